Context: an optimization exercise on an open-source flow, tuned for small area, a short achievable clock period and few clock cycles. The choices shown serve that exercise and are no tape-out recipe.
RTL that was checked went through simulation tests only; none was proved equivalent to the original.
The runs stand in the order in which they began. Some may have run side by side, so a run need not build on the results above it, and the first need not be the original design.
The series may have gaps, and a smaller design here may also do less where the tests do not look.
The RTL of run 3 was laid out without a check of its function.

[flow/design.v]
`default_nettype none
module MAC #(
    parameter DATA_WIDTH  = 16,
    parameter ACCUM_WIDTH = 2*DATA_WIDTH + 1,
    parameter GUARD_BITS  = 2
) (
    input  wire                         rst_n,
    input  wire                         clk,
    input  wire                         clr,
    input  wire                         run,
    input  wire signed [DATA_WIDTH-1:0] in1,
    input  wire signed [DATA_WIDTH-1:0] in2,
    output logic signed [ACCUM_WIDTH-1:0] total,
    output wire                           err
);
    wire  signed [2*DATA_WIDTH-1:0] next_product;
    logic signed  [ACCUM_WIDTH-1:0] SExt_product;
    wire  signed  [ACCUM_WIDTH-1:0]   next_total;
    always_ff @(posedge clk, negedge rst_n) begin
        if(~rst_n) 
            SExt_product <= '0;
        else if (clr)
            SExt_product <= '0;
        else if(run)
            SExt_product <=  next_product;
    end
    assign next_product = in1 * in2;
    always_ff @(posedge clk, negedge rst_n) begin
        if (~rst_n)
            total <= '0;
        else if (clr)
            total <= '0;
        else if (run)
            total <= next_total;
    end
    assign next_total = total + SExt_product;
    logic signed [GUARD_BITS-1:0] guard;
    wire  signed [GUARD_BITS+ACCUM_WIDTH-1:0] ext_total = {guard, total};
    wire  signed [GUARD_BITS+ACCUM_WIDTH-1:0] ext_next  = ext_total + SExt_product;
    always_ff @(posedge clk, negedge rst_n) begin
        if (~rst_n)
            guard <= '0;
        else if (clr)
            guard <= '0;
        else if (run)
            guard <= ext_next[GUARD_BITS+ACCUM_WIDTH-1:ACCUM_WIDTH];
    end
    assign err = (guard != {GUARD_BITS{total[ACCUM_WIDTH-1]}});
endmodule
`default_nettype none
module PE #(
    parameter int P           = 8,
    parameter int DATA_WIDTH  = 16,
    parameter int ACCUM_WIDTH = 2*DATA_WIDTH + 1,
    localparam int unsigned P_BIT_WIDTH = (P > 1) ? $clog2(P) : 1
) (
    input  wire                        clk,
    input  wire                        rst_n,
    input  wire                        load_row,   
    input  wire                        start,      
    input  wire        [P*DATA_WIDTH-1:0] row,         
    input  wire signed [DATA_WIDTH-1:0] col_entry,     
    output logic                       ready,       
    output logic         [P_BIT_WIDTH-1:0] p,         
    output wire                        err,
    output wire signed [ACCUM_WIDTH-1:0] total
);
    logic signed [DATA_WIDTH-1:0] row_buffer [0:P-1];
    logic             init;      
    typedef enum logic [1:0] {
        IDLE,
        COMPUTE,
        SYNC
    } pe_state;
    pe_state curr_state, next_state;
    logic set_ready;
    logic busy;    
    assign init = start & ~busy; 
    always_ff @(posedge clk, negedge rst_n) begin
        if(~rst_n)
            ready <= '1;
        else if (init) 
            ready <= '0;
        else if (set_ready)
            ready <= '1;
    end
    always_ff @(posedge clk, negedge rst_n) begin
        if (~rst_n) begin
            for (int t = 0; t < P; t++) row_buffer[t] <= '0;
        end else if (load_row & ~busy) begin
            for (int t = 0; t < P; t++) row_buffer[t] <= row[t*DATA_WIDTH +: DATA_WIDTH];
        end
    end
    always_ff @(posedge clk, negedge rst_n) begin
        if (~rst_n)
            p <= '0;
        else if (init) 
            p <= '0;
        else if (busy && p != P-1) 
            p <= p + 1'b1;           
    end
    always_ff @(posedge clk, negedge rst_n) begin
        if (~rst_n)
            curr_state <= IDLE;
        else
            curr_state <= next_state;
    end
    always_comb begin
        next_state = curr_state;
        busy  = 1'b0;
        set_ready  = 1'b0;
        case (curr_state)
            IDLE: begin
                if (init) begin
                    set_ready  = 1'b0;
                    next_state = COMPUTE;
                end
            end
            COMPUTE: begin
                busy = 1'b1;                  
                if (p == P-1) begin
                    next_state = SYNC;       
                end
            end
            SYNC: begin
                set_ready  = 1'b1;            
                next_state = IDLE;
            end
            default: next_state = IDLE;
        endcase
    end
    wire run = busy | (curr_state == SYNC);  
    MAC #(
        .DATA_WIDTH  (DATA_WIDTH),
        .ACCUM_WIDTH (ACCUM_WIDTH)
    ) MAC (
        .rst_n (rst_n),
        .clk   (clk),
        .clr   (init),           
        .run   (run),       
        .in1   (row_buffer[p]),   
        .in2   (col_entry),       
        .total (total),
        .err   (err)
    );
endmodule
`default_nettype wire
`default_nettype none
module ring_buffer #(
    parameter int DATA_WIDTH = 8,
    parameter int FIFO_SIZE  = 20
) (
    input  wire clk,
    input  wire rst_n,
    input  wire [DATA_WIDTH-1:0] entry,
    input  wire insert, pop,  
    output logic [DATA_WIDTH-1:0] head,
    output logic full, empty
);
    localparam int FIFO_IDX_WIDTH = (FIFO_SIZE > 1) ? $clog2(FIFO_SIZE)   : 1;   
    localparam int FIFO_CNT_WIDTH = (FIFO_SIZE > 0) ? $clog2(FIFO_SIZE+1) : 1;   
    logic [FIFO_IDX_WIDTH-1:0] head_index;
    wire  [FIFO_IDX_WIDTH-1:0] nxt_head_idx;
    logic [FIFO_CNT_WIDTH-1:0] current_entries;
    wire                       inc, dec;
    logic [DATA_WIDTH-1:0]     fifo [0:FIFO_SIZE-1];
    wire  [FIFO_IDX_WIDTH-1:0] write_idx;
    wire  [FIFO_IDX_WIDTH:0]   sum;  
    wire                       write_en;
    assign full  = (current_entries == FIFO_SIZE[FIFO_CNT_WIDTH-1:0]);
    assign empty = (current_entries == '0);
    assign head  = fifo[head_index];
    always_ff @(posedge clk or negedge rst_n) begin  
        if (~rst_n) 
            head_index <= '0;
        else if (pop & ~empty) 
            head_index <= nxt_head_idx;
    end
    assign nxt_head_idx = (head_index != FIFO_SIZE - 1'b1) ? head_index + 1'b1 : '0;
    always_ff @(posedge clk or negedge rst_n) begin
        if (~rst_n)
            current_entries <= '0;
        else 
            current_entries <= current_entries + inc - dec;
    end
    assign inc =  insert & ~(pop & ~empty) & ~full;
    assign dec = ~insert &  pop & ~empty;
    integer i;
    always_ff @(posedge clk or negedge rst_n) begin
        if (~rst_n)
            for (i = 0; i < FIFO_SIZE; i++) fifo[i] <= '0;
        else if (write_en)
            fifo[write_idx] <= entry;
    end
    assign write_en = insert & (~full | pop);
    assign sum = head_index + current_entries[FIFO_IDX_WIDTH-1:0];
    assign write_idx = (sum >= FIFO_SIZE) ? sum - FIFO_SIZE : sum[FIFO_IDX_WIDTH-1:0];
endmodule
`default_nettype wire
`default_nettype none
module control_unit #(
    parameter int unsigned N = 2,
    parameter int unsigned M = 2,
    localparam int unsigned N_BIT_WIDTH = (N > 1) ? $clog2(N) : 1,
    localparam int unsigned M_BIT_WIDTH = (M > 1) ? $clog2(M) : 1
) (
    input  wire                        clk,
    input  wire                        rst_n,
    input  wire                        start,         
    input  wire                        fetch_stall,
    input  wire                        fifo_full,
    input  wire                        PE_ready,
    input  wire                        data_stall,  
    output logic                       start_PE,     
    output logic                       done,         
    output logic                       load_row,     
    output logic                       fetch_row,    
    output logic                       fetch_col,    
    output logic [N_BIT_WIDTH-1:0]     n,            
    output logic [M_BIT_WIDTH-1:0]     m             
);
    typedef enum logic [2:0] {
        IDLE,         
        FETCH_ROW,    
        PREP_ROW,     
        FETCH_COL,    
        ISSUE_PE,     
        ADVANCE,      
        DONE          
    } state_t;
    state_t curr_state, next_state;
    logic [N_BIT_WIDTH-1:0] n_nxt;
    logic [M_BIT_WIDTH-1:0] m_nxt;
    logic set_done;
    logic last_row, last_col, can_issue, can_fetch;
    assign last_row = (n == N-1);
    assign last_col = (m == M-1);
    assign can_fetch = (PE_ready & ~fetch_stall);
    assign can_issue = (PE_ready & ~fifo_full & ~data_stall);
    always_ff @(posedge clk, negedge rst_n) begin
        if (~rst_n)
            done <= 1'b0;
        else if (start)
            done <= 1'b0;
        else if (set_done)
            done <= 1'b1;
    end
    always_ff @(posedge clk, negedge rst_n) begin
        if (~rst_n) begin
           curr_state   <= IDLE;
            n       <= '0;
            m       <= '0;
        end else begin
           curr_state <= next_state;
            n     <= n_nxt;
            m     <= m_nxt;
        end
    end
    always_comb begin
        next_state = curr_state;
        n_nxt      = n;
        m_nxt      = m;
        start_PE   = 1'b0;
        load_row   = 1'b0;
        fetch_row  = 1'b0;
        fetch_col  = 1'b0;
        set_done   = 1'b0;
        case (curr_state)
            IDLE: begin
                if (start) begin
                    n_nxt   = '0;
                    m_nxt   = '0;
                    next_state = FETCH_ROW;
                end
            end
            FETCH_ROW: begin
                if (can_fetch) begin
                    fetch_row = 1'b1;
                    next_state = PREP_ROW;
                end
            end
            PREP_ROW: begin
                if (~data_stall) begin
                    load_row  = 1'b1;
                    next_state = FETCH_COL;
                end
            end
            FETCH_COL: begin
                if (can_fetch) begin
                    fetch_col = 1'b1;
                    next_state = ISSUE_PE;
                end
            end
            ISSUE_PE: begin
                if (can_issue) begin
                    start_PE = 1'b1;
                    next_state  = ADVANCE;
                end
            end
            ADVANCE: begin
                if(last_row & last_col) begin
                    next_state = DONE;
                end else if (last_col) begin
                    m_nxt      = '0;
                    n_nxt      = n + 1'b1;
                    next_state = FETCH_ROW;
                end else begin 
                    m_nxt      = m + 1'b1;
                    next_state = FETCH_COL;
                end
            end
            DONE: begin
                if (PE_ready) begin
                    set_done = 1'b1;
                    next_state = IDLE;
                end
            end
            default: next_state = IDLE;
        endcase
    end
endmodule
`default_nettype none
module matrix_multiplier #(
    parameter N           = 8,
    parameter P           = 9,
    parameter M           = 10,
    parameter int unsigned N_BIT_WIDTH = (N > 1) ? $clog2(N) : 1,
    localparam int unsigned P_BIT_WIDTH = (P > 1) ? $clog2(P) : 1,
    localparam int unsigned M_BIT_WIDTH = (M > 1) ? $clog2(M) : 1,
    parameter DATA_WIDTH  = 16,
    parameter ACCUM_WIDTH = 2*DATA_WIDTH + 1,
    parameter FIFO_SIZE   = 20
) (
    input wire clk,
    input wire rst_n,
    input wire fetch_stall,
    input wire data_stall,
    input wire pop_fifo,
    input wire start,
    input wire [P*DATA_WIDTH-1:0] mem_line,
    output wire [N_BIT_WIDTH-1:0]     n,            
    output wire [M_BIT_WIDTH-1:0]     m,             
    output wire fetch_row,
    output wire fetch_col,
    output wire [ACCUM_WIDTH-1:0] fifo_head,
    output wire fifo_empty,
    output wire fifo_full,
    output wire done,
    output wire err
);
    wire start_PE;
    wire load_row;
    wire insert;
    wire [P_BIT_WIDTH-1:0] p;
    wire PE_err;
    logic [1:0] PE_ready;
    wire [ACCUM_WIDTH-1:0] PE_total;
    wire [DATA_WIDTH-1:0] col_entry;
    control_unit #(
        .N              (N),
        .M              (M)
    ) controller (
        .clk            (clk),
        .rst_n          (rst_n),
        .start          (start),    
        .fetch_stall    (fetch_stall),
        .fifo_full      (fifo_full),
        .PE_ready       (PE_ready[1]),
        .data_stall     (data_stall),
        .start_PE       (start_PE),  
        .done           (done),  
        .load_row       (load_row),  
        .fetch_row      (fetch_row),  
        .fetch_col      (fetch_col),  
        .n              (n),  
        .m              (m)  
    );
    PE #(
        .P              (P),
        .DATA_WIDTH     (DATA_WIDTH),
        .ACCUM_WIDTH    (ACCUM_WIDTH)
    ) PE (
        .clk            (clk),
        .rst_n          (rst_n),
        .load_row       (load_row),  
        .start          (start_PE),  
        .row            (mem_line),
        .col_entry      (col_entry),
        .ready          (PE_ready[0]),
        .err            (PE_err),
        .p              (p),
        .total          (PE_total)
    );
    assign col_entry = mem_line[p*DATA_WIDTH +: DATA_WIDTH];
    ring_buffer #(
        .DATA_WIDTH    (ACCUM_WIDTH),
        .FIFO_SIZE     (FIFO_SIZE)
    ) ring_buffer (
        .clk           (clk),
        .rst_n         (rst_n),
        .entry         (PE_total),
        .insert        (insert),
        .pop           (pop_fifo),
        .head          (fifo_head),
        .full          (fifo_full),
        .empty         (fifo_empty)
    );
    assign insert = PE_ready[0] & ~PE_ready[1];
    always_ff @(posedge clk, negedge rst_n)
        if (~rst_n)
            PE_ready[1] <= '1;
        else 
            PE_ready[1] <= PE_ready[0];
    logic err_run;
    always_ff @(posedge clk, negedge rst_n)
        if (~rst_n)
            err_run <= 1'b0;
        else if (start)
            err_run <= 1'b0;
        else if (insert & PE_err)
            err_run <= 1'b1;
    assign err = err_run;
endmodule
`default_nettype wire
[flow/config.mk]
export PLATFORM = sky130hd
export DESIGN_NAME = matrix_multiplier
export DESIGN_NICKNAME = matrix_multiplier
export VERILOG_FILES = /design/flow/design.v
export SDC_FILE = /design/flow/constraint.sdc
export NUM_CORES = 4
export LEC_CHECK = 0
export CAP_MARGIN = 20
export CORE_MARGIN = 2
export CORE_UTILIZATION = 40
export SLEW_MARGIN = 20
[flow/run.sh]
#!/bin/bash
# synth_recipe.tcl (not shown) runs the flow's synth.tcl, then flattens the netlist and writes it again
# the make line also repeats each setting of config.mk as NAME=value (left out here)
make -C /OpenROAD-flow-scripts/flow DESIGN_CONFIG=/design/flow/config.mk WORK_HOME=/design/flow/orfs CLKGATE_MAP_FILE= SYNTH_SCRIPT=/design/flow/synth_recipe.tcl finish
[flow/constraint.sdc]
create_clock -name core_clock -period 9.0 [get_ports {clk}]
set_input_delay 1.8000 -clock core_clock [delete_from_list [all_inputs] [get_ports {clk}]]
set_output_delay 1.8000 -clock core_clock [all_outputs]
set_load 0.01 [all_outputs]
==> summary.txt, run 1 <==
Final layout
  – FILL cells: between 10000 and 15000
  – Fin area: roughly 60000 sq um
  – Layout cell share with drive strength beyond 1: about 28%
  – Area delta synth->final: 15.6%
  – Final net count: roughly 5000

Synthesis
  – Avg Inst Size Synth: roughly 12 sq um
  – Warnings from Yosys: 8
  – Post-synth EDFFs: 0
  – Top_reg_cell synth: dfrtp_1
  – Synth Instances: around 4300
  – Area of the mapped netlist: around 52000 sq um
  – Distinct cell type count after synthesis: 72
  – Syn nets: just under 5000
  – Synth Register Bits: 901
  – Synth async-reset ratio: between 90% and 100%
  – Post-synthesis sequential area ratio: about 44%

Min path
  – Hold crit path type: reg -> reg

Timing
  – Period minus WS final: approximately 8700 ps
  – Fin. Hold Viols: 0
  – Fin Clk Skew: 90.3 ps
  – Worst hold slack: a little under 400 ps
  – Final setup fails: 0
  – Fin crit share: 96.5%
  – Slew HR: between 20% and 30%
  – Fin. max-slew vios: 0
  – Setup TNS: 0 ps
  – Final WS setup: 318 ps
  – Worst-Margin Slew: roughly 1200 ps
  – Max Clock Freq: between 100 and 150 MHz

Clock network
  – CTS max path bufs: 3
  – Total CTS buffers: 99
  – H-tree depth: 3
  – Post_cts resized: 0
  – Clk latency of the worst-skew pair: approximately 720 ps
  – Clock Sink Count: approximately 900
  – CTS tree: yes
  – Clk pin slew, worst setup/hold paths: ~60 ps
  – Post-CTS Setup Bufs: 0
  – Root buf cell: clkbuf_16
  – # hold bufs at CTS: 0

Die
  – Site row count: between 100 and 150
  – Die Y: roughly 360 microns
  – Starting Density: 40.4%
  – Ports: roughly 200
  – Die ar.: roughly 130000 sq um
  – Horiz. Die Dim: ~360 microns
  – Core Area: 128000 sq um

Place
  – Placer Congestion: approximately 0.85
  – Post-Place Setup Slack: -470 ps
  – Cell Area, Placed: 56500 sq um
  – Port Buffers: between 150 and 200
  – DP Wirelength: 94400 microns

Status
  – Outcome: no timing/DRC/antenna violations

Routing
  – Post-detailed-route count of antenna-violating nets: 0
  – Vias/cell: 5.65
  – Post-route DRC: 0
  – Drt first pass iters: 5
  – Wirelength per Cell: roughly 24 microns
  – Vias after detailed routing: between 30000 and 40000
  – DR iter-0 viols: 3207
  – Post-Route WL: about 150000 microns

Setup path
  – Source of the critical timing path: mem_line[98]
  – WP data arrival: around 9000 ps
  – Setup CP Type: in -> reg
  – Crit-path max FO: 9
  – R2R Setup Slk: roughly 460 ps
  – Worst EP required: between 9000 and 10000 ps
  – Reg-to-reg startpoint: PE.p[0]
  – Reg2reg end: PE.MAC.SExt_product[31]
  – Reg2reg path depth: 28
  – Worst Setup End Kind: register
  – Setup crit start kind: input port
  – Worst Setup EP: PE.MAC.SExt_product[31]

Global route
  – Initial antenna violation count: 8
  – Global Route Usage Sum: between 20% and 30%
  – Vias in the first global route: roughly 37000
  – First-pass GRT wire length: approximately 230000 microns
  – Largest net degree at the start of global routing: 158
  – GRT overflow: 0

Job
  – # Max-Cap Violations: 0
area by class of cell:
type / instances / area, sq um / area share [%]
well taps: 1729 / 2160 / 3.62
flip-flops and latches: 901 / 22600 / 37.7
clock inverters: 23 / 299 / 0.500
inverters: 327 / 1230 / 2.05
clock buffers: 154 / 2910 / 4.87
diodes: 5 / 12.5 / 0.0209
repair buffers: 401 / 3630 / 6.06
multi-input cells: 2754 / 27000 / 45.2
how the worst min path moves through the flow:
| stage | from | endpoint | slack (ps) | depth (start not counted) |
|---|---|---|---|---|
| after global routing | PE.ready | PE_ready[1] | 400 | 0 |
| after floorplan | PE.ready | PE_ready[1] | 360 | 0 |
| after CTS | PE.ready | PE_ready[1] | 390 | 0 |
| after global placement | PE.ready | PE_ready[1] | 370 | 0 |
| final | PE.ready | PE_ready[1] | 380 | 0 |
| after detailed placement | PE.ready | PE_ready[1] | 370 | 0 |
through the flow:
stage          instances  utilization (%)
2_1_floorplan       4279                -
3_3_place_gp        6111             44.2
3_5_place_dp        6111             44.2
4_1_cts             6288             46.7
5_1_grt             6294             46.7
6_report            6294             46.7
cells in the final DEF (no fill, tap or decap), types with 46 or more instances in the layout:
| cell | instances |
|---|---|
| dfrtp_1 | 898 |
| mux2_2 | 792 |
| inv_1 | 327 |
| fa_1 | 265 |
| nor2_1 | 250 |
| buf_4 | 196 |
| clkdlybuf4s50_1 | 194 |
| ha_1 | 143 |
| nand2_1 | 135 |
| a22oi_1 | 124 |
| a22o_1 | 102 |
| a221oi_1 | 102 |
| clkbuf_16 | 99 |
| a21oi_1 | 71 |
| mux2i_1 | 66 |
| nand4_1 | 55 |
| o21ai_0 | 53 |
| nand3_1 | 50 |
| xnor2_1 | 46 |
state kept, by name (all words and copies together), names as in the netlist:
register                     count
PE.MAC.SExt_product             32
PE.MAC.guard                     2
PE.MAC.total                    33
PE.curr_state                    2
PE.p                             4
PE.ready                         1
PE.row_buffer                  144
PE_ready                         1
controller.curr_state            3
controller.done                  1
controller.m                     4
controller.n                     3
err_run                          1
ring_buffer.current_entries      5
ring_buffer.fifo               660
ring_buffer.head_index           5
synth_stat cells, drive strengths merged, types with 70 or more instances:
cell type | count | area (sq um)
a21oi | 72 | 364
a22oi | 124 | 931
nand2 | 135 | 507
a22o | 102 | 893
mux2 | 808 | 9100
dfrtp | 899 | 22500
clkbuf | 211 | 792
nor2 | 274 | 1030
fa | 266 | 5330
ha | 145 | 1810
inv | 327 | 1230
a221oi | 103 | 920
buf | 86 | 458
o21ai | 70 | 350
cell families after synthesis:
family                   after synthesis  synth area share [%]
buffers and inverters                624                  4.79
flip-flops                           901                  43.6
AO/OA/AOI/OAI                        668                  9.85
XOR/XNOR                              74                  1.25
AND/OR/NAND/NOR                      695                  6.50
adder cells (fa/ha/maj)              411                  13.8
multiplexers                         906                  20.2
worst max-delay path: stages:
cell             delay (ps)
clkdlybuf4s50_1         480
mux4_2                  480
mux2i_1                 250
nor2_1                   80
a21oi_1                 140
buf_4                   210
nor2_1                   90
fa_1                    540
inv_1                    60
fa_1                    490
fa_1                    540
inv_1                    60
fa_1                    490
fa_1                    490
inv_1                    50
fa_1                    470
inv_1                    40
ha_1                    280
and3_1                  210
and4_1                  210
or4_4                   520
a31o_2                  290
a21bo_2                 220
a31o_2                  260
buf_4                   140
a21o_1                  170
a211oi_1                200
routing by layer:
| layer | track usage, % | wire (microns) |
|---|---|---|
| met5 | 0 | 0 |
| met4 | 7.31 | 4390 |
| met3 | 4.25 | 9980 |
| met2 | 36.9 | 69600 |
| met1 | 31.9 | 66200 |
Testbench counts, summed over its fixed seeds: cycles 27,520.
Power of run 1 is left out: the tool's default activity adds up to more than one toggle a clock period on the data nets, which glitch-free logic cannot reach.
## Run 2: large edit since run 1, in outline
flow/design.v: 424 -> 3663 lines; modules unchanged: 0
  dot9: new, 3341 lines, shown in part
  PE: edited, 96 -> 67 lines
  ring_buffer: edited, 50 -> 17 lines
  control_unit: edited, 121 -> 109 lines
  matrix_multiplier: edited, 101 -> 121 lines
  removed: MAC
  code outside the modules changed too, not shown
==> module dot9 as of run 2, first 49 of 3341 lines <==
module dot9 (
    input  wire         clk,
    input  wire         en,         
    input  wire [143:0] a,          
    input  wire [143:0] b,          
    output wire [34:0]  y         
);
    wire [7:0] neg_0, one_0, two_0;
    wire [15:0] pp_0_0; wire npp_0_0;
    wire [15:0] pp_0_1; wire npp_0_1;
    wire [15:0] pp_0_2; wire npp_0_2;
    wire [15:0] pp_0_3; wire npp_0_3;
    wire [15:0] pp_0_4; wire npp_0_4;
    wire [15:0] pp_0_5; wire npp_0_5;
    wire [15:0] pp_0_6; wire npp_0_6;
    wire [15:0] pp_0_7; wire npp_0_7;
    wire [7:0] neg_1, one_1, two_1;
    wire [15:0] pp_1_0; wire npp_1_0;
    wire [15:0] pp_1_1; wire npp_1_1;
    wire [15:0] pp_1_2; wire npp_1_2;
    wire [15:0] pp_1_3; wire npp_1_3;
    wire [15:0] pp_1_4; wire npp_1_4;
    wire [15:0] pp_1_5; wire npp_1_5;
    wire [15:0] pp_1_6; wire npp_1_6;
    wire [15:0] pp_1_7; wire npp_1_7;
    wire [7:0] neg_2, one_2, two_2;
    wire [15:0] pp_2_0; wire npp_2_0;
    wire [15:0] pp_2_1; wire npp_2_1;
    wire [15:0] pp_2_2; wire npp_2_2;
    wire [15:0] pp_2_3; wire npp_2_3;
    wire [15:0] pp_2_4; wire npp_2_4;
    wire [15:0] pp_2_5; wire npp_2_5;
    wire [15:0] pp_2_6; wire npp_2_6;
    wire [15:0] pp_2_7; wire npp_2_7;
    wire [7:0] neg_3, one_3, two_3;
    wire [15:0] pp_3_0; wire npp_3_0;
    wire [15:0] pp_3_1; wire npp_3_1;
    wire [15:0] pp_3_2; wire npp_3_2;
    wire [15:0] pp_3_3; wire npp_3_3;
    wire [15:0] pp_3_4; wire npp_3_4;
    wire [15:0] pp_3_5; wire npp_3_5;
    wire [15:0] pp_3_6; wire npp_3_6;
    wire [15:0] pp_3_7; wire npp_3_7;
    wire [7:0] neg_4, one_4, two_4;
    wire [15:0] pp_4_0; wire npp_4_0;
    wire [15:0] pp_4_1; wire npp_4_1;
    wire [15:0] pp_4_2; wire npp_4_2;
    wire [15:0] pp_4_3; wire npp_4_3;
    wire [15:0] pp_4_4; wire npp_4_4;
==> module PE as of run 2 <==
module PE (
    input  wire         clk,
    input  wire         rst_n,
    input  wire [143:0] mem_line,
    input  wire         ans_row0,
    input  wire         ans_row1,
    input  wire         ans_col,
    input  wire [3:0]   ans_j,
    input  wire         grp_pair,
    input  wire         grp_last,
    output wire         col_busy,
    output logic        res_v,
    output logic        res_r,       
    output logic [3:0]  res_j,
    output logic        res_pair,
    output logic        res_last,
    output wire  [34:0] res
);
    logic [143:0] row0, row1, col;
    always_ff @(posedge clk) begin
        if (ans_row0) row0 <= mem_line;
        if (ans_row1) row1 <= mem_line;
        if (ans_col)  col  <= mem_line;
    end
    logic       s1_v, s1_r, s1_pair, s1_last;
    logic [3:0] s1_j;
    always_ff @(posedge clk, negedge rst_n) begin
        if (~rst_n) begin
            s1_v <= 1'b0;
            s1_r <= 1'b0;
            s1_j <= 4'd0;
            s1_pair <= 1'b0;
            s1_last <= 1'b0;
            res_v <= 1'b0;
            res_r <= 1'b0;
            res_j <= 4'd0;
            res_pair <= 1'b0;
            res_last <= 1'b0;
        end else begin
            if (ans_col) begin
                s1_v <= 1'b1;
                s1_r <= 1'b0;
                s1_j <= ans_j;
                s1_pair <= grp_pair;
                s1_last <= grp_last;
            end else if (s1_v & ~s1_r & s1_pair) begin
                s1_r <= 1'b1;
            end else begin
                s1_v <= 1'b0;
            end
            res_v <= s1_v;
            res_r <= s1_r;
            res_j <= s1_j;
            res_pair <= s1_pair;
            res_last <= s1_last;
        end
    end
    assign col_busy = s1_v & ~s1_r & s1_pair;
    wire [143:0] a = s1_r ? row1 : row0;
    dot9 dot (
        .clk (clk),
        .en  (1'b1),
        .a   (a),
        .b   (col),
        .y   (res)
    );
endmodule
==> module ring_buffer as of run 2 <==
module ring_buffer #(
    parameter int DATA_WIDTH = 33,
    parameter int FIFO_SIZE  = 20
) (
    input  wire                  clk,
    input  wire                  we,
    input  wire  [4:0]           wslot,
    input  wire  [DATA_WIDTH-1:0] wdata,
    input  wire  [4:0]           rslot,
    output wire  [DATA_WIDTH-1:0] head
);
    logic [DATA_WIDTH-1:0] fifo [0:FIFO_SIZE-1];
    always_ff @(posedge clk) begin
        if (we) fifo[wslot] <= wdata;
    end
    assign head = fifo[rslot];
endmodule
==> module control_unit as of run 2 <==
module control_unit (
    input  wire       clk,
    input  wire       rst_n,
    input  wire       start,
    input  wire       fetch_stall,
    input  wire       data_stall,
    input  wire [4:0] space,         
    input  wire       col_busy,      
    output wire       fetch_row,
    output wire       fetch_col,
    output logic [2:0] n,
    output logic [3:0] m,
    output wire       ans_row0,
    output wire       ans_row1,
    output wire       ans_col,
    output logic      grp_pair,      
    output logic      grp_last,      
    output wire [4:0] reserve,       
    output logic [3:0] ans_j         
);
    logic       busy;        
    logic       pend;        
    logic [1:0] pk;          
    logic [1:0] ph;          
    logic [3:0] wait_cnt;    
    logic       two;         
    logic       prer;        
    wire answer  = pend & ~data_stall & ~(pk[1] & col_busy);
    wire mem_ok  = ~pend | answer;
    assign ans_row0 = answer & (pk == 2'd0);
    assign ans_row1 = answer & (pk == 2'd1);
    assign ans_col  = answer & (pk == 2'd2);
    wire first_col = (m == 4'd0);
    wire room1     = (space <= 5'd19);
    wire room11    = (space <= 5'd9);
    wire two_rows  = two;    
    wire go_pair   = two_rows & room11;
    wire go_single = room1 & (~two_rows | (wait_cnt == 4'd15));
    wire col_ok    = first_col ? (go_pair | go_single) : (room1 | prer);
    wire stuck     = busy & (ph == 2'd2) & ~first_col & grp_pair & ~room1;
    wire drop      = stuck & (wait_cnt == 4'd15);
    wire want_row  = busy & (ph != 2'd2);
    wire want_col  = busy & (ph == 2'd2) & col_ok;
    assign fetch_row = want_row & mem_ok & ~fetch_stall;
    assign fetch_col = want_col & mem_ok & ~fetch_stall;
    wire pair_now  = first_col ? go_pair : grp_pair;
    assign reserve = drop ? 5'd0 - {1'b0, m} :
                     ~fetch_col ? 5'd0 : first_col ? (go_pair ? 5'd11 : 5'd1) : prer ? 5'd0 : 5'd1;
    always_ff @(posedge clk, negedge rst_n) begin
        if (~rst_n) begin
            busy     <= 1'b0;
            pend     <= 1'b0;
            pk       <= 2'd0;
            ph       <= 2'd0;
            n        <= 3'd0;
            m        <= 4'd0;
            grp_pair <= 1'b0;
            grp_last <= 1'b0;
            wait_cnt <= 4'd0;
            two      <= 1'b0;
            prer     <= 1'b0;
            ans_j    <= 4'd0;
        end else begin
            if (answer) pend <= 1'b0;
            if (start) begin
                busy     <= 1'b1;
                ph       <= 2'd0;
                n        <= 3'd0;
                m        <= 4'd0;
                wait_cnt <= 4'd0;
            end else if (fetch_row) begin
                pend <= 1'b1;
                pk   <= {1'b0, ph[0]};
                if (ph == 2'd0) two <= (n != 3'd7);
                if (ph == 2'd0 && n != 3'd7) begin
                    ph <= 2'd1;
                    n  <= n + 3'd1;
                end else begin
                    ph <= 2'd2;
                end
            end else if (fetch_col) begin
                pend <= 1'b1;
                pk   <= 2'd2;
                ans_j <= m;
                wait_cnt <= 4'd0;
                if (first_col) begin
                    prer     <= 1'b0;
                    grp_pair <= go_pair;
                    grp_last <= (n == 3'd7) & (go_pair | ~two_rows);
                end
                if (m == 4'd9) begin
                    m  <= 4'd0;
                    ph <= 2'd0;
                    if (n == 3'd7 & (pair_now | ~two_rows)) busy <= 1'b0;
                    else if (pair_now) n <= n + 3'd1;
                end else begin
                    m <= m + 4'd1;
                end
            end else if (drop) begin
                grp_pair <= 1'b0;
                grp_last <= 1'b0;
                prer     <= 1'b1;
                wait_cnt <= 4'd0;
            end else if (busy & (ph == 2'd2) & ((first_col & ~col_ok) | stuck)) begin
                if (wait_cnt != 4'd15) wait_cnt <= wait_cnt + 4'd1;
            end
        end
    end
endmodule
==> module matrix_multiplier as of run 2 <==
module matrix_multiplier #(
    parameter N           = 8,
    parameter P           = 9,
    parameter M           = 10,
    parameter N_BIT_WIDTH = 3,
    parameter M_BIT_WIDTH = 4,
    parameter DATA_WIDTH  = 16,
    parameter ACCUM_WIDTH = 2*DATA_WIDTH + 1,
    parameter FIFO_SIZE   = 20
) (
    input wire clk,
    input wire rst_n,
    input wire fetch_stall,
    input wire data_stall,
    input wire pop_fifo,
    input wire start,
    input wire [P*DATA_WIDTH-1:0] mem_line,
    output wire [N_BIT_WIDTH-1:0]     n,
    output wire [M_BIT_WIDTH-1:0]     m,
    output wire fetch_row,
    output wire fetch_col,
    output wire [ACCUM_WIDTH-1:0] fifo_head,
    output wire fifo_empty,
    output wire fifo_full,
    output wire done,
    output wire err
);
    wire       ans_row0, ans_row1, ans_col;
    wire [3:0] ans_j;
    wire       grp_pair, grp_last;
    wire [4:0] reserve;
    wire       col_busy;
    logic [4:0] cnt;       
    logic [4:0] space;     
    logic [4:0] hp;        
    logic       bsel;      
    logic       done_r, err_r;
    control_unit controller (
        .clk         (clk),
        .rst_n       (rst_n),
        .start       (start),
        .fetch_stall (fetch_stall),
        .data_stall  (data_stall),
        .space       (space),
        .col_busy    (col_busy),
        .fetch_row   (fetch_row),
        .fetch_col   (fetch_col),
        .n           (n),
        .m           (m),
        .ans_row0    (ans_row0),
        .ans_row1    (ans_row1),
        .ans_col     (ans_col),
        .grp_pair    (grp_pair),
        .grp_last    (grp_last),
        .reserve     (reserve),
        .ans_j       (ans_j)
    );
    wire        res_v, res_r, res_pair, res_last;
    wire [3:0]  res_j;
    wire [34:0] res;
    PE pe (
        .clk      (clk),
        .rst_n    (rst_n),
        .mem_line (mem_line),
        .ans_row0 (ans_row0),
        .ans_row1 (ans_row1),
        .ans_col  (ans_col),
        .ans_j    (ans_j),
        .grp_pair (grp_pair),
        .grp_last (grp_last),
        .col_busy (col_busy),
        .res_v    (res_v),
        .res_r    (res_r),
        .res_j    (res_j),
        .res_pair (res_pair),
        .res_last (res_last),
        .res      (res)
    );
    wire [4:0] wslot = {1'b0, res_j} + (((bsel ^ res_r) == 1'b1) ? 5'd10 : 5'd0);
    ring_buffer #(
        .DATA_WIDTH (ACCUM_WIDTH),
        .FIFO_SIZE  (FIFO_SIZE)
    ) queue (
        .clk   (clk),
        .we    (res_v),
        .wslot (wslot),
        .wdata (res[ACCUM_WIDTH-1:0]),
        .rslot (hp),
        .head  (fifo_head)
    );
    assign fifo_empty = (cnt == 5'd0);
    assign fifo_full  = (cnt == 5'd20);
    assign done       = done_r;
    assign err        = err_r;
    wire pop  = pop_fifo & ~fifo_empty;
    wire row9 = (res_j == 4'd9);
    wire [4:0] vis = ~res_v ? 5'd0 : ~res_r ? 5'd1 : row9 ? 5'd10 : 5'd0;
    wire ovf = (res[34:32] != 3'b000) & (res[34:32] != 3'b111);
    always_ff @(posedge clk, negedge rst_n) begin
        if (~rst_n) begin
            cnt    <= 5'd0;
            space  <= 5'd0;
            hp     <= 5'd0;
            bsel   <= 1'b0;
            done_r <= 1'b0;
            err_r  <= 1'b0;
        end else begin
            cnt   <= cnt + vis - {4'd0, pop};
            space <= space + reserve - {4'd0, pop};
            if (pop) hp <= (hp == 5'd19) ? 5'd0 : hp + 5'd1;
            if (res_v & ~res_pair & row9) bsel <= ~bsel;
            if (start) begin
                done_r <= 1'b0;
                err_r  <= 1'b0;
            end else begin
                if (res_v & res_last & row9 & (res_r == res_pair)) done_r <= 1'b1;
                if (res_v & ovf) err_r <= 1'b1;
            end
        end
    end
endmodule
--- a/flow/config.mk
+++ b/flow/config.mk
@@ -6,4 +6,5 @@
 export NUM_CORES = 4
 export LEC_CHECK = 0
+export ABC_AREA = 1
 export CAP_MARGIN = 20
 export CORE_MARGIN = 2
==> run 2 against run 1 <==
  * Still clean on timing, DRC and antenna
  * Global-route usage rose by 7.0 points
  * Cell count up 100%
  * Sequential share of layout area fell by 2.4 points
  * Register-to-register slack gained 2000 ps
  * Sequential cell count up 532
  * Hold slack got worse by 9.7 ps
  * Cell area rose by 89%
  * Die area grew 96%
  * Critical path type is now reg -> out
  * Highest routed layer is now met5
==> summary.txt, run 2 <==
Setup path
  – Worst Setup End Kind: primary output
  – Crit-path max FO: 82 (+73)
  – CP top delay family: buffers and inverters
  – Worst path buffer plus inverter count: 3 (-4)
  – Crit-path cells: inv_4 -> buf_4 -> o21ai_0 -> o221ai_1 -> o211ai_1 -> a2bb2oi_1 -> clkdlybuf4s50_1
  – Worst EP required: 7200 ps (-2390 ps)
  – Setup CP Type: reg -> out
  – Critical Path Max Stage Delay: 810 ps (+270 ps)
  – WP data arrival: 4940 ps (-4330 ps)
  – Setup crit start kind: register
  – Slowest cell on the critical path: dfrtp_4

Timing
  – Fin. Hold Viols: 0 (unchanged)
  – Max Clock Freq: 148 MHz (+29%)
  – Worst-Margin Slew: 1180 ps (-12.4 ps)
  – Slew HR: 19.5% (-0.74 points)
  – Period minus WS final: 6740 ps (-1940 ps)
  – RSZ-0062 raised after global routing: false
  – Fin Clk Skew: 72.3 ps (-18.0 ps)
  – Final setup fails: 0 (unchanged)
  – Fin crit share: 74.9% (-22 points)
  – Setup TNS: 0 ps (unchanged)
  – Fin. max-slew vios: 0 (unchanged)

Synthesis
  – Avg Inst Size Synth: 11.0 sq um (-9.2%)
  – Syn nets: 10720 (+120%)
  – Post-synth EDFFs: 1092 (+1092)
  – Most area-hungry cell type in the Yosys netlist: edfxtp_1
  – Post-synthesis sequential area ratio: 39.1% (-4.5 points)
  – Distinct cell type count after synthesis: 54 (-25%)
  – Top post-synthesis cells by area: edfxtp_1 (32%), fa_1 (23%), xor2_1 (10%)
  – Synth async-reset ratio: 4.12% (-96 points)
  – Synth Instances: 9295 (+120%)
  – Top_reg_cell synth: edfxtp_1
  – Most frequent cell after synthesis: inv_1
  – Area of the mapped netlist: 102000 sq um (+97%)
  – Top cells by count, synth: inv_1 (1387), xor2_1 (1194), fa_1 (1187)
  – Synth Register Bits: 1433 (+59%)
  – Warnings from Yosys: 5 (-3)
  – Share of the synthesized area in the top cell type: 32.1% (-11 points)

Final layout
  – Fin area: 113000 sq um (+89%)
  – Biggest regs: queue.fifo x660, pe.dot.rr x282
  – Commonest non-fill, non-tap cell in the layout: inv_1
  – FF+latch area: 39900 sq um (+77%)
  – Largest Register: queue.fifo
  – Area delta synth->final: 10.8%
  – Layout cell share with drive strength beyond 1: 6.74% (-21 points)
  – Largest register FFs: 660 (unchanged)
  – Final net count: 10710 (+110%)
  – Commonest non-fill, non-tap cells in the layout: inv_1 (1386), xor2_1 (1187), fa_1 (1187)
  – Area taken by multi-input logic gates: 54300 sq um (+100%)
  – FILL cells: 23546 (+100%)

Clock network
  – Clock Sink Count: 1433 (+59%)
  – CTS tree: yes
  – Clk latency of the worst-skew pair: 880 ps (+160 ps)
  – H-tree depth: 4 (+1)
  – Root buf cell: clkbuf_16
  – Total CTS buffers: 161 (+63%)
  – Post-CTS Setup Bufs: 0 (unchanged)
  – # hold bufs at CTS: 0 (unchanged)
  – CTS max path bufs: 3 (unchanged)
  – Clk pin slew, worst setup/hold paths: 60 ps (about the same)
  – Post_cts resized: 0 (unchanged)

Die
  – Core Area: 254000 sq um (+98%)
  – Horiz. Die Dim: 509 microns (+40%)
  – Die Y: 509 microns (+40%)
  – Ports: 196 (unchanged)
  – Site row count: 185 (+41%)
  – Starting Density: 40.2% (-0.24 points)
  – Die ar.: 259000 sq um (+96%)

Place
  – DP Wirelength: 297000 microns (+210%)
  – Port Buffers: 195 (unchanged)
  – Cell Area, Placed: 107000 sq um (+90%)
  – Placer Congestion: 1.08 (+27%)

Global route
  – Global Route Usage Sum: 30.1% (+7.0 points)
  – Vias in the first global route: 72095 (+92%)
  – GRT overflow: 0 (unchanged)
  – First-pass GRT wire length: 551000 microns (+140%)
  – Initial antenna violation count: 10 (+2)
  – Largest net degree at the start of global routing: 200 (+27%)

Routing
  – Post-detailed-route count of antenna-violating nets: 0 (unchanged)
  – Post-Route WL: 395000 microns (+160%)
  – Drt first pass iters: 8 (+3)
  – Post-route DRC: 0 (unchanged)
  – Vias/cell: 5.74 (+1.5%)
  – Wirelength per Cell: 30.9 microns (+29%)
  – Vias after detailed routing: 73432 (+110%)
  – DR iter-0 viols: 9323 (+190%)

Min path
  – Hold crit path type: reg -> reg

Status
  – Outcome: no timing/DRC/antenna violations

Job
  – # Max-Cap Violations: 0 (unchanged)
[run 2: cell count changes in the layout (fill, tap and decap cells not counted), moves of 124 or more]
cell      delta
inv_1     +1059
nor2_1     +338
nand2_1    +326
fa_1       +922
dfxtp_1    +282
edfxtp_1  +1092
dfrtp_1    -843
o21ai_0    +441
a22oi_1    -124
mux2_2     -792
o22ai_1   +1156
xor2_1    +1159
[run 2: per-stage QoR]
step / worst slack, ps / cells / hold slack (ps) / util (%)
after floorplan: 355 / 9295 / 343 / -
after global placement: 2650 / 12485 / 364 / 42.3
after detailed placement: 2630 / 12486 / 366 / 42.3
after CTS: 2290 / 12786 / 379 / 44.5
after global routing: 2080 / 12793 / 397 / 44.5
final: 2260 / 12794 / 375 / 44.5
[run 2: worst reg2reg max path, delay by kind of cell, from the launching register on]
family | cells | cell delay, ps
adder cells (fa/ha/maj) | 6 | 3080
multiplexers | 1 | 1020
buffers and inverters | 5 | 930
flip-flops | 1 | 820
AO/OA/AOI/OAI | 1 | 260
XOR/XNOR | 1 | 230
[run 2: cell families after synthesis]
| group | Yosys count | share of synthesized area [%] |
|---|---|---|
| muxes | 129 | 1.52 |
| AOI/OAI and AO/OA | 1951 | 11.6 |
| xor gates and xnor gates | 1251 | 10.8 |
| DFF | 1433 | 39.1 |
| buffers and inverters | 2066 | 8.00 |
| and+or+nand+nor | 1190 | 4.58 |
| adders and majority gates | 1275 | 24.4 |
[run 2: metal layers]
| layer | part of all wire [%] | up-vias | wire [microns] | global-route usage, % |
|---|---|---|---|---|
| li1 | - | 30955 | - | - |
| met1 | 39 | 37719 | 155000 | 39.8 |
| met2 | 46 | 3982 | 180000 | 47.3 |
| met3 | 8.1 | 764 | 31900 | 4.60 |
| met4 | 7.0 | 12 | 27700 | 17.2 |
| met5 | 0.019 | - | 74 | 0 |
[run 2: worst paths after layout]
| check | startpoint | endpoint | slack, ps | cells after the start |
|---|---|---|---|---|
| max | hp[1] | fifo_head[14] | 2260 | 7 |
| min | pe.s1_j[3] | pe.res_j[3] | 370 | 0 |
| max reg2reg | pe.s1_r | pe.dot.rr[151] | 2490 | 14 |
| min reg2reg | pe.s1_j[3] | pe.res_j[3] | 370 | 0 |
| max in group asynchronous | rst_n | hp[1] | 7310 | 1 |
| min in group asynchronous | rst_n | controller.m[0] | 1030 | 1 |
[run 2: area by class of cell]
cell class,count,share of cell area (%)
inverters,1498,4.98
multi-input cells,5796,48.0
diodes,6,0.0133
repair buffers,395,3.12
well taps,3366,3.72
clock buffers,189,3.68
clock inverters,111,1.19
flip-flops and latches,1433,35.3
Testbench counts for the RTL of run 2, summed over its fixed seeds: cycles 2,592.
Power of run 2 is left out for the same reason.
==> inputs of run 3 (changes only) <==
--- a/flow/design.v
+++ b/flow/design.v
@@ -3418,6 +3418,8 @@
     input  wire  [4:0]           wslot,
     input  wire  [DATA_WIDTH-1:0] wdata,
-    input  wire  [4:0]           rslot,
-    output wire  [DATA_WIDTH-1:0] head
+    input  wire  [4:0]           hslot,      
+    input  wire  [4:0]           rslot,      
+    input  wire                  pop,        
+    output logic [DATA_WIDTH-1:0] head       
 );
     logic [DATA_WIDTH-1:0] fifo [0:FIFO_SIZE-1];
@@ -3425,5 +3427,9 @@
         if (we) fifo[wslot] <= wdata;
     end
-    assign head = fifo[rslot];
+    wire [4:0] nslot = pop ? rslot : hslot;
+    always_ff @(posedge clk) begin
+        if (we && wslot == nslot) head <= wdata;
+        else if (pop)             head <= fifo[rslot];
+    end
 endmodule
 `default_nettype wire
@@ -3575,4 +3581,6 @@
     logic [4:0] space;     
     logic [4:0] hp;        
+    logic [4:0] hp1;       
+    logic       empty_r, full_r;
     logic       bsel;      
     logic       done_r, err_r;
@@ -3627,9 +3635,11 @@
         .wslot (wslot),
         .wdata (res[ACCUM_WIDTH-1:0]),
-        .rslot (hp),
+        .hslot (hp),
+        .rslot (hp1),
+        .pop   (pop),
         .head  (fifo_head)
     );
-    assign fifo_empty = (cnt == 5'd0);
-    assign fifo_full  = (cnt == 5'd20);
+    assign fifo_empty = empty_r;
+    assign fifo_full  = full_r;
     assign done       = done_r;
     assign err        = err_r;
@@ -3637,17 +3647,26 @@
     wire row9 = (res_j == 4'd9);
     wire [4:0] vis = ~res_v ? 5'd0 : ~res_r ? 5'd1 : row9 ? 5'd10 : 5'd0;
+    wire [4:0] cnt_n = cnt + vis - {4'd0, pop};
     wire ovf = (res[34:32] != 3'b000) & (res[34:32] != 3'b111);
     always_ff @(posedge clk, negedge rst_n) begin
         if (~rst_n) begin
             cnt    <= 5'd0;
+            empty_r <= 1'b1;
+            full_r <= 1'b0;
             space  <= 5'd0;
             hp     <= 5'd0;
+            hp1    <= 5'd1;
             bsel   <= 1'b0;
             done_r <= 1'b0;
             err_r  <= 1'b0;
         end else begin
-            cnt   <= cnt + vis - {4'd0, pop};
+            cnt   <= cnt_n;
+            empty_r <= (cnt_n == 5'd0);
+            full_r  <= (cnt_n == 5'd20);
             space <= space + reserve - {4'd0, pop};
-            if (pop) hp <= (hp == 5'd19) ? 5'd0 : hp + 5'd1;
+            if (pop) begin
+                hp  <= hp1;
+                hp1 <= (hp1 == 5'd19) ? 5'd0 : hp1 + 5'd1;
+            end
             if (res_v & ~res_pair & row9) bsel <= ~bsel;
             if (start) begin
--- a/flow/config.mk
+++ b/flow/config.mk
@@ -10,3 +10,4 @@
 export CORE_MARGIN = 2
 export CORE_UTILIZATION = 40
+export SETUP_SLACK_MARGIN = 4.5
 export SLEW_MARGIN = 20
==> run 3 against run 2 <==
  * Still clean on timing, DRC and antenna
  * Non-clock buffer count increased by 635
  * Maximum frequency increased by 32%
  * Setup slack improved by 1600 ps
  * Hold slack got worse by 63 ps
  * Routed wire length increased by 14%
  * Die area increased by 1.9%
  * Cell area increased by 13%
  * Cell count increased by 7.6%
  * Register-to-register slack improved by 1400 ps
  * Largest cell class unchanged
==> summary.txt, run 3 <==
Setup path
  – Worst path buffer plus inverter count: 5 (+2)
  – R2R Setup Slk: 3880 ps (+1390 ps)
  – Worst Setup End Kind: register
  – Slowest cell on the critical path: fa_2
  – Setup CP Type: reg -> reg
  – Top cell by count, worst path: fa_2
  – CP top delay family: adder cells
  – Crit-path max FO: 6 (-93%)
  – Critical Path Max Stage Delay: 660 ps (-150 ps)
  – Worst EP required: 9830 ps (+2630 ps)
  – Crit-path cells: buf_12 -> buf_12 -> buf_16 -> mux2i_4 -> buf_12 -> o22ai_2 -> xor2_1 -> fa_2 -> fa_1 -> fa_2 -> fa_2 -> fa_2 -> inv_2 -> fa_2
  – Setup crit start kind: register
  – WP data arrival: 5960 ps (+1020 ps)

Final layout
  – Fin area: 128000 sq um (+13%)
  – Largest register FFs: 660 (unchanged)
  – Biggest regs: queue.fifo x660, pe.dot.rr x282
  – Area delta synth->final: 23.2%
  – Commonest non-fill, non-tap cell in the layout: inv_1
  – Commonest non-fill, non-tap cells in the layout: inv_1 (1217), edfxtp_1 (1125), xor2_1 (1114)
  – Layout cell share with drive strength beyond 1: 24.9% (+18 points)
  – Final net count: 11645 (+8.7%)
  – FILL cells: 23037 (-2.2%)
  – Largest Register: queue.fifo

Place
  – Port Buffers: 195 (unchanged)
  – Cell Area, Placed: 110000 sq um (+2.1%)
  – DP Wirelength: 321000 microns (+8.0%)
  – Placer Congestion: 1.09 (+0.54%)

Timing
  – Fin crit share: 56.9% (-18 points)
  – RSZ-0062 raised after global routing: true
  – Setup TNS: 0 ps (unchanged)
  – Fin Clk Skew: 102 ps (+29.6 ps)
  – Fin. max-slew vios: 0 (unchanged)
  – Slew HR: 18.9% (-0.52 points)
  – Fin. Hold Viols: 0 (unchanged)
  – Worst-Margin Slew: 1210 ps (+27.1 ps)
  – Max Clock Freq: 195 MHz (+32%)
  – Period minus WS final: 5120 ps (-1620 ps)
  – Final setup fails: 0 (unchanged)

Status
  – Outcome: no timing/DRC/antenna violations

Synthesis
  – Syn nets: 11001 (+2.6%)
  – Distinct cell type count after synthesis: 57 (+5.6%)
  – Synth Instances: 9576 (+3.0%)
  – Top post-synthesis cells by area: edfxtp_1 (32%), fa_1 (23%), xor2_1 (10%)
  – Area of the mapped netlist: 104000 sq um (+1.9%)
  – Share of the synthesized area in the top cell type: 32.5% (+0.34 points)
  – Post-synthesis sequential area ratio: 39.5% (+0.38 points)
  – Most area-hungry cell type in the Yosys netlist: edfxtp_1
  – Warnings from Yosys: 5 (unchanged)
  – Synth Register Bits: 1473 (+2.8%)
  – Most frequent cell after synthesis: inv_1
  – Avg Inst Size Synth: 10.9 sq um (-1.0%)
  – Post-synth EDFFs: 1125 (+3.0%)
  – Synth async-reset ratio: 4.48% (+0.36 points)
  – Top cells by count, synth: inv_1 (1424), xor2_1 (1196), fa_1 (1187)
  – Top_reg_cell synth: edfxtp_1

Global route
  – Vias in the first global route: 78079 (+8.3%)
  – Global Route Usage Sum: 33.1% (+3.0 points)
  – GRT overflow: 0 (unchanged)
  – First-pass GRT wire length: 613000 microns (+11%)
  – Largest net degree at the start of global routing: 189 (-5.5%)
  – Initial antenna violation count: 25 (+15)

Die
  – Ports: 196 (unchanged)
  – Starting Density: 40.2% (about the same)
  – Die Y: 514 microns (+0.96%)
  – Core Area: 259000 sq um (+2.0%)
  – Horiz. Die Dim: 514 microns (+0.96%)
  – Die ar.: 264000 sq um (+1.9%)
  – Site row count: 187 (+1.1%)

Clock network
  – Total CTS buffers: 163 (+1.2%)
  – # hold bufs at CTS: 0 (unchanged)
  – CTS max path bufs: 3 (unchanged)
  – Clk latency of the worst-skew pair: 920 ps (+40 ps)
  – CTS tree: yes
  – Clock Sink Count: 1473 (+2.8%)
  – Clk pin slew, worst setup/hold paths: 60 ps (about the same)
  – H-tree depth: 4 (unchanged)
  – Root buf cell: clkbuf_16

Routing
  – Post-route DRC: 0 (unchanged)
  – Vias after detailed routing: 79669 (+8.5%)
  – Post-detailed-route count of antenna-violating nets: 0 (unchanged)
  – Vias/cell: 5.79 (+0.81%)
  – DR iter-0 viols: 10206 (+9.5%)
  – Wirelength per Cell: 32.7 microns (+5.9%)
  – Drt first pass iters: 6 (-2)
  – Post-Route WL: 450000 microns (+14%)

Min path
  – Hold crit path type: reg -> reg

Job
  – # Max-Cap Violations: 0 (unchanged)
## run 3: cell types whose count changed after synthesis, moves of 20 or more
cell / previous run / this run
clkbuf_1: 294 / 274
a221oi_1: 29 / 6
nand2_1: 461 / 534
a2bb2oi_1: 27 / 0
inv_1: 1387 / 1424
edfxtp_1: 1092 / 1125
o22ai_1: 1159 / 1180
a32oi_1: 30 / 4
o21ai_0: 495 / 567
a21oi_1: 91 / 69
nor2_1: 610 / 659
nand3_1: 63 / 86
nand4_1: 3 / 33
## run 3: cell families (layout without fill, tap and decap cells)
family / count (synthesis) / in the layout / share of synthesized area [%]
and+or+nand+nor: 1368 / 1389 / 5.27
adders and majority gates: 1275 / 1275 / 23.9
xor gates and xnor gates: 1244 / 1248 / 10.5
AOI/OAI and AO/OA: 1982 / 1982 / 11.4
muxes: 116 / 116 / 1.33
buffers and inverters: 2118 / 2873 / 8.11
other: 0 / 11 / 0
DFF: 1473 / 1473 / 39.5
## run 3: final timing paths
kind | startpoint | to | cells past startpoint
max reg2reg | pe.s1_r | pe.dot.rr[151] | 14
min | pe.s1_v | pe.res_v | 0
max in group asynchronous | rst_n | pe.s1_r | 1
min in group asynchronous | rst_n | hp1[1] | 1
min reg2reg | pe.s1_v | pe.res_v | 0
max | pe.s1_r | pe.dot.rr[151] | 14
## run 3: metrics by stage
step | hold slack [ps] | cells | utilization (%) | setup slack [ps]
after floorplan | 343 | 9576 | - | 2570
after detailed placement | 360 | 12745 | 42.4 | 2750
after CTS | 304 | 13586 | 47.9 | 3930
after global placement | 359 | 12744 | 42.4 | 2750
after global routing | 322 | 13763 | 49.5 | 3820
final | 312 | 13769 | 49.5 | 3880
## run 3: what timing repair did
item,in CTS,in global routing
resized for setup,1083,668
setup endpoints to repair,692,594
setup buffers,501,144
gates cloned,39,28
pin swaps,236,347
## run 3: layer usage
layer	share of wire (%)	up-vias	track usage [%]
met5	0.034	-	0
met4	8.6	22	21.7
met3	8.9	1135	6.46
met2	45	4652	51.6
met1	38	40725	42.1
li1	-	33135	-
## run 3: area by class of cell
cell class	instances	area (sq um)	share of cell area (%)
Multi-Input combinational cell	6010	60800	47.4
Sequential cell	1473	41100	32.1
Timing Repair Buffer	1030	10300	8.08
Inverter	1540	6040	4.71
Clock buffer	199	4280	3.34
Tap cell	3402	4260	3.32
Clock inverter	102	1260	0.980
Antenna cell	11	27.5	0.0215
Timing Repair inverter	2	12.5	0.00976
Power of run 3 is left out for the same reason.
## Run 4: large edit since run 3, in outline
flow/design.v: 3682 -> 2426 lines; modules unchanged: 3
  dot9: edited, 3341 -> 2084 lines, shown in part
  PE: edited, 67 -> 68 lines
==> module dot9 as of run 4, first 49 of 2084 lines <==
module dot9 (
    input  wire         clk,
    input  wire         en,         
    input  wire [143:0] a,          
    input  wire [143:0] b,          
    output wire [34:0]  y         
);
    wire [7:0] neg_0, one_0, two_0;
    wire [15:0] pp_0_0; wire npp_0_0;
    wire [15:0] pp_0_1; wire npp_0_1;
    wire [15:0] pp_0_2; wire npp_0_2;
    wire [15:0] pp_0_3; wire npp_0_3;
    wire [15:0] pp_0_4; wire npp_0_4;
    wire [15:0] pp_0_5; wire npp_0_5;
    wire [15:0] pp_0_6; wire npp_0_6;
    wire [15:0] pp_0_7; wire npp_0_7;
    wire [7:0] neg_1, one_1, two_1;
    wire [15:0] pp_1_0; wire npp_1_0;
    wire [15:0] pp_1_1; wire npp_1_1;
    wire [15:0] pp_1_2; wire npp_1_2;
    wire [15:0] pp_1_3; wire npp_1_3;
    wire [15:0] pp_1_4; wire npp_1_4;
    wire [15:0] pp_1_5; wire npp_1_5;
    wire [15:0] pp_1_6; wire npp_1_6;
    wire [15:0] pp_1_7; wire npp_1_7;
    wire [7:0] neg_2, one_2, two_2;
    wire [15:0] pp_2_0; wire npp_2_0;
    wire [15:0] pp_2_1; wire npp_2_1;
    wire [15:0] pp_2_2; wire npp_2_2;
    wire [15:0] pp_2_3; wire npp_2_3;
    wire [15:0] pp_2_4; wire npp_2_4;
    wire [15:0] pp_2_5; wire npp_2_5;
    wire [15:0] pp_2_6; wire npp_2_6;
    wire [15:0] pp_2_7; wire npp_2_7;
    wire [7:0] neg_3, one_3, two_3;
    wire [15:0] pp_3_0; wire npp_3_0;
    wire [15:0] pp_3_1; wire npp_3_1;
    wire [15:0] pp_3_2; wire npp_3_2;
    wire [15:0] pp_3_3; wire npp_3_3;
    wire [15:0] pp_3_4; wire npp_3_4;
    wire [15:0] pp_3_5; wire npp_3_5;
    wire [15:0] pp_3_6; wire npp_3_6;
    wire [15:0] pp_3_7; wire npp_3_7;
    wire [7:0] neg_4, one_4, two_4;
    wire [15:0] pp_4_0; wire npp_4_0;
    wire [15:0] pp_4_1; wire npp_4_1;
    wire [15:0] pp_4_2; wire npp_4_2;
    wire [15:0] pp_4_3; wire npp_4_3;
    wire [15:0] pp_4_4; wire npp_4_4;
==> module PE, changes in run 4 <==
@@ -57,5 +57,6 @@
     end
     assign col_busy = s1_v & ~s1_r & s1_pair;
-    wire [143:0] a = s1_r ? row1 : row0;
+    logic [143:0] a;
+    always_ff @(posedge clk) a <= ans_col ? row0 : row1;
     dot9 dot (
         .clk (clk),
==> run 4 against run 3 <==
  * Still clean
  * Core utilization shrank 1.9 points
  * Register-to-register slack improved by 200 ps
  * Clock-buffer cell count grew 18
  * Cell count increased by 0.70%
  * Hold slack gained 58 ps
  * Synthesized cell count up 2.1%
  * Sequential share of layout area up 3.2 points
  * Via count is 1.6% lower
  * Clock skew decreased by 21 ps
  * Global-route usage decreased by 1.9 points
  * Setup slack improved by 200 ps
  * Largest cell class unchanged
==> summary.txt, run 4 <==
Status
  – Outcome: no timing/DRC/antenna violations

Final layout
  – FF+latch area: 44000 sq um (+7.0%)
  – Largest register FFs: 660 (unchanged)
  – Layout cell share with drive strength beyond 1: 16.8% (-8.1 points)
  – Commonest non-fill, non-tap cell in the layout: o22ai_1
  – Area taken by multi-input logic gates: 58000 sq um (-4.7%)
  – Commonest non-fill, non-tap cells in the layout: o22ai_1 (1157), edfxtp_1 (1125), xor2_1 (1095)
  – Largest Register: queue.fifo
  – Fin area: 125000 sq um (-2.6%)
  – Biggest regs: queue.fifo x660, pe.dot.rr x282
  – Final net count: 11600 (-0.39%)
  – FILL cells: 23812 (+3.4%)
  – Area delta synth->final: 18.5%

Synthesis
  – Syn nets: 11203 (+1.8%)
  – Distinct cell type count after synthesis: 62 (+8.8%)
  – Most area-hungry cell type in the Yosys netlist: edfxtp_1
  – Synth async-reset ratio: 4.08% (-0.40 points)
  – Avg Inst Size Synth: 10.8 sq um (-0.88%)
  – Post-synth EDFFs: 1125 (unchanged)
  – Top post-synthesis cells by area: edfxtp_1 (32%), fa_1 (23%), xor2_1 (9.5%)
  – Top cells by count, synth: o22ai_1 (1189), fa_1 (1187), inv_1 (1184)
  – Share of the synthesized area in the top cell type: 32.1% (-0.39 points)
  – Synth Register Bits: 1617 (+9.8%)
  – Area of the mapped netlist: 105000 sq um (+1.2%)
  – Most frequent cell after synthesis: o22ai_1
  – Top_reg_cell synth: edfxtp_1
  – Warnings from Yosys: 5 (unchanged)
  – Synth Instances: 9778 (+2.1%)
  – Post-synthesis sequential area ratio: 41.8% (+2.3 points)

Routing
  – Vias after detailed routing: 78405 (-1.6%)
  – Drt first pass iters: 6 (unchanged)
  – Wirelength per Cell: 30.8 microns (-5.7%)
  – Post-Route WL: 427000 microns (-5.0%)
  – Vias/cell: 5.65 (-2.3%)
  – DR iter-0 viols: 9576 (-6.2%)
  – Post-route DRC: 0 (unchanged)
  – Post-detailed-route count of antenna-violating nets: 0 (unchanged)

Global route
  – First-pass GRT wire length: 587000 microns (-4.2%)
  – Initial antenna violation count: 27 (+8.0%)
  – Vias in the first global route: 76379 (-2.2%)
  – Largest net degree at the start of global routing: 216 (+14%)
  – GRT overflow: 0 (unchanged)
  – Global Route Usage Sum: 31.3% (-1.9 points)

Timing
  – RSZ-0062 raised after global routing: true
  – Fin crit share: 54.7% (-2.2 points)
  – Final setup fails: 0 (unchanged)
  – Worst-Margin Slew: 1240 ps (+25.5 ps)
  – Slew HR: 16.6% (-2.3 points)
  – Fin. max-slew vios: 0 (unchanged)
  – Period minus WS final: 4920 ps (-199 ps)
  – Fin Clk Skew: 81.1 ps (-20.7 ps)
  – Max Clock Freq: 203 MHz (+4.0%)
  – Final WS setup: 4080 ps (+199 ps)
  – Fin. Hold Viols: 0 (unchanged)
  – Setup TNS: 0 ps (unchanged)

Place
  – Placer Congestion: 1.06 (-3.1%)
  – Port Buffers: 195 (unchanged)
  – DP Wirelength: 311000 microns (-3.3%)
  – Post-Place Setup Slack: 3250 ps (+507 ps)
  – Cell Area, Placed: 111000 sq um (+0.81%)

Setup path
  – Slowest cell on the critical path: fa_2
  – Worst EP required: 9720 ps (-110 ps)
  – Critical Path Max Stage Delay: 670 ps (about the same)
  – Worst Setup End Kind: register
  – Worst path buffer plus inverter count: 5 (unchanged)
  – Reg2reg path depth: 16 (+2)
  – R2R Setup Slk: 4080 ps (+200 ps)
  – Reg2reg end: pe.dot.rr[124]
  – Setup CP Type: reg -> reg
  – Setup crit start kind: register
  – WP depth: 16 (+2)
  – Top cell by count, worst path: fa_2
  – Crit-path max FO: 6 (unchanged)
  – Crit-path cells: buf_6 -> nand2_4 -> nand2_4 -> o21ai_4 -> buf_12 -> o22ai_4 -> xor2_2 -> fa_1 -> inv_2 -> fa_1 -> inv_1 -> fa_2 -> fa_2 -> fa_2 -> fa_2 -> inv_1
  – Reg-to-reg startpoint: pe.col[1]
  – CP top delay family: adder cells
  – WP data arrival: 5650 ps (-310 ps)

Die
  – Ports: 196 (unchanged)
  – Starting Density: 40.2% (about the same)
  – Die ar.: 267000 sq um (+1.2%)
  – Site row count: 188 (+0.53%)
  – Die Y: 517 microns (+0.60%)
  – Core Area: 262000 sq um (+1.2%)
  – Horiz. Die Dim: 517 microns (+0.60%)

Clock network
  – CTS max path bufs: 3 (unchanged)
  – Clk latency of the worst-skew pair: 900 ps (-20 ps)
  – Clk pin slew, worst setup/hold paths: 60 ps (about the same)
  – Total CTS buffers: 175 (+7.4%)
  – CTS tree: yes
  – H-tree depth: 4 (unchanged)
  – Clock Sink Count: 1617 (+9.8%)
  – Root buf cell: clkbuf_16

Min path
  – Hold Crit Depth: 0 (unchanged)
  – Hold EP: pe.res_v
  – Hold crit path type: reg -> reg
  – Hold path start: pe.s1_v

Job
  – # Max-Cap Violations: 0 (unchanged)
-- run 4: worst register-to-register path, stage by stage, from the launching register on --
cell	delay, ps
edfxtp_1	480
buf_6	180
nand2_4	110
nand2_4	70
o21ai_4	70
buf_12	160
o22ai_4	80
xor2_2	210
fa_1	600
inv_2	70
fa_1	500
inv_1	50
fa_2	670
fa_2	510
fa_2	460
fa_2	530
inv_1	40
-- run 4: worst max-delay path by stage --
stage / end / slack, ps / startpoint
after global placement: pe.dot.rr[178] / 3180 / pe.col[127]
after CTS: pe.dot.rr[133] / 4180 / pe.col[1]
final: pe.dot.rr[124] / 4080 / pe.col[1]
after floorplan: pe.row0[0] / 4460 / data_stall
after global routing: pe.dot.rr[133] / 4040 / pe.a[7]
after detailed placement: pe.dot.rr[187] / 3250 / pe.col[15]
-- run 4: logic make-up after synthesis --
group	count (synthesis)	synth area share (%)
muxes	4	0.0404
adders and majority gates	1275	23.6
and+or+nand+nor	1869	6.96
AOI/OAI and AO/OA	2007	11.2
DFF	1617	41.8
xor gates and xnor gates	1170	9.73
buffers and inverters	1836	6.70
-- run 4: final cells by class --
cell class	instances	share of cell area, %
tap	3515	3.52
inverter	1255	4.13
sequential	1617	35.3
clock inverter	113	1.21
multi-input combinational	6341	46.4
timing repair inverter	1	0.00702
antenna	22	0.0441
timing repair buffer	784	5.66
clock buffer	217	3.70
-- run 4: per-layer routing --
metal / part of all wire, % / routed length, microns / vias to the layer above / track usage, %
li1: - / - / 33369 / -
met1: 39 / 166000 / 40047 / 40.2
met2: 46 / 196000 / 4109 / 49.9
met3: 8.4 / 36100 / 862 / 5.89
met4: 6.8 / 29000 / 18 / 16.9
met5: 0.027 / 117 / - / 0
-- run 4: stage by stage --
stage	util [%]	hold WS (ps)	std cells
floorplan	-	343	9778
global placement	42.2	359	13030
detailed placement	42.2	364	13030
CTS	46.7	373	13722
global route	47.6	389	13851
finish	47.6	370	13865
-- run 4: what timing repair did --
item / 4_1_cts / 5_1_grt
pin swaps: 239 / 188
gates resized for setup: 745 / 377
endpoints found under the setup margin: 734 / 399
buffers inserted: 346 / 100
gates cloned: 16 / 21
hold buffers: 0 / 0
Testbench counts for the RTL of run 4, summed over its fixed seeds: cycles 2,592.
Power of run 4 is left out for the same reason.
--- run 5: outline of the changes from run 4 ---
flow/design.v: 2426 -> 2333 lines; modules unchanged: 3
  dot9: edited, 2084 -> 1992 lines, shown in part
  PE: edited, 68 -> 67 lines
==> module dot9 as of run 5, first 49 of 1992 lines <==
module dot9 (
    input  wire         clk,
    input  wire [143:0] a,          
    input  wire [143:0] b,          
    output wire [34:0]  y          
);
    wire [7:0] neg_0, one_0, two_0;
    wire [15:0] pp_0_0; wire npp_0_0;
    wire [15:0] pp_0_1; wire npp_0_1;
    wire [15:0] pp_0_2; wire npp_0_2;
    wire [15:0] pp_0_3; wire npp_0_3;
    wire [15:0] pp_0_4; wire npp_0_4;
    wire [15:0] pp_0_5; wire npp_0_5;
    wire [15:0] pp_0_6; wire npp_0_6;
    wire [15:0] pp_0_7; wire npp_0_7;
    wire [7:0] neg_1, one_1, two_1;
    wire [15:0] pp_1_0; wire npp_1_0;
    wire [15:0] pp_1_1; wire npp_1_1;
    wire [15:0] pp_1_2; wire npp_1_2;
    wire [15:0] pp_1_3; wire npp_1_3;
    wire [15:0] pp_1_4; wire npp_1_4;
    wire [15:0] pp_1_5; wire npp_1_5;
    wire [15:0] pp_1_6; wire npp_1_6;
    wire [15:0] pp_1_7; wire npp_1_7;
    wire [7:0] neg_2, one_2, two_2;
    wire [15:0] pp_2_0; wire npp_2_0;
    wire [15:0] pp_2_1; wire npp_2_1;
    wire [15:0] pp_2_2; wire npp_2_2;
    wire [15:0] pp_2_3; wire npp_2_3;
    wire [15:0] pp_2_4; wire npp_2_4;
    wire [15:0] pp_2_5; wire npp_2_5;
    wire [15:0] pp_2_6; wire npp_2_6;
    wire [15:0] pp_2_7; wire npp_2_7;
    wire [7:0] neg_3, one_3, two_3;
    wire [15:0] pp_3_0; wire npp_3_0;
    wire [15:0] pp_3_1; wire npp_3_1;
    wire [15:0] pp_3_2; wire npp_3_2;
    wire [15:0] pp_3_3; wire npp_3_3;
    wire [15:0] pp_3_4; wire npp_3_4;
    wire [15:0] pp_3_5; wire npp_3_5;
    wire [15:0] pp_3_6; wire npp_3_6;
    wire [15:0] pp_3_7; wire npp_3_7;
    wire [7:0] neg_4, one_4, two_4;
    wire [15:0] pp_4_0; wire npp_4_0;
    wire [15:0] pp_4_1; wire npp_4_1;
    wire [15:0] pp_4_2; wire npp_4_2;
    wire [15:0] pp_4_3; wire npp_4_3;
    wire [15:0] pp_4_4; wire npp_4_4;
    wire [15:0] pp_4_5; wire npp_4_5;
==> module PE, changes in run 5 <==
@@ -61,5 +61,4 @@
     dot9 dot (
         .clk (clk),
-        .en  (1'b1),
         .a   (a),
         .b   (col),
==> run 5 against run 4 <==
  * Maximum frequency is 8.2% higher
  * Sequential cell count is 82 lower
  * Routed wire length is 0.30% higher
==> summary.txt, run 5 <==
Routing
  – Wirelength per Cell: 32.0 microns (+3.9%)
  – Post-detailed-route count of antenna-violating nets: 0 (unchanged)
  – Post-Route WL: 428000 microns (+0.30%)
  – Vias after detailed routing: 77526 (-1.1%)
  – Post-route DRC: 0 (unchanged)
  – Post-Route M1 WL: 164000 microns (-0.79%)
  – Met2 WL: 190000 microns (-3.2%)
  – Vias/cell: 5.79 (+2.4%)
  – WL met3: 41600 microns (+15%)
  – DR iter-0 viols: 10411 (+8.7%)
  – Top Layer Used: met5
  – Drt first pass iters: 6 (unchanged)

Timing
  – Fin. Hold Viols: 0 (unchanged)
  – Max Clock Freq: 220 MHz (+8.2%)
  – RSZ-0062 raised after global routing: true
  – Final WS setup: 4450 ps (+375 ps)
  – Worst-Margin Slew: 1090 ps (-146 ps)
  – Final setup fails: 0 (unchanged)
  – Fin crit share: 50.5% (-4.2 points)
  – Setup TNS: 0 ps (unchanged)
  – Fin. max-slew vios: 0 (unchanged)
  – Period minus WS final: 4550 ps (-375 ps)
  – Fin Clk Skew: 49.0 ps (-32.1 ps)
  – Slew HR: 27.2% (+11 points)
  – Worst hold slack: 372 ps (+1.74 ps)

Clock network
  – Total CTS buffers: 169 (-3.4%)
  – Clk pin slew, worst setup/hold paths: 60 ps (about the same)
  – CTS max path bufs: 3 (unchanged)
  – CTS tree: yes
  – H-tree depth: 4 (unchanged)
  – Clock Sink Count: 1535 (-5.1%)
  – Clk latency of the worst-skew pair: 890 ps (about the same)
  – # hold bufs at CTS: 0 (unchanged)
  – Root buf cell: clkbuf_16

Setup path
  – Setup crit start kind: register
  – Worst Setup End Kind: register
  – Crit-path max FO: 5 (-1)
  – Worst EP required: 9640 ps (-80 ps)
  – Setup CP Type: reg -> reg
  – Reg2reg path depth: 19 (+3)
  – WP data arrival: 5190 ps (-460 ps)

Synthesis
  – Distinct cell type count after synthesis: 58 (-6.5%)
  – Top cells by count, synth: fa_1 (1232), xor2_1 (1169), nand2_1 (1148)
  – Top_reg_cell synth: edfxtp_1
  – Post-synthesis sequential area ratio: 41.0% (-0.80 points)
  – Warnings from Yosys: 5 (unchanged)
  – Area of the mapped netlist: 103000 sq um (-1.9%)
  – Top post-synthesis cells by area: edfxtp_1 (33%), fa_1 (24%), xor2_1 (9.9%)
  – Most area-hungry cell type in the Yosys netlist: edfxtp_1
  – Synth async-reset ratio: 4.30% (+0.22 points)
  – Synth Instances: 9449 (-3.4%)
  – Syn nets: 10907 (-2.6%)
  – Share of the synthesized area in the top cell type: 32.7% (+0.61 points)
  – Avg Inst Size Synth: 10.9 sq um (+1.6%)
  – Most frequent cell after synthesis: fa_1
  – Synth Register Bits: 1535 (-5.1%)
  – Post-synth EDFFs: 1125 (unchanged)

Place
  – Placer Congestion: 1.13 (+7.5%)
  – Port Buffers: 195 (unchanged)
  – DP Wirelength: 315000 microns (+1.5%)
  – Post-Place Setup Slack: 3430 ps (+174 ps)

Final layout
  – Commonest non-fill, non-tap cell in the layout: xor2_1
  – Final net count: 11300 (-2.6%)
  – Largest Register: queue.fifo
  – Biggest regs: queue.fifo x660, pe.dot.rr x200
  – Layout cell share with drive strength beyond 1: 15.3% (-1.4 points)
  – Largest register FFs: 660 (unchanged)
  – Area delta synth->final: 18.0%
  – Commonest non-fill, non-tap cells in the layout: xor2_1 (1131), edfxtp_1 (1125), o22ai_1 (1105)
  – Post-layout util: 47.4% (-0.17 points)

Die
  – Site row count: 186 (-1.1%)
  – Starting Density: 40.2% (about the same)
  – Die ar.: 262000 sq um (-1.8%)
  – Die Y: 512 microns (-0.93%)
  – Core Area: 257000 sq um (-2.0%)
  – Ports: 196 (unchanged)
  – Horiz. Die Dim: 512 microns (-0.93%)

Min path
  – Hold crit path type: reg -> reg
  – Hold Crit Depth: 0 (unchanged)

Global route
  – First-pass GRT wire length: 585000 microns (-0.40%)
  – Global Route Usage Sum: 31.7% (+0.49 points)
  – Vias in the first global route: 74141 (-2.9%)
  – GRT overflow: 0 (unchanged)
  – Initial antenna violation count: 20 (-26%)
  – Largest net degree at the start of global routing: 227 (+5.1%)

Status
  – Outcome: no timing/DRC/antenna violations

Job
  – # Max-Cap Violations: 0 (unchanged)
==> run 5: cell types whose count changed in the layout (fill, tap and decap cells not counted), sizes merged, moves of 41 or more <==
cell | previous run | this run
inv | 1224 | 1022
dfxtp | 426 | 344
o22ai | 1189 | 1111
buf | 588 | 543
fa | 1187 | 1232
nand3 | 103 | 62
==> run 5: layout make-up <==
type	instances	area, sq um
timing repair buffer	737	6780
clock buffer	217	4580
fill	23215	135000
timing repair inverter	10	67.6
inverter	1063	4430
multi-input combinational	6326	58200
sequential	1535	42300
clock inverter	102	1260
antenna	12	30.0
tap	3384	4230
==> run 5: worst max-delay path: stages (launching register included) <==
cell	delay [ps]
dfxtp_2	340
fa_2	580
inv_2	40
fa_2	360
fa_2	550
fa_2	200
inv_2	40
fa_1	580
ha_4	240
nand2_4	100
inv_2	30
nand2_1	50
nand2_1	60
a21oi_2	150
nand3_4	170
a21oi_4	240
o21ai_4	110
xor2_4	180
buf_4	190
buf_16	120
==> run 5: cell families (layout without fill, tap and decap cells) <==
kind of cell,count (synthesis),count (layout),share of synthesized area [%]
XOR/XNOR,1184,1197,10.0
other,0,12,0
AND/OR/NAND/NOR,1832,1841,6.96
multiplexers,3,3,0.0291
flip-flops,1535,1535,41.0
adder cells (fa/ha/maj),1308,1308,24.8
buffers and inverters,1611,2129,5.99
AO/OA/AOI/OAI,1976,1977,11.2
==> run 5: stage by stage <==
step                instance area [sq um]  std cells
global placement                   108000      12574
global route                       122000      13375
CTS                                118000      13091
floorplan                          103000       9449
finish                             122000      13386
detailed placement                 108000      12575
==> run 5: worst paths after layout <==
check,start,end,slack [ps]
worst max-delay path,pe.dot.rr[75],queue.fifo[0][29],4450
max in group asynchronous,rst_n,hp1[1],7270
worst min register to register,pe.s1_v,pe.res_v,370
worst min-delay path,pe.s1_v,pe.res_v,370
min in group asynchronous,rst_n,controller.ph[1],1030
worst max register to register,pe.dot.rr[75],queue.fifo[0][29],4450
==> run 5: what timing repair did <==
action                     4_1_cts  5_1_grt
setup buffers                  174      268
cloned                          23       15
pin swaps                       85      139
setup endpoints to repair      556      466
gates resized for setup        573      415
==> run 5: metal layers <==
metal  up-vias  GRT usage (%)
met5         -              0
met4        10           18.9
met2      4766           48.5
met3       951           6.88
met1     39329           41.5
li1      32470              -
Testbench counts for the RTL of run 5, summed over its fixed seeds: cycles 2,592.
Power of run 5 is left out for the same reason.
==> inputs of run 6 (changes only) <==
==> flow/flow/run.sh (new file) <==
#!/bin/bash
# The standard layout (standard synthesis unchanged), with two changes to
# placement and repair: the port buffers are buf_4 cells instead of the
# default delay-buffer cells, and the resizer may swap a cell for any cell of
# the same function (not only one of the same footprint).
set -euo pipefail
bash standard.sh \
    "BUFFER_PORTS_ARGS=-buffer_cell sky130_fd_sc_hd__buf_4" \
    MATCH_CELL_FOOTPRINT=0 \
    finish > standard_flow.log 2>&1
==> flow/standard.sh (new file) <==
#!/bin/bash
# synth_recipe.tcl (not shown) runs the flow's synth.tcl, then flattens the netlist and writes it again
# the make line also repeats each setting of config.mk as NAME=value (left out here)
make -C /OpenROAD-flow-scripts/flow DESIGN_CONFIG=/design/flow/config.mk WORK_HOME=/design/flow/orfs CLKGATE_MAP_FILE= SYNTH_SCRIPT=/design/flow/synth_recipe.tcl "${@:-finish}"
removed: flow/run.sh
==> run 6 against run 5 <==
  * Die area is the same
  * Still clean
  * Via count shrank 0.94%
  * Core utilization shrank 0.53 points
  * Cell count shrank 0.52%
  * Sequential share of layout area grew 0.39 points
  * Hold slack gained 1.6 ps
  * Sequential cell count is the same
==> summary.txt, run 6 <==
Status
  – Outcome: no timing/DRC/antenna violations

Min path
  – Hold EP: pe.res_j[2]
  – Hold crit path type: reg -> reg
  – Hold path start: pe.s1_j[2]
  – Hold Crit Depth: 0 (unchanged)

Setup path
  – Crit-path max FO: 8 (+3)
  – Setup CP Type: reg -> reg
  – Worst Setup End Kind: register
  – Setup crit start kind: register
  – Reg-to-reg startpoint: pe.dot.rr[72]
  – Worst EP required: 9590 ps (-50 ps)
  – R2R Setup Slk: 4460 ps (about the same)
  – Reg2reg end: queue.head[25]
  – Source of the critical timing path: pe.dot.rr[72]
  – Reg2reg path depth: 20 (+1)
  – WP data arrival: 5130 ps (-60 ps)

Die
  – Starting Density: 40.2% (unchanged)
  – Core Area: 257000 sq um (unchanged)
  – Die ar.: 262000 sq um (unchanged)
  – Die Y: 512 microns (unchanged)
  – Ports: 196 (unchanged)
  – Horiz. Die Dim: 512 microns (unchanged)
  – Site row count: 186 (unchanged)

Global route
  – Vias in the first global route: 74681 (+0.73%)
  – Global Route Usage Sum: 32.3% (+0.60 points)
  – Initial antenna violation count: 10 (-50%)
  – GRT overflow: 0 (unchanged)
  – First-pass GRT wire length: 594000 microns (+1.6%)
  – Largest net degree at the start of global routing: 198 (-13%)

Synthesis
  – Syn nets: 10907 (unchanged)
  – Synth Register Bits: 1535 (unchanged)
  – Most area-hungry cell type in the Yosys netlist: edfxtp_1
  – Top post-synthesis cells by area: edfxtp_1 (33%), fa_1 (24%), xor2_1 (9.9%)
  – Share of the synthesized area in the top cell type: 32.7% (unchanged)
  – Post-synth EDFFs: 1125 (unchanged)
  – Top_reg_cell synth: edfxtp_1
  – Synth Instances: 9449 (unchanged)
  – Avg Inst Size Synth: 10.9 sq um (unchanged)
  – Top cells by count, synth: fa_1 (1232), xor2_1 (1169), nand2_1 (1148)
  – Distinct cell type count after synthesis: 58 (unchanged)
  – Warnings from Yosys: 5 (unchanged)
  – Post-synthesis sequential area ratio: 41.0% (unchanged)
  – Most frequent cell after synthesis: fa_1
  – Area of the mapped netlist: 103000 sq um (unchanged)
  – Synth async-reset ratio: 4.30% (unchanged)

Timing
  – Final WS setup: 4460 ps (+12.6 ps)
  – Fin Clk Skew: 56.2 ps (+7.18 ps)
  – Setup TNS: 0 ps (unchanged)
  – Period minus WS final: 4540 ps (-12.6 ps)
  – Fin crit share: 50.4% (-0.14 points)
  – Slew HR: 28.2% (+0.99 points)
  – RSZ-0062 raised after global routing: true
  – Worst-Margin Slew: 1080 ps (-14.9 ps)
  – Max Clock Freq: 220 MHz (+0.28%)
  – Fin. Hold Viols: 0 (unchanged)
  – Final setup fails: 0 (unchanged)
  – Fin. max-slew vios: 0 (unchanged)

Final layout
  – Commonest non-fill, non-tap cells in the layout: edfxtp_1 (1125), xor2_1 (1122), o22ai_1 (1108)
  – Commonest non-fill, non-tap cell in the layout: edfxtp_1
  – Fin area: 121000 sq um (-1.1%)
  – Biggest regs: queue.fifo x660, pe.dot.rr x200
  – Post-layout util: 46.9% (-0.53 points)
  – Final net count: 11240 (-0.53%)
  – Layout cell share with drive strength beyond 1: 16.6% (+1.2 points)
  – Area delta synth->final: 16.7%
  – Largest Register: queue.fifo
  – Largest register FFs: 660 (unchanged)

Place
  – Placer Congestion: 1.08 (-4.6%)
  – DP Wirelength: 321000 microns (+1.9%)
  – Port Buffers: 195 (unchanged)
  – Cell Area, Placed: 108000 sq um (-0.36%)
  – Post-Place Setup Slack: 3450 ps (+22.6 ps)

Routing
  – Drt first pass iters: 6 (unchanged)
  – Vias after detailed routing: 76800 (-0.94%)
  – Wirelength per Cell: 32.6 microns (+1.8%)
  – Top Layer Used: met4
  – Met2 WL: 191000 microns (+0.71%)
  – WL met3: 37000 microns (-11%)
  – Post-Route WL: 434000 microns (+1.3%)
  – DR iter-0 viols: 10202 (-2.0%)
  – Post-Route M1 WL: 170000 microns (+3.5%)
  – Post-detailed-route count of antenna-violating nets: 0 (unchanged)
  – Vias/cell: 5.77 (-0.42%)
  – Post-route DRC: 0 (unchanged)

Clock network
  – Clock Sink Count: 1535 (unchanged)
  – Root buf cell: clkbuf_16
  – H-tree depth: 4 (unchanged)
  – Clk latency of the worst-skew pair: 870 ps (-20 ps)
  – CTS tree: yes
  – Clk pin slew, worst setup/hold paths: 60 ps (about the same)
  – CTS max path bufs: 3 (unchanged)
  – Total CTS buffers: 169 (unchanged)

Job
  – # Max-Cap Violations: 0 (unchanged)
-- run 6: cell types whose count changed in the layout (fill, tap and decap cells not counted), moves of 8 or more --
cell / before / now
buf_12: 48 / 30
clkbuf_1: 34 / 25
xor2_1: 1131 / 1122
clkdlybuf4s50_1: 190 / 0
nand2_2: 58 / 50
nor2_1: 464 / 476
buf_4: 456 / 614
-- run 6: routing by layer --
layer | up-vias | GRT usage (%)
met5 | - | 0
met4 | 0 | 21.0
met3 | 916 | 5.40
met2 | 4372 | 49.1
met1 | 39205 | 43.0
li1 | 32307 | -
-- run 6: logic make-up after synthesis --
logic type / count (synthesis) / share of synthesized area [%]
AO/OA/AOI/OAI: 1976 / 11.2
AND/OR/NAND/NOR: 1832 / 6.96
buffers and inverters: 1611 / 5.99
flip-flops: 1535 / 41.0
adder cells (fa/ha/maj): 1308 / 24.8
XOR/XNOR: 1184 / 10.0
multiplexers: 3 / 0.0291
-- run 6: final cells by class --
| cell class | instances | area (sq um) |
|---|---|---|
| Antenna cell | 6 | 15.0 |
| Clock buffer | 213 | 4590 |
| Clock inverter | 102 | 1190 |
| Fill cell | 23540 | 136000 |
| Inverter | 1063 | 4420 |
| Multi-Input combinational cell | 6323 | 58100 |
| Sequential cell | 1535 | 42300 |
| Tap cell | 3384 | 4230 |
| Timing Repair Buffer | 679 | 5590 |
| Timing Repair inverter | 11 | 82.6 |
-- run 6: how the worst max path moves through the flow --
| stage | endpoint | slack, ps | cells past startpoint |
|---|---|---|---|
| floorplan | pe.row0[0] | 4460 | 3 |
| global placement | queue.fifo[6][26] | 3520 | 16 |
| detailed placement | queue.fifo[6][26] | 3450 | 16 |
| CTS | queue.fifo[3][26] | 4370 | 16 |
| global route | queue.head[25] | 4330 | 20 |
| finish | queue.head[25] | 4460 | 20 |
-- run 6: what timing repair did --
item / 4_1_cts / 5_1_grt
resized for setup: 615 / 395
endpoints found under the setup margin: 550 / 449
pin swaps: 86 / 126
buffers inserted: 174 / 194
gates cloned: 21 / 16
hold buffers: 0 / 0
-- run 6: through the flow --
step	hold WS, ps	instances
finish	373	13316
CTS	375	13100
global placement	360	12590
global route	381	13311
detailed placement	359	12590
floorplan	354	9449
-- run 6: critical path, stage by stage (launching register included) --
cell     delay [ps]
dfxtp_2         320
fa_1            550
inv_2            50
fa_2            390
fa_2            390
inv_2            70
fa_1            400
fa_1            550
ha_4            250
nand2_4         100
inv_2            40
nand2_2          60
nand2_2          50
a21oi_2         150
nand3_4         130
buf_6           150
a31oi_4         270
xnor2_4         100
buf_12          150
nand2_4          50
o21ai_2          60
Power of run 6 is left out for the same reason.
==> inputs of run 7 (changes only) <==
==> flow/run.sh (new file) <==
#!/bin/bash
# synth_recipe.tcl (not shown) runs the flow's synth.tcl, then flattens the netlist and writes it again
# the make line also repeats each setting of config.mk as NAME=value (left out here)
make -C /OpenROAD-flow-scripts/flow DESIGN_CONFIG=/design/flow/config.mk WORK_HOME=/design/flow/orfs CLKGATE_MAP_FILE= SYNTH_SCRIPT=/design/flow/synth_recipe.tcl finish
--- a/flow/config.mk
+++ b/flow/config.mk
@@ -10,4 +10,4 @@
 export CORE_MARGIN = 2
 export CORE_UTILIZATION = 40
-export SETUP_SLACK_MARGIN = 4.5
+export SETUP_SLACK_MARGIN = 4.0
 export SLEW_MARGIN = 20
removed: flow/flow/run.sh
removed: flow/standard.sh
==> run 7 against run 6 <==
  * Still clean on timing, DRC and antenna
  * Hold slack worse by 3.6 ps
  * Clock skew is 13 ps higher
  * Area after synthesis stayed put
  * Core utilization is 2.1 points lower
  * Synthesized cell count stayed put
  * Maximum frequency is 9.1% lower
  * Die area stayed put
  * Global-route usage is 1.2 points lower
  * Setup slack worse by 450 ps
  * Sequential cell count stayed put
  * Routed wire length is 4.1% lower
  * Non-clock buffer count is 340 lower
  * Largest cell class unchanged
  * Highest routed layer is now met5
==> summary.txt, run 7 <==
Clock network
  – CTS max path bufs: 3 (unchanged)
  – Clk latency of the worst-skew pair: 870 ps (about the same)
  – CTS tree: yes
  – Clock Sink Count: 1535 (unchanged)
  – H-tree depth: 4 (unchanged)
  – Clk pin slew, worst setup/hold paths: 60 ps (about the same)
  – Root buf cell: clkbuf_16
  – Total CTS buffers: 170 (+0.59%)

Timing
  – Fin. Hold Viols: 0 (unchanged)
  – Max Clock Freq: 200 MHz (-9.1%)
  – Period minus WS final: 4990 ps (+452 ps)
  – Slew HR: 13.6% (-15 points)
  – Fin Clk Skew: 69.0 ps (+12.8 ps)
  – Fin. max-slew vios: 0 (unchanged)
  – RSZ-0062 raised after global routing: false
  – Setup TNS: 0 ps (unchanged)
  – Worst-Margin Slew: 1280 ps (+206 ps)
  – Final setup fails: 0 (unchanged)
  – Fin crit share: 55.4% (+5.0 points)

Final layout
  – Largest register FFs: 660 (unchanged)
  – Final non-filler cell total: 12946 (-2.8%)
  – Commonest non-fill, non-tap cell in the layout: fa_1
  – Commonest non-fill, non-tap cells in the layout: fa_1 (1228), xor2_1 (1159), edfxtp_1 (1125)
  – Biggest regs: queue.fifo x660, pe.dot.rr x200
  – Final net count: 10872 (-3.3%)
  – Area delta synth->final: 11.5%
  – Layout cell share with drive strength beyond 1: 6.96% (-9.6 points)
  – Largest Register: queue.fifo

Routing
  – Post-route DRC: 0 (unchanged)
  – DR iter-0 viols: 9373 (-8.1%)
  – Post-detailed-route count of antenna-violating nets: 0 (unchanged)
  – Vias/cell: 5.79 (+0.39%)
  – Vias after detailed routing: 74958 (-2.4%)
  – Drt first pass iters: 6 (unchanged)
  – Wirelength per Cell: 32.1 microns (-1.4%)
  – Post-Route WL: 416000 microns (-4.1%)

Synthesis
  – Area of the mapped netlist: 103000 sq um (unchanged)
  – Avg Inst Size Synth: 10.9 sq um (unchanged)
  – Top cells by count, synth: fa_1 (1232), xor2_1 (1169), nand2_1 (1148)
  – Top post-synthesis cells by area: edfxtp_1 (33%), fa_1 (24%), xor2_1 (9.9%)
  – Most area-hungry cell type in the Yosys netlist: edfxtp_1
  – Synth async-reset ratio: 4.30% (unchanged)
  – Distinct cell type count after synthesis: 58 (unchanged)
  – Share of the synthesized area in the top cell type: 32.7% (unchanged)
  – Post-synth EDFFs: 1125 (unchanged)
  – Post-synthesis sequential area ratio: 41.0% (unchanged)
  – Synth Register Bits: 1535 (unchanged)
  – Syn nets: 10907 (unchanged)
  – Top_reg_cell synth: edfxtp_1
  – Most frequent cell after synthesis: fa_1
  – Synth Instances: 9449 (unchanged)
  – Warnings from Yosys: 5 (unchanged)

Setup path
  – Slowest cell on the critical path: xor2_1
  – Reg2reg path depth: 10 (-50%)
  – Setup CP Type: reg -> reg
  – Reg-to-reg startpoint: pe.col[139]
  – Reg2reg end: pe.dot.rr[178]
  – Critical Path Max Stage Delay: 690 ps (+140 ps)
  – Crit-path cells: inv_2 -> o21ai_2 -> o22ai_1 -> xor2_1 -> fa_1 -> fa_1 -> fa_1 -> fa_1 -> inv_1 -> fa_1
  – Top cell by count, worst path: fa_1
  – Setup crit start kind: register
  – R2R Setup Slk: 4010 ps (-450 ps)
  – Worst Setup End Kind: register
  – CP top delay family: adder cells
  – Crit-path max FO: 18 (+10)
  – WP data arrival: 5720 ps (+590 ps)
  – Worst EP required: 9730 ps (+140 ps)
  – Worst path buffer plus inverter count: 2 (-3)

Die
  – Site row count: 186 (unchanged)
  – Starting Density: 40.2% (unchanged)
  – Core Area: 257000 sq um (unchanged)
  – Die ar.: 262000 sq um (unchanged)
  – Horiz. Die Dim: 512 microns (unchanged)
  – Die Y: 512 microns (unchanged)
  – Ports: 196 (unchanged)

Global route
  – First-pass GRT wire length: 572000 microns (-3.7%)
  – GRT overflow: 0 (unchanged)
  – Largest net degree at the start of global routing: 183 (-7.6%)
  – Global Route Usage Sum: 31.1% (-1.2 points)
  – Initial antenna violation count: 14 (+4)
  – Vias in the first global route: 72829 (-2.5%)

Place
  – Port Buffers: 195 (unchanged)
  – Inst Count DP: 12587 (-0.024%)
  – Placer Congestion: 1.11 (+2.1%)
  – DP Wirelength: 314000 microns (-2.2%)

Min path
  – Hold crit path type: reg -> reg
  – Hold Crit Depth: 0 (unchanged)
  – Hold path start: pe.s1_j[2]
  – Hold EP: pe.res_j[2]

Job
  – # Max-Cap Violations: 0 (unchanged)

Status
  – Outcome: no timing/DRC/antenna violations
-- run 7: cell count changes in the layout (fill, tap and decap cells not counted), moves of 39 or more --
cell             delta
nand2_4            -80
nor2_1             +39
nand2_1            +99
buf_4             -487
clkinv_4           -42
clkdlybuf4s50_1   +192
fa_1              +147
fa_2              -147
-- run 7: final cells by class --
cell class              instances  area, sq um
fillers                     23863       142000
repair buffers                339         3180
diodes                          4         10.0
well taps                    3384         4230
clock buffers                 219         4610
clock inverters                97         1140
flip-flops and latches       1535        42300
inverters                    1063         4080
multi-input cells            6304        55600
repair inverters                1         7.51
-- run 7: how the worst max path moves through the flow --
stage | startpoint | to | slack, ps | depth (start not counted)
3_3_place_gp | pe.dot.rr[92] | queue.fifo[0][26] | 3200 | 16
6_report | pe.col[139] | pe.dot.rr[178] | 4010 | 10
5_1_grt | pe.col[59] | pe.dot.rr[134] | 3980 | 11
2_1_floorplan | data_stall | pe.row0[0] | 2790 | 3
4_1_cts | pe.dot.rr[92] | queue.fifo[10][19] | 3990 | 16
3_5_place_dp | pe.dot.rr[92] | queue.fifo[3][26] | 3130 | 16
-- run 7: layer usage --
layer  global-route usage [%]  vias to the layer above  part of all wire [%]
li1                         -                    31545                     -
met1                     40.6                    38182                    39
met2                     47.5                     4282                    44
met3                     6.60                      935                   9.3
met4                     18.9                       14                   7.7
met5                        0                        -                 0.021
-- run 7: worst register-to-register path: cells and delay by family, from the launching register on --
kind,cells,cell delay (ps)
adder cells (fa/ha/maj),5,2450
AO/OA/AOI/OAI,2,770
XOR/XNOR,1,690
flip-flops,1,600
buffers and inverters,2,370
-- run 7: cell families (layout without fill, tap and decap cells) --
family	after synthesis	count (layout)	synth area share (%)
compound gates	1976	1976	11.2
simple gates	1832	1832	6.96
buf+inv	1611	1719	5.99
flops	1535	1535	41.0
fa+ha+maj	1308	1308	24.8
xor+xnor	1184	1185	10.0
mux	3	3	0.0291
other cells	0	4	0
-- run 7: stage by stage --
stage	util, %	hold WS, ps	setup WS, ps	cell area [sq um]
floorplan	-	354	2790	103000
global placement	42.2	362	3200	108000
detailed placement	42.2	363	3130	108000
CTS	44.5	375	3990	114000
global route	44.8	390	3980	115000
finish	44.8	370	4010	115000
-- run 7: what timing repair did --
action | CTS | global route
hold buffers | 0 | 0
setup endpoints to repair | 266 | 360
pin swaps | 1 | 12
gates cloned | 1 | 4
gates resized for setup | 56 | 135
buffers inserted | 3 | 31
Power of run 7 is left out for the same reason.
==> inputs of run 8 (changes only) <==
==> flow/flow/run.sh (new file) <==
#!/bin/bash
# The standard layout (standard synthesis unchanged), with two changes to
# placement and repair: the port buffers are buf_4 cells instead of the
# default delay-buffer cells, and the resizer may swap a cell for any cell of
# the same function (not only one of the same footprint).
set -euo pipefail
bash standard.sh \
    "BUFFER_PORTS_ARGS=-buffer_cell sky130_fd_sc_hd__buf_4" \
    MATCH_CELL_FOOTPRINT=0 \
    finish > standard_flow.log 2>&1
==> flow/standard.sh (new file) <==
#!/bin/bash
# synth_recipe.tcl (not shown) runs the flow's synth.tcl, then flattens the netlist and writes it again
# the make line also repeats each setting of config.mk as NAME=value (left out here)
make -C /OpenROAD-flow-scripts/flow DESIGN_CONFIG=/design/flow/config.mk WORK_HOME=/design/flow/orfs CLKGATE_MAP_FILE= SYNTH_SCRIPT=/design/flow/synth_recipe.tcl "${@:-finish}"
--- a/flow/config.mk
+++ b/flow/config.mk
@@ -9,5 +9,5 @@
 export CAP_MARGIN = 20
 export CORE_MARGIN = 2
-export CORE_UTILIZATION = 40
-export SETUP_SLACK_MARGIN = 4.0
+export CORE_UTILIZATION = 55
+export SETUP_SLACK_MARGIN = 4.5
 export SLEW_MARGIN = 20
removed: flow/run.sh
==> run 8 against run 7 <==
  * Still clean
  * Via count up 2.8%
  * Synthesized cell count stayed put
  * Cell area up 3.1%
  * Clock skew rose by 4.5 ps
  * Cell count is 4.6% lower
  * Critical path type unchanged
  * Highest routed layer unchanged
==> summary.txt, run 8 <==
Final layout
  – Largest Register: queue.fifo
  – Biggest regs: queue.fifo x660, pe.dot.rr x200
  – FF+latch area: 42300 sq um (about the same)
  – Commonest non-fill, non-tap cells in the layout: xor2_1 (1135), edfxtp_1 (1125), o22ai_1 (1107)
  – Layout cell share with drive strength beyond 1: 16.0% (+9.0 points)
  – Final net count: 11181 (+2.8%)
  – Area taken by multi-input logic gates: 58100 sq um (+4.5%)
  – Commonest non-fill, non-tap cell in the layout: xor2_1
  – FILL cells: 14859 (-38%)
  – Largest register FFs: 660 (unchanged)
  – Post-layout util: 63.5% (+19 points)
  – Area delta synth->final: 15.0%

Setup path
  – Crit-path max FO: 5 (-13)
  – Worst Setup EP: queue.fifo[9][26]
  – Reg2reg path depth: 17 (+7)
  – Source of the critical timing path: pe.dot.rr[100]
  – Setup crit start kind: register
  – Worst EP required: 9580 ps (-150 ps)
  – Worst Setup End Kind: register
  – Setup CP Type: reg -> reg
  – Critical Path Max Stage Delay: 550 ps (-140 ps)
  – CP top delay family: adder cells
  – WP data arrival: 5140 ps (-580 ps)
  – WP depth: 17 (+7)
  – Reg2reg end: queue.fifo[9][26]
  – Worst path buffer plus inverter count: 2 (unchanged)
  – Crit-path cells: fa_1 -> inv_2 -> fa_2 -> fa_2 -> fa_2 -> inv_1 -> ha_4 -> ha_4 -> nand2_1 -> nand2_2 -> o21bai_4 -> a21oi_2 -> nand2_2 -> a21oi_4 -> o21bai_4 -> or2_4 -> and2_4
  – Top cell by count, worst path: fa_2
  – R2R Setup Slk: 4440 ps (+430 ps)
  – Reg-to-reg startpoint: pe.dot.rr[100]
  – Slowest cell on the critical path: fa_1

Synthesis
  – Post-synth EDFFs: 1125 (unchanged)
  – Distinct cell type count after synthesis: 58 (unchanged)
  – Synth Register Bits: 1535 (unchanged)
  – Synth async-reset ratio: 4.30% (unchanged)
  – Top post-synthesis cells by area: edfxtp_1 (33%), fa_1 (24%), xor2_1 (9.9%)
  – Avg Inst Size Synth: 10.9 sq um (unchanged)
  – Warnings from Yosys: 5 (unchanged)
  – Top_reg_cell synth: edfxtp_1
  – Area of the mapped netlist: 103000 sq um (unchanged)
  – Most area-hungry cell type in the Yosys netlist: edfxtp_1
  – Syn nets: 10907 (unchanged)
  – Top cells by count, synth: fa_1 (1232), xor2_1 (1169), nand2_1 (1148)
  – Most frequent cell after synthesis: fa_1
  – Post-synthesis sequential area ratio: 41.0% (unchanged)
  – Synth Instances: 9449 (unchanged)
  – Share of the synthesized area in the top cell type: 32.7% (unchanged)

Timing
  – Final setup fails: 0 (unchanged)
  – Slew HR: 18.9% (+5.3 points)
  – RSZ-0062 raised after global routing: true
  – Worst-Margin Slew: 1220 ps (-65.4 ps)
  – Fin crit share: 50.6% (-4.8 points)
  – Fin Clk Skew: 73.5 ps (+4.50 ps)
  – Max Clock Freq: 219 MHz (+9.5%)
  – Fin. Hold Viols: 0 (unchanged)
  – Period minus WS final: 4560 ps (-433 ps)
  – Fin. max-slew vios: 0 (unchanged)
  – Setup TNS: 0 ps (unchanged)

Job
  – # Max-Cap Violations: 0 (unchanged)

Die
  – Die Y: 437 microns (-15%)
  – Site row count: 159 (-15%)
  – Core Area: 187000 sq um (-27%)
  – Die ar.: 191000 sq um (-27%)
  – Starting Density: 55.2% (+15 points)
  – Horiz. Die Dim: 437 microns (-15%)
  – Ports: 196 (unchanged)

Clock network
  – CTS tree: yes
  – H-tree depth: 4 (unchanged)
  – CTS max path bufs: 3 (unchanged)
  – Clk pin slew, worst setup/hold paths: 60 ps (about the same)
  – Clk latency of the worst-skew pair: 890 ps (+20 ps)
  – Root buf cell: clkbuf_16
  – # hold bufs at CTS: 0 (unchanged)
  – Clock Sink Count: 1535 (unchanged)
  – Total CTS buffers: 157 (-7.6%)

Global route
  – Vias in the first global route: 73663 (+1.1%)
  – GRT overflow: 0 (unchanged)
  – Global Route Usage Sum: 42.3% (+11 points)
  – Initial antenna violation count: 4 (-10)
  – First-pass GRT wire length: 563000 microns (-1.6%)
  – Largest net degree at the start of global routing: 150 (-18%)

Routing
  – Vias after detailed routing: 77070 (+2.8%)
  – Drt first pass iters: 7 (+1)
  – Post-detailed-route count of antenna-violating nets: 0 (unchanged)
  – Wirelength per Cell: 33.2 microns (+3.2%)
  – Post-route DRC: 0 (unchanged)
  – DR iter-0 viols: 11139 (+19%)
  – Post-Route WL: 410000 microns (-1.5%)
  – Vias/cell: 6.24 (+7.7%)

Min path
  – Hold crit path type: reg -> reg

Status
  – Outcome: no timing/DRC/antenna violations

Place
  – Port Buffers: 195 (unchanged)
  – DP Wirelength: 303000 microns (-3.6%)
  – Placer Congestion: 1.13 (+2.4%)
## run 8: worst reg2reg max path: stages, from the launching register on
cell and delay (ps):
dfxtp_2 320, fa_1 550, inv_2 40, fa_2 530
fa_2 440, fa_2 530, inv_1 60, ha_4 270
ha_4 200, nand2_1 70, nand2_2 60, o21bai_4 190
a21oi_2 130, nand2_2 130, a21oi_4 180, o21bai_4 100
or2_4 270, and2_4 200
## run 8: cell type report
type	instances	area share, %
tap	2495	2.63
antenna	3	0.00632
sequential	1535	35.6
inverter	1063	3.69
timing repair buffer	628	4.48
multi-input combinational	6326	48.9
clock buffer	205	3.55
timing repair inverter	12	0.0737
clock inverter	88	1.02
## run 8: kinds of logic (layout without fill, tap and decap cells)
kind of cell,count (synthesis),count (layout),share of synthesized area [%]
xor gates and xnor gates,1184,1197,10.0
AOI/OAI and AO/OA,1976,1977,11.2
other,0,3,0
adders and majority gates,1308,1308,24.8
DFF,1535,1535,41.0
buffers and inverters,1611,1996,5.99
muxes,3,3,0.0291
and+or+nand+nor,1832,1841,6.96
## run 8: worst min-delay path by stage
stage	depth (start not counted)	from	slack (ps)	endpoint
floorplan	0	pe.s1_v	350	pe.res_v
global placement	0	pe.s1_j[2]	360	pe.res_j[2]
detailed placement	0	pe.s1_last	360	pe.res_last
CTS	0	pe.s1_last	380	pe.res_last
global route	0	pe.s1_v	390	pe.res_v
finish	0	pe.s1_last	380	pe.res_last
## run 8: stage by stage
step | hold WS (ps) | worst slack, ps | cells | instance area [sq um]
after floorplan | 354 | 4460 | 9449 | 103000
after global placement | 360 | 3540 | 11681 | 107000
after detailed placement | 364 | 3500 | 11685 | 107000
after CTS | 377 | 4400 | 12188 | 116000
after global routing | 391 | 4300 | 12352 | 119000
final | 376 | 4440 | 12355 | 119000
## run 8: repair_timing
action / CTS / global route
cloned: 23 / 15
resized for setup: 581 / 405
setup endpoints to repair: 576 / 484
setup buffers: 187 / 149
pin swaps: 89 / 103
## run 8: layer usage
metal | part of all wire, % | vias up | global-route usage [%]
li1 | - | 32196 | -
met4 | 8.4 | 6 | 26.6
met3 | 11 | 1059 | 11.3
met5 | 0.056 | - | 0
met1 | 36 | 38702 | 55.0
met2 | 44 | 5107 | 63.2
Power of run 8 is left out for the same reason.
==> inputs of run 9 (changes only) <==
--- a/flow/design.v
+++ b/flow/design.v
@@ -2093,4 +2093,5 @@
     input  wire       data_stall,
     input  wire [4:0] space,         
+    input  wire [4:0] space_n,       
     input  wire       col_busy,      
     output wire       fetch_row,
@@ -2129,9 +2130,71 @@
     wire want_row  = busy & (ph != 2'd2);
     wire want_col  = busy & (ph == 2'd2) & col_ok;
-    assign fetch_row = want_row & mem_ok & ~fetch_stall;
-    assign fetch_col = want_col & mem_ok & ~fetch_stall;
+    logic row_idle, row_wait, col_idle, col_wait;
+    assign fetch_row = ~fetch_stall & (row_idle | (row_wait & ~data_stall));
+    assign fetch_col = ~fetch_stall & (col_idle | (col_wait & ~data_stall));
     wire pair_now  = first_col ? go_pair : grp_pair;
     assign reserve = drop ? 5'd0 - {1'b0, m} :
                      ~fetch_col ? 5'd0 : first_col ? (go_pair ? 5'd11 : 5'd1) : prer ? 5'd0 : 5'd1;
+    logic       busy_n, pend_n, grp_pair_n, grp_last_n, two_n, prer_n;
+    logic [1:0] pk_n, ph_n;
+    logic [2:0] n_n;
+    logic [3:0] m_n, wait_cnt_n, ans_j_n;
+    always_comb begin
+        busy_n = busy; pend_n = pend; pk_n = pk; ph_n = ph; n_n = n; m_n = m;
+        grp_pair_n = grp_pair; grp_last_n = grp_last; wait_cnt_n = wait_cnt;
+        two_n = two; prer_n = prer; ans_j_n = ans_j;
+        if (answer) pend_n = 1'b0;
+        if (start) begin
+            busy_n     = 1'b1;
+            ph_n       = 2'd0;
+            n_n        = 3'd0;
+            m_n        = 4'd0;
+            wait_cnt_n = 4'd0;
+        end else if (fetch_row) begin
+            pend_n = 1'b1;
+            pk_n   = {1'b0, ph[0]};
+            if (ph == 2'd0) two_n = (n != 3'd7);
+            if (ph == 2'd0 && n != 3'd7) begin
+                ph_n = 2'd1;
+                n_n  = n + 3'd1;
+            end else begin
+                ph_n = 2'd2;
+            end
+        end else if (fetch_col) begin
+            pend_n     = 1'b1;
+            pk_n       = 2'd2;
+            ans_j_n    = m;
+            wait_cnt_n = 4'd0;
+            if (first_col) begin
+                prer_n     = 1'b0;
+                grp_pair_n = go_pair;
+                grp_last_n = (n == 3'd7) & (go_pair | ~two_rows);
+            end
+            if (m == 4'd9) begin
+                m_n  = 4'd0;
+                ph_n = 2'd0;
+                if (n == 3'd7 & (pair_now | ~two_rows)) busy_n = 1'b0;
+                else if (pair_now) n_n = n + 3'd1;
+            end else begin
+                m_n = m + 4'd1;
+            end
+        end else if (drop) begin
+            grp_pair_n = 1'b0;
+            grp_last_n = 1'b0;
+            prer_n     = 1'b1;
+            wait_cnt_n = 4'd0;
+        end else if (busy & (ph == 2'd2) & ((first_col & ~col_ok) | stuck)) begin
+            if (wait_cnt != 4'd15) wait_cnt_n = wait_cnt + 4'd1;
+        end
+    end
+    wire col_busy_n  = ans_col & grp_pair;        
+    wire room1_n     = (space_n <= 5'd19);
+    wire room11_n    = (space_n <= 5'd9);
+    wire go_pair_nx  = two_n & room11_n;
+    wire go_single_nx = room1_n & (~two_n | (wait_cnt_n == 4'd15));
+    wire col_ok_n    = (m_n == 4'd0) ? (go_pair_nx | go_single_nx) : (room1_n | prer_n);
+    wire want_row_n  = busy_n & (ph_n != 2'd2);
+    wire want_col_n  = busy_n & (ph_n == 2'd2) & col_ok_n;
+    wire blocked_n   = pk_n[1] & col_busy_n;
     always_ff @(posedge clk, negedge rst_n) begin
         if (~rst_n) begin
@@ -2148,48 +2211,25 @@
             prer     <= 1'b0;
             ans_j    <= 4'd0;
+            row_idle <= 1'b0;
+            row_wait <= 1'b0;
+            col_idle <= 1'b0;
+            col_wait <= 1'b0;
         end else begin
-            if (answer) pend <= 1'b0;
-            if (start) begin
-                busy     <= 1'b1;
-                ph       <= 2'd0;
-                n        <= 3'd0;
-                m        <= 4'd0;
-                wait_cnt <= 4'd0;
-            end else if (fetch_row) begin
-                pend <= 1'b1;
-                pk   <= {1'b0, ph[0]};
-                if (ph == 2'd0) two <= (n != 3'd7);
-                if (ph == 2'd0 && n != 3'd7) begin
-                    ph <= 2'd1;
-                    n  <= n + 3'd1;
-                end else begin
-                    ph <= 2'd2;
-                end
-            end else if (fetch_col) begin
-                pend <= 1'b1;
-                pk   <= 2'd2;
-                ans_j <= m;
-                wait_cnt <= 4'd0;
-                if (first_col) begin
-                    prer     <= 1'b0;
-                    grp_pair <= go_pair;
-                    grp_last <= (n == 3'd7) & (go_pair | ~two_rows);
-                end
-                if (m == 4'd9) begin
-                    m  <= 4'd0;
-                    ph <= 2'd0;
-                    if (n == 3'd7 & (pair_now | ~two_rows)) busy <= 1'b0;
-                    else if (pair_now) n <= n + 3'd1;
-                end else begin
-                    m <= m + 4'd1;
-                end
-            end else if (drop) begin
-                grp_pair <= 1'b0;
-                grp_last <= 1'b0;
-                prer     <= 1'b1;
-                wait_cnt <= 4'd0;
-            end else if (busy & (ph == 2'd2) & ((first_col & ~col_ok) | stuck)) begin
-                if (wait_cnt != 4'd15) wait_cnt <= wait_cnt + 4'd1;
-            end
+            busy     <= busy_n;
+            pend     <= pend_n;
+            pk       <= pk_n;
+            ph       <= ph_n;
+            n        <= n_n;
+            m        <= m_n;
+            grp_pair <= grp_pair_n;
+            grp_last <= grp_last_n;
+            wait_cnt <= wait_cnt_n;
+            two      <= two_n;
+            prer     <= prer_n;
+            ans_j    <= ans_j_n;
+            row_idle <= want_row_n & ~pend_n;
+            row_wait <= want_row_n & pend_n & ~blocked_n;
+            col_idle <= want_col_n & ~pend_n;
+            col_wait <= want_col_n & pend_n & ~blocked_n;
         end
     end
@@ -2229,4 +2269,5 @@
     wire [4:0] reserve;
     wire       col_busy;
+    wire [4:0] space_n;
     logic [4:0] cnt;       
     logic [4:0] space;     
@@ -2243,4 +2284,5 @@
         .data_stall  (data_stall),
         .space       (space),
+        .space_n     (space_n),
         .col_busy    (col_busy),
         .fetch_row   (fetch_row),
@@ -2299,4 +2341,5 @@
     wire [4:0] vis = ~res_v ? 5'd0 : ~res_r ? 5'd1 : row9 ? 5'd10 : 5'd0;
     wire [4:0] cnt_n = cnt + vis - {4'd0, pop};
+    assign space_n = space + reserve - {4'd0, pop};
     wire ovf = (res[34:32] != 3'b000) & (res[34:32] != 3'b111);
     always_ff @(posedge clk, negedge rst_n) begin
@@ -2315,5 +2358,5 @@
             empty_r <= (cnt_n == 5'd0);
             full_r  <= (cnt_n == 5'd20);
-            space <= space + reserve - {4'd0, pop};
+            space <= space_n;
             if (pop) begin
                 hp  <= hp1;
==> run 9 against run 8 <==
  * Core utilization is 0.16 points higher
  * Setup slack worse by 140 ps
  * Via count grew 1.3%
  * First-iteration DRC count increased by 3.2%
  * Highest routed layer unchanged
  * Register-to-register slack got worse by 140 ps
  * Synthesized cell count down 0.68%
  * Cell count down 0.24%
  * Maximum frequency shrank 2.9%
  * Hold slack worse by 2.1 ps
==> summary.txt, run 9 <==
Status
  – Outcome: no timing/DRC/antenna violations

Routing
  – Vias after detailed routing: 78070 (+1.3%)
  – Post-Route WL: 413000 microns (+0.73%)
  – Wirelength per Cell: 33.5 microns (+0.97%)
  – DR iter-0 viols: 11492 (+3.2%)
  – Post-detailed-route count of antenna-violating nets: 0 (unchanged)
  – Vias/cell: 6.33 (+1.5%)
  – Drt first pass iters: 8 (+1)
  – Post-route DRC: 0 (unchanged)

Setup path
  – Setup crit start kind: register
  – CP top delay family: adder cells
  – Slowest cell on the critical path: fa_1
  – Setup CP Type: reg -> reg
  – Worst path buffer plus inverter count: 3 (+1)
  – Source of the critical timing path: pe.dot.rr[85]
  – WP data arrival: 5470 ps (+330 ps)
  – Reg2reg path depth: 17 (unchanged)
  – Worst Setup End Kind: register
  – Worst EP required: 9770 ps (+190 ps)
  – WP depth: 17 (unchanged)
  – Top cell by count, worst path: fa_1
  – Reg-to-reg startpoint: pe.dot.rr[85]
  – Crit-path max FO: 4 (-1)
  – Critical Path Max Stage Delay: 610 ps (+60 ps)
  – Crit-path cells: fa_1 -> inv_1 -> fa_1 -> fa_2 -> fa_2 -> fa_1 -> inv_2 -> ha_4 -> nand2_4 -> nor2_4 -> inv_2 -> nor4_4 -> nand3_1 -> nand3_2 -> nand3b_1 -> nand3_4 -> a21oi_2

Timing
  – Setup TNS: 0 ps (unchanged)
  – Fin Clk Skew: 60.6 ps (-12.9 ps)
  – Slew HR: 33.0% (+14 points)
  – Fin. Hold Viols: 0 (unchanged)
  – RSZ-0062 raised after global routing: true
  – Max Clock Freq: 213 MHz (-2.9%)
  – Fin crit share: 52.1% (+1.5 points)
  – Fin. max-slew vios: 0 (unchanged)
  – Period minus WS final: 4690 ps (+137 ps)
  – Worst-Margin Slew: 1000 ps (-213 ps)
  – Final setup fails: 0 (unchanged)

Clock network
  – # hold bufs at CTS: 0 (unchanged)
  – Clk latency of the worst-skew pair: 860 ps (-30 ps)
  – CTS tree: yes
  – H-tree depth: 4 (unchanged)
  – Clock Sink Count: 1539 (+0.26%)
  – Total CTS buffers: 158 (+0.64%)
  – Clk pin slew, worst setup/hold paths: 70 ps (about the same)
  – CTS max path bufs: 3 (unchanged)
  – Root buf cell: clkbuf_16

Die
  – Ports: 196 (unchanged)
  – Core Area: 187000 sq um (unchanged)
  – Die ar.: 191000 sq um (about the same)
  – Site row count: 159 (unchanged)
  – Horiz. Die Dim: 438 microns (about the same)
  – Starting Density: 55.2% (about the same)
  – Die Y: 438 microns (about the same)

Synthesis
  – Top_reg_cell synth: edfxtp_1
  – Post-synth EDFFs: 1125 (unchanged)
  – Warnings from Yosys: 5 (unchanged)
  – Synth async-reset ratio: 4.55% (+0.25 points)
  – Distinct cell type count after synthesis: 58 (unchanged)
  – Synth Register Bits: 1539 (+0.26%)
  – Syn nets: 10843 (-0.59%)
  – Top cells by count, synth: o22ai_1 (1233), fa_1 (1232), xor2_1 (1171)
  – Share of the synthesized area in the top cell type: 32.7% (about the same)
  – Synth Instances: 9385 (-0.68%)
  – Top post-synthesis cells by area: edfxtp_1 (33%), fa_1 (24%), xor2_1 (9.9%)
  – Avg Inst Size Synth: 11.0 sq um (+0.73%)
  – Most area-hungry cell type in the Yosys netlist: edfxtp_1
  – Area of the mapped netlist: 103000 sq um (about the same)
  – Post-synthesis sequential area ratio: 41.0% (+0.078 points)
  – Most frequent cell after synthesis: o22ai_1

Global route
  – Global Route Usage Sum: 42.5% (+0.20 points)
  – Largest net degree at the start of global routing: 136 (-9.3%)
  – First-pass GRT wire length: 567000 microns (+0.60%)
  – GRT overflow: 0 (unchanged)
  – Vias in the first global route: 73702 (+0.053%)
  – Initial antenna violation count: 10 (+6)

Place
  – DP Wirelength: 300000 microns (-0.93%)
  – Placer Congestion: 1.14 (+0.74%)
  – Port Buffers: 195 (unchanged)
  – Cell Area, Placed: 107000 sq um (about the same)

Min path
  – Hold Crit Depth: 0 (unchanged)
  – Hold path start: pe.s1_j[1]
  – Hold crit path type: reg -> reg

Final layout
  – Commonest non-fill, non-tap cell in the layout: o22ai_1
  – Commonest non-fill, non-tap cells in the layout: o22ai_1 (1232), xor2_1 (1140), edfxtp_1 (1125)
  – Area delta synth->final: 15.2%
  – Largest register FFs: 660 (unchanged)
  – Fin area: 119000 sq um (+0.25%)
  – Final net count: 11150 (-0.28%)
  – Layout cell share with drive strength beyond 1: 16.0% (+0.030 points)
  – Biggest regs: queue.fifo x660, pe.dot.rr x200
  – Largest Register: queue.fifo

Job
  – # Max-Cap Violations: 0 (unchanged)
-- run 9: changes by cell type after synthesis, sizes merged, moves of 14 or more --
cell and change:
inv +19, nor2 +18, o21ai -114, o22ai +122, nand3 +19, buf -14
nand2 -136, clkbuf +16
-- run 9: area by class of cell --
type / instances / area [sq um]
Sequential cell: 1539 / 42400
Fill cell: 14650 / 68100
Clock buffer: 215 / 4370
Multi-Input combinational cell: 6239 / 57900
Timing Repair inverter: 6 / 40.0
Tap cell: 2495 / 3120
Inverter: 1085 / 4500
Timing Repair Buffer: 663 / 5670
Antenna cell: 4 / 10.0
Clock inverter: 79 / 1000
-- run 9: worst paths after layout --
| check | to | slack, ps |
|---|---|---|
| worst max-delay path | err_r | 4310 |
| worst min-delay path | pe.res_j[1] | 370 |
| worst max register to register | err_r | 4310 |
| worst min register to register | pe.res_j[1] | 370 |
| max in group asynchronous | hp1[1] | 7260 |
| min in group asynchronous | controller.two | 1050 |
-- run 9: per-stage QoR --
stage | worst slack [ps] | instances | hold WS, ps | utilization [%]
floorplan | 4460 | 9385 | 354 | -
global route | 4220 | 12322 | 389 | 63.6
global placement | 3520 | 11622 | 361 | 57.1
CTS | 4390 | 12114 | 376 | 62.0
detailed placement | 3490 | 11623 | 361 | 57.1
finish | 4310 | 12325 | 374 | 63.6
-- run 9: repair_timing --
item                       4_1_cts  5_1_grt
pin swaps                       82       80
gates cloned                    18       19
setup endpoints to repair      533      453
buffers inserted               179      188
gates resized for setup        593      384
-- run 9: kinds of logic (layout without fill, tap and decap cells) --
logic type      after synthesis  in the layout  synth area share [%]
fa+ha+maj                  1308           1308                  24.8
simple gates               1721           1737                  6.57
xor+xnor                   1186           1198                  10.0
other cells                   0              4                     0
buf+inv                    1635           2048                  6.10
flops                      1539           1539                  41.0
compound gates             1996           1996                  11.5
-- run 9: worst register-to-register path: stages, from the launching register on --
cell and delay, ps:
dfxtp_2 360, fa_1 610, inv_1 80, fa_1 420, fa_2 410, fa_2 400, fa_1 500, inv_2 50
ha_4 320, nand2_4 90, nor2_4 120, inv_2 70, nor4_4 400, nand3_1 180, nand3_2 160, nand3b_1 170
nand3_4 120, a21oi_2 150
-- run 9: layer usage --
layer,routed length [microns],share of wire (%),track usage (%)
met2,179000,43,63.1
met5,66,0.016,0
met4,36100,8.7,27.4
met1,151000,37,55.9
met3,46100,11,10.6
Testbench counts for the RTL of run 9, summed over its fixed seeds: cycles 2,592.
Power of run 9 is left out for the same reason.
==> inputs of run 10 (changes only) <==
--- a/flow/config.mk
+++ b/flow/config.mk
@@ -10,4 +10,5 @@
 export CORE_MARGIN = 2
 export CORE_UTILIZATION = 55
+export CTS_BUF_LIST = sky130_fd_sc_hd__clkbuf_4 sky130_fd_sc_hd__clkbuf_8
 export SETUP_SLACK_MARGIN = 4.5
 export SLEW_MARGIN = 20
==> run 10 against run 9 <==
  * First-iteration DRC count is 3.6% lower
  * Largest cell class unchanged
  * Still clean on timing, DRC and antenna
  * Sequential share of layout area is 0.16 points higher
  * Non-clock buffer count is 31 lower
==> summary.txt, run 10 <==
Die
  – Core Area: 187000 sq um (unchanged)
  – Horiz. Die Dim: 438 microns (unchanged)
  – Ports: 196 (unchanged)
  – Starting Density: 55.2% (unchanged)
  – Die Y: 438 microns (unchanged)
  – Die ar.: 191000 sq um (unchanged)
  – Site row count: 159 (unchanged)

Synthesis
  – Post-synth EDFFs: 1125 (unchanged)
  – Area of the mapped netlist: 103000 sq um (unchanged)
  – Distinct cell type count after synthesis: 58 (unchanged)
  – Syn nets: 10843 (unchanged)
  – Most frequent cell after synthesis: o22ai_1
  – Synth Register Bits: 1539 (unchanged)
  – Top_reg_cell synth: edfxtp_1
  – Post-synthesis sequential area ratio: 41.0% (unchanged)
  – Top cells by count, synth: o22ai_1 (1233), fa_1 (1232), xor2_1 (1171)
  – Most area-hungry cell type in the Yosys netlist: edfxtp_1
  – Warnings from Yosys: 5 (unchanged)
  – Share of the synthesized area in the top cell type: 32.7% (unchanged)
  – Avg Inst Size Synth: 11.0 sq um (unchanged)
  – Top post-synthesis cells by area: edfxtp_1 (33%), fa_1 (24%), xor2_1 (9.9%)
  – Synth async-reset ratio: 4.55% (unchanged)
  – Synth Instances: 9385 (unchanged)

Timing
  – Fin. Hold Viols: 0 (unchanged)
  – Max Clock Freq: 217 MHz (+1.7%)
  – Fin crit share: 51.3% (-0.86 points)
  – Final setup fails: 0 (unchanged)
  – Fin Clk Skew: 105 ps (+44.0 ps)
  – RSZ-0062 raised after global routing: true
  – Setup TNS: 0 ps (unchanged)
  – Period minus WS final: 4620 ps (-77.7 ps)
  – Slew HR: 36.4% (+3.4 points)
  – Worst hold slack: 379 ps (+4.81 ps)
  – Fin. max-slew vios: 0 (unchanged)
  – Worst-Margin Slew: 954 ps (-50.8 ps)

Final layout
  – Area delta synth->final: 14.7%
  – Commonest non-fill, non-tap cell in the layout: o22ai_1
  – Largest Register: queue.fifo
  – Biggest regs: queue.fifo x660, pe.dot.rr x200
  – Largest register FFs: 660 (unchanged)
  – Commonest non-fill, non-tap cells in the layout: o22ai_1 (1230), xor2_1 (1145), fa_1 (1131)
  – Final net count: 11234 (+0.75%)
  – Layout cell share with drive strength beyond 1: 17.1% (+1.1 points)
  – Fin area: 119000 sq um (-0.45%)

Min path
  – Hold crit path type: reg -> reg

Routing
  – Vias/cell: 6.29 (-0.64%)
  – DR iter-0 viols: 11076 (-3.6%)
  – Post-detailed-route count of antenna-violating nets: 0 (unchanged)
  – Post-route DRC: 0 (unchanged)
  – Post-Route WL: 413000 microns (about the same)
  – Wirelength per Cell: 33.1 microns (-1.1%)
  – Drt first pass iters: 6 (-2)
  – Vias after detailed routing: 78464 (+0.50%)

Place
  – DP Wirelength: 300000 microns (unchanged)
  – Placer Congestion: 1.14 (unchanged)
  – Cell Area, Placed: 107000 sq um (unchanged)
  – Port Buffers: 195 (unchanged)

Setup path
  – Crit-path max FO: 5 (+1)
  – Reg2reg path depth: 16 (-1)
  – Worst Setup EP: queue.head[31]
  – WP data arrival: 5390 ps (-80 ps)
  – Worst Setup End Kind: register
  – Setup CP Type: reg -> reg
  – Setup crit start kind: register
  – R2R Setup Slk: 4380 ps (+80 ps)
  – Reg-to-reg startpoint: pe.dot.rr[85]
  – Worst EP required: 9780 ps (about the same)
  – Source of the critical timing path: pe.dot.rr[85]
  – Reg2reg end: queue.head[31]

Job
  – # Max-Cap Violations: 0 (unchanged)

Clock network
  – Clk pin slew, worst setup/hold paths: 60 ps (about the same)
  – Clk latency of the worst-skew pair: 1080 ps (+220 ps)
  – CTS max path bufs: 4 (+1)
  – H-tree depth: 5 (+1)
  – CTS tree: yes
  – Root buf cell: clkbuf_8
  – Clock Sink Count: 1539 (unchanged)
  – Total CTS buffers: 275 (+74%)

Global route
  – GRT overflow: 0 (unchanged)
  – Largest net degree at the start of global routing: 136 (unchanged)
  – Global Route Usage Sum: 42.6% (+0.14 points)
  – Vias in the first global route: 74779 (+1.5%)
  – Initial antenna violation count: 10 (unchanged)
  – First-pass GRT wire length: 569000 microns (+0.49%)

Status
  – Outcome: no timing/DRC/antenna violations
[run 10: cell counts after synthesis]
No cell type changed its count.
[run 10: worst min path at each step]
stage | from | endpoint | slack [ps] | cells past startpoint
6_report | pe.s1_v | pe.res_v | 380 | 0
5_1_grt | pe.s1_v | pe.res_v | 390 | 0
4_1_cts | pe.s1_v | pe.res_v | 380 | 0
3_5_place_dp | pe.s1_j[1] | pe.res_j[1] | 360 | 0
3_3_place_gp | pe.s1_j[0] | pe.res_j[0] | 360 | 0
2_1_floorplan | pe.s1_r | pe.res_r | 350 | 0
[run 10: what timing repair did]
| action | 4_1_cts | 5_1_grt |
|---|---|---|
| pin swaps | 98 | 75 |
| setup endpoints to repair | 528 | 396 |
| setup buffers | 180 | 159 |
| gates cloned | 19 | 13 |
| gates resized for setup | 598 | 328 |
| hold buffers | 0 | 0 |
[run 10: worst max-delay path, stage by stage, from the launching register on]
cell,delay [ps]
dfxtp_2,360
fa_1,610
inv_1,80
fa_1,420
fa_2,410
fa_2,400
fa_1,530
inv_2,50
ha_4,270
a21oi_4,170
o21ai_2,90
a21oi_2,150
nor2_1,70
a211oi_2,330
nand3_2,220
nand3_2,130
o21ai_2,80
[run 10: metrics by stage]
step / setup slack [ps] / std cells / utilization, %
after floorplan: 4460 / 9385 / -
after global placement: 3520 / 11622 / 57.1
after detailed placement: 3490 / 11623 / 57.1
after CTS: 4430 / 12289 / 62.0
after global routing: 4260 / 12465 / 63.3
final: 4380 / 12467 / 63.3
[run 10: cells by family after synthesis]
group	Yosys count	share of synthesized area, %
buffers and inverters	1635	6.10
adder cells (fa/ha/maj)	1308	24.8
AO/OA/AOI/OAI	1996	11.5
XOR/XNOR	1186	10.0
AND/OR/NAND/NOR	1721	6.57
flip-flops	1539	41.0
[run 10: area by class of cell]
| cell class | count | area, sq um |
|---|---|---|
| Antenna cell | 6 | 15.0 |
| Clock buffer | 386 | 4730 |
| Clock inverter | 81 | 520 |
| Fill cell | 14763 | 68600 |
| Inverter | 1085 | 4480 |
| Multi-Input combinational cell | 6238 | 57800 |
| Sequential cell | 1539 | 42400 |
| Tap cell | 2495 | 3120 |
| Timing Repair Buffer | 632 | 5430 |
| Timing Repair inverter | 5 | 35.0 |
[run 10: per-layer routing]
metal / vias to the layer above / routed length [microns] / global-route usage (%)
li1: 32421 / - / -
met1: 39415 / 151000 / 55.6
met4: 8 / 36900 / 28.8
met3: 1227 / 46300 / 11.1
met5: - / 58 / 0
met2: 5393 / 179000 / 62.8
Power of run 10 is left out for the same reason.
==> inputs of run 11 (changes only) <==
--- a/flow/config.mk
+++ b/flow/config.mk
@@ -9,5 +9,5 @@
 export CAP_MARGIN = 20
 export CORE_MARGIN = 2
-export CORE_UTILIZATION = 55
+export CORE_UTILIZATION = 40
 export CTS_BUF_LIST = sky130_fd_sc_hd__clkbuf_4 sky130_fd_sc_hd__clkbuf_8
 export SETUP_SLACK_MARGIN = 4.5
==> run 11 against run 10 <==
  * Still clean
  * Sequential cell count unchanged
  * Cell area is 2.1% higher
  * Routed wire length increased by 6.0%
  * Hold slack lost 4.4 ps
  * Sequential share of layout area fell by 0.74 points
  * Synthesized cell count stayed put
  * Global-route usage is 10 points lower
  * Area after synthesis unchanged
  * Setup slack worse by 11 ps
  * Clock-buffer cell count rose by 7
  * Critical path depth rose by 1
  * Clock skew is 12 ps higher
  * Largest cell class unchanged
==> summary.txt, run 11 <==
Setup path
  – Crit-path max FO: 4 (-1)
  – Setup CP Type: reg -> reg
  – Worst Setup End Kind: register
  – Worst path buffer plus inverter count: 3 (+1)
  – WP data arrival: 5560 ps (+170 ps)
  – Reg2reg path depth: 17 (+1)
  – Worst EP required: 9930 ps (+150 ps)
  – CP top delay family: adder cells
  – WP depth: 17 (+1)
  – Reg-to-reg startpoint: pe.dot.rr[101]
  – Critical Path Max Stage Delay: 600 ps (about the same)
  – R2R Setup Slk: 4370 ps (about the same)
  – Source of the critical timing path: pe.dot.rr[101]
  – Crit-path cells: fa_2 -> inv_2 -> fa_2 -> fa_2 -> fa_2 -> fa_1 -> inv_2 -> ha_4 -> a21oi_4 -> o21ai_2 -> nand2_1 -> nand2_2 -> o21bai_4 -> buf_12 -> xor2_4 -> nand2_1 -> o21ai_2
  – Reg2reg end: queue.head[25]
  – Worst Setup EP: queue.head[25]
  – Top cell by count, worst path: fa_2
  – Slowest cell on the critical path: fa_2
  – Setup crit start kind: register

Clock network
  – Clock Sink Count: 1539 (unchanged)
  – Root buf cell: clkbuf_8
  – Clk pin slew, worst setup/hold paths: 60 ps (about the same)
  – CTS tree: yes
  – Clk latency of the worst-skew pair: 1100 ps (+20 ps)
  – CTS max path bufs: 4 (unchanged)
  – Total CTS buffers: 285 (+3.6%)
  – H-tree depth: 5 (unchanged)
  – # hold bufs at CTS: 0 (unchanged)

Global route
  – Initial antenna violation count: 12 (+2)
  – Top Usage Layer GRT: met2
  – First-pass GRT wire length: 598000 microns (+5.0%)
  – Global Route Usage Sum: 32.5% (-10 points)
  – Met2 Resource Use GR: 49.2% (-14 points)
  – GRT overflow: 0 (unchanged)
  – Vias in the first global route: 76140 (+1.8%)
  – Met1 Resource Use GR: 42.0% (-14 points)
  – Largest net degree at the start of global routing: 136 (unchanged)
  – Routing usage on met3: 7.51% (-3.6 points)

Synthesis
  – Synth Instances: 9385 (unchanged)
  – Synth async-reset ratio: 4.55% (unchanged)
  – Post-synthesis sequential area ratio: 41.0% (unchanged)
  – Top cells by count, synth: o22ai_1 (1233), fa_1 (1232), xor2_1 (1171)
  – Distinct cell type count after synthesis: 58 (unchanged)
  – Synth Register Bits: 1539 (unchanged)
  – Post-synth EDFFs: 1125 (unchanged)
  – Area of the mapped netlist: 103000 sq um (unchanged)
  – Warnings from Yosys: 5 (unchanged)
  – Most area-hungry cell type in the Yosys netlist: edfxtp_1
  – Syn nets: 10843 (unchanged)
  – Most frequent cell after synthesis: o22ai_1
  – Avg Inst Size Synth: 11.0 sq um (unchanged)
  – Top post-synthesis cells by area: edfxtp_1 (33%), fa_1 (24%), xor2_1 (9.9%)
  – Share of the synthesized area in the top cell type: 32.7% (unchanged)
  – Top_reg_cell synth: edfxtp_1

Place
  – DP Wirelength: 318000 microns (+6.0%)
  – Post-Place Setup Slack: 3230 ps (-259 ps)
  – Cell Area, Placed: 108000 sq um (+1.1%)
  – Port Buffers: 195 (unchanged)
  – Placer Congestion: 1.11 (-3.0%)

Routing
  – Vias after detailed routing: 78138 (-0.42%)
  – Post-route DRC: 0 (unchanged)
  – Vias/cell: 5.79 (-7.9%)
  – DR iter-0 viols: 9876 (-11%)
  – Post-detailed-route count of antenna-violating nets: 0 (unchanged)
  – Post-Route WL: 438000 microns (+6.0%)
  – Wirelength per Cell: 32.5 microns (-2.0%)
  – Drt first pass iters: 8 (+2)

Timing
  – Fin. Hold Viols: 0 (unchanged)
  – Final setup fails: 0 (unchanged)
  – RSZ-0062 raised after global routing: true
  – Max Clock Freq: 216 MHz (-0.24%)
  – Worst-Margin Slew: 1080 ps (+127 ps)
  – Fin crit share: 51.4% (+0.13 points)
  – Slew HR: 27.9% (-8.4 points)
  – Fin. max-slew vios: 0 (unchanged)
  – Period minus WS final: 4630 ps (+11.3 ps)
  – Final WS setup: 4370 ps (-11.3 ps)
  – Fin Clk Skew: 116 ps (+11.8 ps)
  – Setup TNS: 0 ps (unchanged)

Min path
  – Hold crit path type: reg -> reg

Final layout
  – Post-layout util: 47.1% (-16 points)
  – Area delta synth->final: 17.1%
  – Fin area: 121000 sq um (+2.1%)
  – Final net count: 11349 (+1.0%)
  – Commonest non-fill, non-tap cell in the layout: o22ai_1
  – Commonest non-fill, non-tap cells in the layout: o22ai_1 (1225), xor2_1 (1141), edfxtp_1 (1125)
  – Layout cell share with drive strength beyond 1: 18.8% (+1.7 points)
  – Biggest regs: queue.fifo x660, pe.dot.rr x200
  – Largest register FFs: 660 (unchanged)
  – Largest Register: queue.fifo

Die
  – Core Area: 257000 sq um (+37%)
  – Starting Density: 40.2% (-15 points)
  – Site row count: 186 (+17%)
  – Horiz. Die Dim: 512 microns (+17%)
  – Ports: 196 (unchanged)
  – Die Y: 512 microns (+17%)
  – Die ar.: 262000 sq um (+37%)

Status
  – Outcome: no timing/DRC/antenna violations

Job
  – # Max-Cap Violations: 0 (unchanged)
run 11: worst min-delay path by stage:
stage,start,end,slack [ps],depth (start not counted)
after global routing,pe.row1[6],pe.a[6],380,2
after floorplan,pe.s1_r,pe.res_r,350,0
after CTS,pe.row1[0],pe.a[0],360,2
final,pe.s1_last,pe.res_last,370,0
after detailed placement,pe.s1_r,pe.res_r,360,0
after global placement,pe.s1_r,pe.res_r,360,0
run 11: per-layer routing:
metal | wire length, microns | vias to the layer above
met4 | 34800 | 4
met5 | 23 | -
li1 | - | 32662
met2 | 192000 | 4687
met1 | 169000 | 39788
met3 | 42100 | 997
run 11: cell families after synthesis:
family	Yosys count	synth area share (%)
AOI/OAI and AO/OA	1996	11.5
and+or+nand+nor	1721	6.57
buffers and inverters	1635	6.10
DFF	1539	41.0
adders and majority gates	1308	24.8
xor gates and xnor gates	1186	10.0
run 11: what timing repair did:
item                       CTS  global route
setup endpoints to repair  550           453
setup buffers              216           205
pin swaps                  101           131
hold endpoints to repair     0             0
cloned                      19            24
resized for setup          654           387
run 11: final cells by class:
class,instances,area (sq um)
fill,23564,136000
timing repair inverter,4,30.0
timing repair buffer,733,6110
clock buffer,393,4850
antenna,5,12.5
multi-input combinational,6243,58000
clock inverter,100,831
inverter,1085,4510
sequential,1539,42400
tap,3384,4230
run 11: per-stage QoR:
stage / hold WS [ps] / std cells
floorplan: 354 / 9385
global placement: 361 / 12523
detailed placement: 362 / 12524
CTS: 361 / 13252
global route: 377 / 13485
finish: 375 / 13486
run 11: worst reg2reg max path: cells and delay by family, from the launching register on:
kind | cells | cell delay [ps]
buf+inv | 3 | 240
compound gates | 4 | 540
flops | 1 | 340
fa+ha+maj | 6 | 2790
simple gates | 3 | 330
xor+xnor | 1 | 290
Power of run 11 is left out for the same reason.

-- re-timing with driven ports --
The flow's constraints put no driver on any port. The routed layouts listed below were extracted and timed again, unchanged, in two steps.
Step 1: set_driving_cell puts a clkbuf_16 on clk and a buf_2 on each other input, an assumption about the parent block.
Step 2, shift: input delay + t, output delay - t, t = (earliest + latest rising clock arrival at the registers) / 2. This alone moves slack from input paths to output paths.
a / b / c = ideal ports / drivers / drivers and shift; a / b = the first two.
| run | t (ns) | slack for setup (ns) | slew at the worst register clock pin (ns) | worst slew at a driven data input, ns | cell pins on the clock port's net |
|---|---|---|---|---|---|
| run 1 | 0.756 | 0.318 / 0.370 / -0.387 | 0.06 / 0.06 | 0.17 | 1 |
| run 2 | 0.936 | 2.259 / 2.161 / 2.491 | 0.07 / 0.07 | 0.20 | 1 |
| run 3 | 0.960 | 3.877 / 3.877 / 3.877 | 0.08 / 0.08 | 0.12 | 1 |
| run 4 | 0.954 | 4.076 / 4.076 / 4.076 | 0.07 / 0.07 | 0.19 | 1 |
| run 5 | 0.969 | 4.451 / 4.451 / 3.638 | 0.08 / 0.08 | 0.18 | 1 |
| run 6 | 0.944 | 4.463 / 4.463 / 4.463 | 0.08 / 0.08 | 0.17 | 1 |
| run 7 | 0.936 | 4.011 / 4.011 / 3.679 | 0.07 / 0.07 | 0.17 | 1 |
| run 8 | 0.950 | 4.444 / 4.444 / 4.108 | 0.08 / 0.08 | 0.11 | 1 |
| run 9 | 0.934 | 4.307 / 4.307 / 4.065 | 0.08 / 0.08 | 0.06 | 1 |
| run 10 | 1.115 | 4.385 / 4.385 / 3.985 | 0.09 / 0.09 | 0.06 | 1 |
| run 11 | 1.141 | 4.373 / 4.373 / 4.190 | 0.07 / 0.07 | 0.13 | 1 |
Met with ideal ports but missed after step 2: setup timing in run 1. The setup slack of run 5, which loses most, moves by 0.000 ns with the drivers and by -0.813 ns with both steps.
